What follows belongs to an exercise in optimizing a design on an open flow for small area and a short achievable clock period; a production flow would make more cautious choices. In this exercise RTL edits were held to simulation tests only and were not proved equivalent to the original. Runs are listed by start time; runs that overlapped did not see each other's results, and the first one shown may already differ from the original design. Some runs may be left out. An edit can pass the tests and still lose a function that they never use. Power is estimated from default activity; no workload was simulated.

## flow/config.mk

```make
export PLATFORM = sky130hd
export DESIGN_NAME = alu_top
export DESIGN_NICKNAME = alu_top
export VERILOG_FILES = /design/flow/design.v
export SDC_FILE = /design/flow/constraint.sdc
export NUM_CORES = 4
export LEC_CHECK = 0
export CAP_MARGIN = 20
export CORE_MARGIN = 2
export CORE_UTILIZATION = 40
export SLEW_MARGIN = 20
```

## flow/constraint.sdc

```tcl
create_clock -name core_clock -period 8.0 [get_ports {clk}]
set_input_delay 1.6000 -clock core_clock [delete_from_list [all_inputs] [get_ports {clk}]]
set_output_delay 1.6000 -clock core_clock [all_outputs]
set_load 0.01 [all_outputs]
```

## flow/design.v

```verilog
module alu(output reg [31:0] Y, output reg vout, zout, nout, cout, input [31:0] a, b, input [3:0] opcode, input vin, zin, nin, cin);
	always @(*)
		case(opcode)
			4'b0000:  
				begin
					Y = a & b;
					nout = Y[31];
					cout = cin;
					vout = vin;
					if (Y == 32'b0) zout = 1;
					else zout = 0;
				end
			4'b0001:  
				begin
					Y = a ^ b;
					nout = Y[31];
					cout = cin;
					vout = vin;
					if (Y == 32'b0) zout =1;
					else zout = 0;
				end
			4'b0010:  
				begin
					{cout, Y} = {1'b0, a} + {1'b0, ~b} + 33'd1;
					nout = Y[31];
					vout = (a[31] != b[31]) && (Y[31] != a[31]);
					if (Y==32'b0) zout = 1;
					else zout = 0;
				end
			4'b0011:  
				begin
					{cout, Y} = {1'b0, b} + {1'b0, ~a} + 33'd1;
					nout = Y[31];
					vout = (a[31] != b[31]) && (Y[31] != b[31]);
					if (Y ==32'b0) zout = 1;
					else zout = 0;
				end
			4'b0100:  
				begin
					{cout, Y} = {1'b0, a} + {1'b0, b};
					nout = Y[31];
					vout = (a[31] == b[31]) && (Y[31] != a[31]);
					if (Y==32'b0) zout = 1;
					else zout = 0;
				end
			4'b0101:  
				begin
					{cout, Y} = {1'b0, a} + {1'b0, b} + {32'b0, cin};
					nout = Y[31];
					vout = (a[31] == b[31]) && (Y[31] != a[31]);
					if (Y==32'b0) zout = 1;
					else zout = 0;
				end
			4'b0110:  
				begin
					{cout, Y} = {1'b0, a} + {1'b0, ~b} + {32'b0, cin};
					nout = Y[31];
					vout = (a[31] != b[31]) && (Y[31] != a[31]);
					if (Y==32'b0) zout = 1;
					else zout = 0;
				end
			4'b0111:  
				begin
					{cout, Y} = {1'b0, b} + {1'b0, ~a} + {32'b0, cin};
					nout = Y[31];
					vout = (a[31] != b[31]) && (Y[31] != b[31]);
					if (Y==32'b0) zout = 1;
					else zout = 0;
				end
			4'b1000:  
				begin
					Y = a & b;
					nout = Y[31];
					vout = vin;
					if (Y==32'b0) zout = 1;
					else zout = 0;
					cout = cin;
				end
			4'b1001:  
				begin
					Y = a ^ b;
					nout = Y[31];
					cout = cin;
					vout = vin;
					if (Y == 32'b0) zout =1;
					else zout = 0;
				end
			4'b1010:  
				begin
					{cout, Y} = {1'b0, a} + {1'b0, ~b} + 33'd1;
					nout = Y[31];
					vout = (a[31] != b[31]) && (Y[31] != a[31]);
					if (Y==32'b0) zout = 1;
					else zout = 0;
				end
			4'b1011:  
				begin
					{cout, Y} = {1'b0, a} + {1'b0, b};
					nout = Y[31];
					vout = (a[31] == b[31]) && (Y[31] != a[31]);
					if (Y==32'b0) zout = 1;
					else zout = 0;
				end
			4'b1100:  
				begin
					Y = a | b;
					nout = Y[31];
					cout = cin;
					vout = vin;
					if (Y == 32'b0) zout = 1;
					else zout = 0;
				end
			4'b1101:  
				begin
					Y = b;
					nout = Y[31];
					cout = cin;
					vout = vin;
					if (Y == 32'b0) zout = 1;
					else zout = 0;
				end
			4'b1110:  
				begin
					Y = a & ~b;
					nout = Y[31];
					cout = cin;
					vout = vin;
					if (Y == 32'b0) zout = 1;
					else zout = 0;
				end
			4'b1111:  
				begin
					Y = ~b;
					nout = Y[31];
					cout = cin;
					vout = vin;
					if (Y == 32'b0) zout = 1;
					else zout = 0;
				end
		endcase
endmodule
module alu_top(
	input             clk,
	input      [31:0] a,
	input      [31:0] b,
	input      [3:0]  opcode,
	input             vin,
	input             zin,
	input             nin,
	input             cin,
	output reg [31:0] Y,
	output reg        vout,
	output reg        zout,
	output reg        nout,
	output reg        cout
);
	wire [31:0] y_c;
	wire v_c, z_c, n_c, c_c;
	alu alu1(y_c, v_c, z_c, n_c, c_c, a, b, opcode, vin, zin, nin, cin);
	always @(posedge clk) begin
		Y    <= y_c;
		vout <= v_c;
		zout <= z_c;
		nout <= n_c;
		cout <= c_c;
	end
endmodule
```

## flow/run.sh

```bash
#!/bin/bash
# synth_recipe.tcl (not shown) runs the flow's synth.tcl, then flattens the netlist and writes it again
# the make line also repeats each setting of config.mk as NAME=value (left out here)
make -C /OpenROAD-flow-scripts/flow DESIGN_CONFIG=/design/flow/config.mk WORK_HOME=/design/flow/orfs CLKGATE_MAP_FILE= SYNTH_SCRIPT=/design/flow/synth_recipe.tcl finish
```

==> flow_metrics.tcl, run 1 <==
set metrics [dict create \
    run_status "complete, no violations" \
    track_usage 0.430 \
    fin_crit_sh 0.901 \
    drc 0 \
    power_density_nw_per_um2 128 \
    vias_per_cell 6.97 \
    yosysUniqueCellTypes 115 \
    period_needed_ns 7.21 \
    start_util 0.405 \
    cts.clk_slew.worst_paths_ns 0.06 \
    vias 21400 \
    cts_num_sinks 35 \
    core_um2 39800 \
    ys_seq_area_frac 0.0434 \
    cts_hold_buf 0 \
    wirelength_mm 93.3 \
    synth_common_cells "215 x nor2_1, 193 x nand2_1, 170 x a21oi_1, 163 x xnor2_1, 136 x ha_1" \
    clock_path_buffers 2 \
    peakVddDrop_mv 0.0850 \
    grt_pass1_wl_mm 133 \
    nNetsFinal 2755 \
    drive_gt1_frac 0.107 \
    slew_violations 0 \
    cts_buffers 5 \
    hp-class "input port to flip-flop" \
    postCtsSetupBuffers 0 \
    setup_viol 0 \
    die_h_um 205 \
    fmax_mhz 139 \
    path_max_fanout 13 \
    io_pins 109 \
    port_buffers 106 \
    rsz0062_at_grt "false" \
    htreeDepth 2 \
    max_slew.worst_pin.slew_ns 1.19 \
    synth_top_cell_by_area "ha_1" \
    setup.worst_path.start "b[14]" \
    die_x_um 205 \
    dr.pass1.iters 8 \
    synth_area_leaders "ha_1 11%, xnor2_1 8.8%, a21oi_1 5.3%, nor2_1 5.0%, nand2_1 4.5%" \
    synthCells 2399 \
    place_area_um2 18500 \
    yosys_warnings 2 \
    synth_top_area_frac 0.105 \
    area_growth_pct 15.6 \
    place_congestion 1.10 \
    crit_path_start_kind "input port" \
    overflow 0 \
    antenna_found_initial 1 \
    antenna_left 0 \
    synth_edf_count 0 \
    syn-num-nets 2611 \
    end_kind "flip-flop" \
    crit_arrival_ns 7.44 \
    cts-root-buf "clkbuf_16" \
    grt_pass1_vias 19400 \
    rows 73 \
    cts_tree "yes" \
    crit_type "input port to flip-flop" \
    syn-cell-area_um2 16100 \
    ctsResizeCount 0 \
    grt_max_degree 49 \
    synth_top_flop_cell "dfxtp_1" \
    final_cell_area_um2 18700 \
    dpl.hpwl_mm 77.4 \
    final_util 0.468 \
    timing.slew.headroom 0.202 \
    final.setup.tns_ns 0 \
    drt_iter0_drc 3847 \
    cap_viol_max_count 0 \
    hold_viol_final 0 \
    synth_seq_cells 35 \
    synthArstFlopShare 0 \
    die_area_um2 42000 \
    crit_required_ns 8.23 \
    wl_per_cell_um 30.4 \
    avgSynthCellArea_um2 6.73 \
    hp-start "opcode[0]" \
    leakagePower_uw 0.00689 \
    yosysMostFrequentCell "nor2_1" \
]
==> cell type report <==
| class | count | area, um2 |
|---|---|---|
| fillers | 4188 | 21200 |
| multi-input cells | 2127 | 14500 |
| repair buffers | 261 | 2210 |
| flip-flops and latches | 35 | 701 |
| well taps | 525 | 657 |
| inverters | 113 | 427 |
| clock buffers | 7 | 133 |
| clock inverters | 1 | 5.00 |
| diodes | 1 | 2.50 |
==> worst max-delay path, cell delays in order <==
cell             delay, ns
clkdlybuf4s50_1       0.72
inv_1                 0.13
ha_1                  0.51
buf_4                 0.30
nor4_2                0.54
nand2_1               0.16
nor2_1                0.39
nand3_1               0.24
a31oi_1               0.65
o211ai_1              0.25
or4_1                 0.52
nor4b_1               0.40
buf_4                 0.19
xor2_1                0.18
nand2_1               0.07
nor4_1                0.30
a211oi_1              0.13
nand3_1               0.13
==> placed cells by master (no fill, tap or decap), drive strengths merged, types with 33 or more instances in the layout <==
cell type / count
a31oi: 43
nand3: 101
xnor2: 164
or3: 35
a21oi: 174
nand2: 194
dfxtp: 35
a22oi: 33
nand4: 78
nor3: 93
clkdlybuf4s50: 104
ha: 136
o21ai: 135
buf: 157
o211ai: 37
inv: 108
nor2: 216
nor2b: 37
xor2: 47
nor4: 91
a221oi: 42
==> layer usage <==
layer | part of all wire | vias up | GRT usage
li1 | - | 9419 | -
met1 | 0.40 | 10200 | 0.580
met2 | 0.42 | 1504 | 0.653
met3 | 0.13 | 263 | 0.0869
met4 | 0.057 | 0 | 0.204
met5 | 0 | - | 0
==> power by group <==
| group | total (uW) | internal (uW) | switching (uW) |
|---|---|---|---|
| logic | 1980 | 678 | 1300 |
| registers | 219 | 210 | 8.71 |
| clock network | 197 | 115 | 81.8 |
| total | 2390 | 1000 | 1390 |
==> logic make-up after synthesis <==
family	count (synthesis)	synth area share
buffers and inverters	237	0.0593
xor gates and xnor gates	211	0.115
adders and majority gates	139	0.109
DFF	35	0.0434
muxes	17	0.0107
and+or+nand+nor	1004	0.334
AOI/OAI and AO/OA	756	0.329
==> flip-flops by register name, indices dropped and copies added (netlist names) <==
| signal | count |
|---|---|
| Y | 32 |
| cout | 1 |
| vout | 1 |
| zout | 1 |
==> stage by stage <==
stage / total power, uW / std cells / hold slack (ns) / setup WS, ns
2_1_floorplan: 1360 / 2399 / 1.80 / 2.53
3_3_place_gp: 2090 / 3061 / 2.10 / 0.775
3_5_place_dp: 2100 / 3061 / 2.09 / 0.754
4_1_cts: 2300 / 3069 / 1.79 / 1.04
5_1_grt: 2480 / 3069 / 1.84 / 0.630
6_report: 2390 / 3070 / 1.84 / 0.789
==> final timing paths <==
check | slack [ns] | cells after the start | end
worst max-delay path | 0.79 | 18 | zout$_DFF_P_
worst min-delay path | 1.84 | 3 | Y[0]$_DFF_P_
==> run 2, diff against run 1 <==
==> flow/design.v (replaced) <==
module alu(output [31:0] Y, output vout, zout, nout, cout, input [31:0] a, b, input [3:0] opcode, input vin, zin, nin, cin);
	wire op_and = (opcode[2:0] == 3'b000);                                 
	wire op_eor = (opcode[2:0] == 3'b001);                                 
	wire op_sub = (opcode == 4'b0010) | (opcode == 4'b0110) | (opcode == 4'b1010);  
	wire op_rsb = (opcode == 4'b0011) | (opcode == 4'b0111);               
	wire op_add = (opcode == 4'b0100) | (opcode == 4'b0101) | (opcode == 4'b1011);  
	wire op_orr = (opcode == 4'b1100);
	wire op_mov = (opcode == 4'b1101);
	wire op_bic = (opcode == 4'b1110);
	wire op_mvn = (opcode == 4'b1111);
	wire arith  = op_sub | op_rsb | op_add;
	wire invb   = op_sub | op_rsb | op_bic | op_mvn;
	wire ma     = ~(op_mov | op_mvn);
	wire kp     = op_eor | op_sub | op_add | op_orr | op_mov | op_mvn;
	wire kg     = op_and | op_orr | op_bic | op_rsb;
	wire kn     = op_rsb;
	wire c0     = (opcode == 4'b0010) | (opcode == 4'b1010) | (cin & ((opcode == 4'b0101) | (opcode == 4'b0110))) |
	              (~cin & (opcode == 4'b0111));
	wire c0n    = ~c0;
	wire [31:0] y, g, qn, p, tn;
	wire gn0_0;
	wire gn0_1;
	wire gn0_2;
	wire gn0_3;
	wire gn0_4;
	wire gn0_5;
	wire gn0_6;
	wire gn0_7;
	wire gn0_8;
	wire gn0_9;
	wire gn0_10;
	wire gn0_11;
	wire gn0_12;
	wire gn0_13;
	wire gn0_14;
	wire gn0_15;
	wire gn0_16;
	wire gn0_17;
	wire gn0_18;
	wire gn0_19;
	wire gn0_20;
	wire gn0_21;
	wire gn0_22;
	wire gn0_23;
	wire gn0_24;
	wire gn0_25;
	wire gn0_26;
	wire gn0_27;
	wire gn0_28;
	wire gn0_29;
	wire gn0_30;
	wire gn0_31;
	wire G1_1;
	wire G1_3;
	wire P1_3;
	wire G1_5;
	wire P1_5;
	wire G1_7;
	wire P1_7;
	wire G1_9;
	wire P1_9;
	wire G1_11;
	wire P1_11;
	wire G1_13;
	wire P1_13;
	wire G1_15;
	wire P1_15;
	wire G1_17;
	wire P1_17;
	wire G1_19;
	wire P1_19;
	wire G1_21;
	wire P1_21;
	wire G1_23;
	wire P1_23;
	wire G1_25;
	wire P1_25;
	wire G1_27;
	wire P1_27;
	wire G1_29;
	wire P1_29;
	wire G1_31;
	wire P1_31;
	wire G2_3n;
	wire G2_7n;
	wire P2_7n;
	wire G2_11n;
	wire P2_11n;
	wire G2_15n;
	wire P2_15n;
	wire G2_19n;
	wire P2_19n;
	wire G2_23n;
	wire P2_23n;
	wire G2_27n;
	wire P2_27n;
	wire G2_31n;
	wire P2_31n;
	wire G3_7;
	wire G3_15;
	wire P3_15;
	wire G3_23;
	wire P3_23;
	wire G3_31;
	wire P3_31;
	wire G4_15n;
	wire G4_31n;
	wire P4_31n;
	wire G5_31;
	wire G4_15n_i;
	wire G6_23n;
	wire G3_7_i;
	wire G7_11;
	wire G7_19;
	wire G7_27;
	wire G2_3n_i;
	wire G8_5n;
	wire G8_9n;
	wire G8_13n;
	wire G8_17n;
	wire G8_21n;
	wire G6_23n_i;
	wire G8_25n;
	wire G8_29n;
	wire G1_1_i;
	wire G9_2;
	wire G9_4;
	wire G9_6;
	wire G9_8;
	wire G9_10;
	wire G7_11_i;
	wire G9_12;
	wire G9_14;
	wire G9_16;
	wire G9_18;
	wire G7_19_i;
	wire G9_20;
	wire G9_22;
	wire G9_24;
	wire G9_26;
	wire G7_27_i;
	wire G9_28;
	wire G9_30;
	genvar i;
	generate for (i = 0; i < 32; i = i + 1) begin : sl
		alu_xor2   ux (.y(y[i]),  .a(b[i]), .b(invb));
		alu_and3   ug (.y(g[i]),  .a(a[i]), .b(ma), .c(y[i]));
		alu_a21oi  uq (.y(qn[i]), .a1(a[i]), .a2(ma), .b(y[i]));
		alu_nor2   up (.y(p[i]),  .a(qn[i]), .b(g[i]));
		alu_a222oi ut (.y(tn[i]), .a1(p[i]), .a2(kp), .b1(g[i]), .b2(kg), .c1(qn[i]), .c2(kn));
	end endgenerate
	alu_a2bb2oi u1 (.y(gn0_0), .a1n(qn[0]), .a2n(c0n), .b1(g[0]), .b2(arith));
	alu_nand2 u2 (.y(gn0_1), .a(g[1]), .b(arith));
	alu_nand2 u3 (.y(gn0_2), .a(g[2]), .b(arith));
	alu_nand2 u4 (.y(gn0_3), .a(g[3]), .b(arith));
	alu_nand2 u5 (.y(gn0_4), .a(g[4]), .b(arith));
	alu_nand2 u6 (.y(gn0_5), .a(g[5]), .b(arith));
	alu_nand2 u7 (.y(gn0_6), .a(g[6]), .b(arith));
	alu_nand2 u8 (.y(gn0_7), .a(g[7]), .b(arith));
	alu_nand2 u9 (.y(gn0_8), .a(g[8]), .b(arith));
	alu_nand2 u10 (.y(gn0_9), .a(g[9]), .b(arith));
	alu_nand2 u11 (.y(gn0_10), .a(g[10]), .b(arith));
	alu_nand2 u12 (.y(gn0_11), .a(g[11]), .b(arith));
	alu_nand2 u13 (.y(gn0_12), .a(g[12]), .b(arith));
	alu_nand2 u14 (.y(gn0_13), .a(g[13]), .b(arith));
	alu_nand2 u15 (.y(gn0_14), .a(g[14]), .b(arith));
	alu_nand2 u16 (.y(gn0_15), .a(g[15]), .b(arith));
	alu_nand2 u17 (.y(gn0_16), .a(g[16]), .b(arith));
	alu_nand2 u18 (.y(gn0_17), .a(g[17]), .b(arith));
	alu_nand2 u19 (.y(gn0_18), .a(g[18]), .b(arith));
	alu_nand2 u20 (.y(gn0_19), .a(g[19]), .b(arith));
	alu_nand2 u21 (.y(gn0_20), .a(g[20]), .b(arith));
	alu_nand2 u22 (.y(gn0_21), .a(g[21]), .b(arith));
	alu_nand2 u23 (.y(gn0_22), .a(g[22]), .b(arith));
	alu_nand2 u24 (.y(gn0_23), .a(g[23]), .b(arith));
	alu_nand2 u25 (.y(gn0_24), .a(g[24]), .b(arith));
	alu_nand2 u26 (.y(gn0_25), .a(g[25]), .b(arith));
	alu_nand2 u27 (.y(gn0_26), .a(g[26]), .b(arith));
	alu_nand2 u28 (.y(gn0_27), .a(g[27]), .b(arith));
	alu_nand2 u29 (.y(gn0_28), .a(g[28]), .b(arith));
	alu_nand2 u30 (.y(gn0_29), .a(g[29]), .b(arith));
	alu_nand2 u31 (.y(gn0_30), .a(g[30]), .b(arith));
	alu_nand2 u32 (.y(gn0_31), .a(g[31]), .b(arith));
	alu_o21ai u33 (.y(G1_1), .a1(qn[1]), .a2(gn0_0), .b(gn0_1));
	alu_o21ai u34 (.y(G1_3), .a1(qn[3]), .a2(gn0_2), .b(gn0_3));
	alu_nor2 u35 (.y(P1_3), .a(qn[3]), .b(qn[2]));
	alu_o21ai u36 (.y(G1_5), .a1(qn[5]), .a2(gn0_4), .b(gn0_5));
	alu_nor2 u37 (.y(P1_5), .a(qn[5]), .b(qn[4]));
	alu_o21ai u38 (.y(G1_7), .a1(qn[7]), .a2(gn0_6), .b(gn0_7));
	alu_nor2 u39 (.y(P1_7), .a(qn[7]), .b(qn[6]));
	alu_o21ai u40 (.y(G1_9), .a1(qn[9]), .a2(gn0_8), .b(gn0_9));
	alu_nor2 u41 (.y(P1_9), .a(qn[9]), .b(qn[8]));
	alu_o21ai u42 (.y(G1_11), .a1(qn[11]), .a2(gn0_10), .b(gn0_11));
	alu_nor2 u43 (.y(P1_11), .a(qn[11]), .b(qn[10]));
	alu_o21ai u44 (.y(G1_13), .a1(qn[13]), .a2(gn0_12), .b(gn0_13));
	alu_nor2 u45 (.y(P1_13), .a(qn[13]), .b(qn[12]));
	alu_o21ai u46 (.y(G1_15), .a1(qn[15]), .a2(gn0_14), .b(gn0_15));
	alu_nor2 u47 (.y(P1_15), .a(qn[15]), .b(qn[14]));
	alu_o21ai u48 (.y(G1_17), .a1(qn[17]), .a2(gn0_16), .b(gn0_17));
	alu_nor2 u49 (.y(P1_17), .a(qn[17]), .b(qn[16]));
	alu_o21ai u50 (.y(G1_19), .a1(qn[19]), .a2(gn0_18), .b(gn0_19));
	alu_nor2 u51 (.y(P1_19), .a(qn[19]), .b(qn[18]));
	alu_o21ai u52 (.y(G1_21), .a1(qn[21]), .a2(gn0_20), .b(gn0_21));
	alu_nor2 u53 (.y(P1_21), .a(qn[21]), .b(qn[20]));
	alu_o21ai u54 (.y(G1_23), .a1(qn[23]), .a2(gn0_22), .b(gn0_23));
	alu_nor2 u55 (.y(P1_23), .a(qn[23]), .b(qn[22]));
	alu_o21ai u56 (.y(G1_25), .a1(qn[25]), .a2(gn0_24), .b(gn0_25));
	alu_nor2 u57 (.y(P1_25), .a(qn[25]), .b(qn[24]));
	alu_o21ai u58 (.y(G1_27), .a1(qn[27]), .a2(gn0_26), .b(gn0_27));
	alu_nor2 u59 (.y(P1_27), .a(qn[27]), .b(qn[26]));
	alu_o21ai u60 (.y(G1_29), .a1(qn[29]), .a2(gn0_28), .b(gn0_29));
	alu_nor2 u61 (.y(P1_29), .a(qn[29]), .b(qn[28]));
	alu_o21ai u62 (.y(G1_31), .a1(qn[31]), .a2(gn0_30), .b(gn0_31));
	alu_nor2 u63 (.y(P1_31), .a(qn[31]), .b(qn[30]));
	alu_a21oi u64 (.y(G2_3n), .a1(P1_3), .a2(G1_1), .b(G1_3));
	alu_a21oi u65 (.y(G2_7n), .a1(P1_7), .a2(G1_5), .b(G1_7));
	alu_nand2 u66 (.y(P2_7n), .a(P1_7), .b(P1_5));
	alu_a21oi u67 (.y(G2_11n), .a1(P1_11), .a2(G1_9), .b(G1_11));
	alu_nand2 u68 (.y(P2_11n), .a(P1_11), .b(P1_9));
	alu_a21oi u69 (.y(G2_15n), .a1(P1_15), .a2(G1_13), .b(G1_15));
	alu_nand2 u70 (.y(P2_15n), .a(P1_15), .b(P1_13));
	alu_a21oi u71 (.y(G2_19n), .a1(P1_19), .a2(G1_17), .b(G1_19));
	alu_nand2 u72 (.y(P2_19n), .a(P1_19), .b(P1_17));
	alu_a21oi u73 (.y(G2_23n), .a1(P1_23), .a2(G1_21), .b(G1_23));
	alu_nand2 u74 (.y(P2_23n), .a(P1_23), .b(P1_21));
	alu_a21oi u75 (.y(G2_27n), .a1(P1_27), .a2(G1_25), .b(G1_27));
	alu_nand2 u76 (.y(P2_27n), .a(P1_27), .b(P1_25));
	alu_a21oi u77 (.y(G2_31n), .a1(P1_31), .a2(G1_29), .b(G1_31));
	alu_nand2 u78 (.y(P2_31n), .a(P1_31), .b(P1_29));
	alu_o21ai u79 (.y(G3_7), .a1(P2_7n), .a2(G2_3n), .b(G2_7n));
	alu_o21ai u80 (.y(G3_15), .a1(P2_15n), .a2(G2_11n), .b(G2_15n));
	alu_nor2 u81 (.y(P3_15), .a(P2_15n), .b(P2_11n));
	alu_o21ai u82 (.y(G3_23), .a1(P2_23n), .a2(G2_19n), .b(G2_23n));
	alu_nor2 u83 (.y(P3_23), .a(P2_23n), .b(P2_19n));
	alu_o21ai u84 (.y(G3_31), .a1(P2_31n), .a2(G2_27n), .b(G2_31n));
	alu_nor2 u85 (.y(P3_31), .a(P2_31n), .b(P2_27n));
	alu_a21oi u86 (.y(G4_15n), .a1(P3_15), .a2(G3_7), .b(G3_15));
	alu_a21oi u87 (.y(G4_31n), .a1(P3_31), .a2(G3_23), .b(G3_31));
	alu_nand2 u88 (.y(P4_31n), .a(P3_31), .b(P3_23));
	alu_o21ai u89 (.y(G5_31), .a1(P4_31n), .a2(G4_15n), .b(G4_31n));
	alu_inv u90 (.y(G4_15n_i), .a(G4_15n));
	alu_a21oi u91 (.y(G6_23n), .a1(P3_23), .a2(G4_15n_i), .b(G3_23));
	alu_inv u92 (.y(G3_7_i), .a(G3_7));
	alu_o21ai u93 (.y(G7_11), .a1(P2_11n), .a2(G3_7_i), .b(G2_11n));
	alu_o21ai u94 (.y(G7_19), .a1(P2_19n), .a2(G4_15n), .b(G2_19n));
	alu_o21ai u95 (.y(G7_27), .a1(P2_27n), .a2(G6_23n), .b(G2_27n));
	alu_inv u96 (.y(G2_3n_i), .a(G2_3n));
	alu_a21oi u97 (.y(G8_5n), .a1(P1_5), .a2(G2_3n_i), .b(G1_5));
	alu_a21oi u98 (.y(G8_9n), .a1(P1_9), .a2(G3_7), .b(G1_9));
	alu_a21oi u99 (.y(G8_13n), .a1(P1_13), .a2(G7_11), .b(G1_13));
	alu_a21oi u100 (.y(G8_17n), .a1(P1_17), .a2(G4_15n_i), .b(G1_17));
	alu_a21oi u101 (.y(G8_21n), .a1(P1_21), .a2(G7_19), .b(G1_21));
	alu_inv u102 (.y(G6_23n_i), .a(G6_23n));
	alu_a21oi u103 (.y(G8_25n), .a1(P1_25), .a2(G6_23n_i), .b(G1_25));
	alu_a21oi u104 (.y(G8_29n), .a1(P1_29), .a2(G7_27), .b(G1_29));
	alu_inv u105 (.y(G1_1_i), .a(G1_1));
	alu_o21ai u106 (.y(G9_2), .a1(qn[2]), .a2(G1_1_i), .b(gn0_2));
	alu_o21ai u107 (.y(G9_4), .a1(qn[4]), .a2(G2_3n), .b(gn0_4));
	alu_o21ai u108 (.y(G9_6), .a1(qn[6]), .a2(G8_5n), .b(gn0_6));
	alu_o21ai u109 (.y(G9_8), .a1(qn[8]), .a2(G3_7_i), .b(gn0_8));
	alu_o21ai u110 (.y(G9_10), .a1(qn[10]), .a2(G8_9n), .b(gn0_10));
	alu_inv u111 (.y(G7_11_i), .a(G7_11));
	alu_o21ai u112 (.y(G9_12), .a1(qn[12]), .a2(G7_11_i), .b(gn0_12));
	alu_o21ai u113 (.y(G9_14), .a1(qn[14]), .a2(G8_13n), .b(gn0_14));
	alu_o21ai u114 (.y(G9_16), .a1(qn[16]), .a2(G4_15n), .b(gn0_16));
	alu_o21ai u115 (.y(G9_18), .a1(qn[18]), .a2(G8_17n), .b(gn0_18));
	alu_inv u116 (.y(G7_19_i), .a(G7_19));
	alu_o21ai u117 (.y(G9_20), .a1(qn[20]), .a2(G7_19_i), .b(gn0_20));
	alu_o21ai u118 (.y(G9_22), .a1(qn[22]), .a2(G8_21n), .b(gn0_22));
	alu_o21ai u119 (.y(G9_24), .a1(qn[24]), .a2(G6_23n), .b(gn0_24));
	alu_o21ai u120 (.y(G9_26), .a1(qn[26]), .a2(G8_25n), .b(gn0_26));
	alu_inv u121 (.y(G7_27_i), .a(G7_27));
	alu_o21ai u122 (.y(G9_28), .a1(qn[28]), .a2(G7_27_i), .b(gn0_28));
	alu_o21ai u123 (.y(G9_30), .a1(qn[30]), .a2(G8_29n), .b(gn0_30));
	assign Y[0] = ~(tn[0] ^ c0);
	alu_xor2 u124 (.y(Y[1]), .a(tn[1]), .b(gn0_0));
	alu_xnor2 u125 (.y(Y[2]), .a(tn[2]), .b(G1_1));
	alu_xnor2 u126 (.y(Y[3]), .a(tn[3]), .b(G9_2));
	alu_xor2 u127 (.y(Y[4]), .a(tn[4]), .b(G2_3n));
	alu_xnor2 u128 (.y(Y[5]), .a(tn[5]), .b(G9_4));
	alu_xor2 u129 (.y(Y[6]), .a(tn[6]), .b(G8_5n));
	alu_xnor2 u130 (.y(Y[7]), .a(tn[7]), .b(G9_6));
	alu_xnor2 u131 (.y(Y[8]), .a(tn[8]), .b(G3_7));
	alu_xnor2 u132 (.y(Y[9]), .a(tn[9]), .b(G9_8));
	alu_xor2 u133 (.y(Y[10]), .a(tn[10]), .b(G8_9n));
	alu_xnor2 u134 (.y(Y[11]), .a(tn[11]), .b(G9_10));
	alu_xnor2 u135 (.y(Y[12]), .a(tn[12]), .b(G7_11));
	alu_xnor2 u136 (.y(Y[13]), .a(tn[13]), .b(G9_12));
	alu_xor2 u137 (.y(Y[14]), .a(tn[14]), .b(G8_13n));
	alu_xnor2 u138 (.y(Y[15]), .a(tn[15]), .b(G9_14));
	alu_xor2 u139 (.y(Y[16]), .a(tn[16]), .b(G4_15n));
	alu_xnor2 u140 (.y(Y[17]), .a(tn[17]), .b(G9_16));
	alu_xor2 u141 (.y(Y[18]), .a(tn[18]), .b(G8_17n));
	alu_xnor2 u142 (.y(Y[19]), .a(tn[19]), .b(G9_18));
	alu_xnor2 u143 (.y(Y[20]), .a(tn[20]), .b(G7_19));
	alu_xnor2 u144 (.y(Y[21]), .a(tn[21]), .b(G9_20));
	alu_xor2 u145 (.y(Y[22]), .a(tn[22]), .b(G8_21n));
	alu_xnor2 u146 (.y(Y[23]), .a(tn[23]), .b(G9_22));
	alu_xor2 u147 (.y(Y[24]), .a(tn[24]), .b(G6_23n));
	alu_xnor2 u148 (.y(Y[25]), .a(tn[25]), .b(G9_24));
	alu_xor2 u149 (.y(Y[26]), .a(tn[26]), .b(G8_25n));
	alu_xnor2 u150 (.y(Y[27]), .a(tn[27]), .b(G9_26));
	alu_xnor2 u151 (.y(Y[28]), .a(tn[28]), .b(G7_27));
	alu_xnor2 u152 (.y(Y[29]), .a(tn[29]), .b(G9_28));
	alu_xor2 u153 (.y(Y[30]), .a(tn[30]), .b(G8_29n));
	alu_xnor2 u154 (.y(Y[31]), .a(tn[31]), .b(G9_30));
	wire c32 = G5_31;
	wire c31 = G9_30;
	assign nout = Y[31];
	assign cout = arith ? (c32 ^ kn) : cin;
	assign vout = arith ? (c32 ^ c31) : vin;
	assign zout = ~|Y;
endmodule
module alu_a21oi(output y, input a1, a2, b);
	assign y = ~((a1 & a2) | b);
endmodule
module alu_a222oi(output y, input a1, a2, b1, b2, c1, c2);
	assign y = ~((a1 & a2) | (b1 & b2) | (c1 & c2));
endmodule
module alu_a2bb2oi(output y, input a1n, a2n, b1, b2);
	assign y = ~((~a1n & ~a2n) | (b1 & b2));
endmodule
module alu_and3(output y, input a, b, c);
	assign y = a & b & c;
endmodule
module alu_inv(output y, input a);
	assign y = ~a;
endmodule
module alu_nand2(output y, input a, b);
	assign y = ~(a & b);
endmodule
module alu_nor2(output y, input a, b);
	assign y = ~(a | b);
endmodule
module alu_o21ai(output y, input a1, a2, b);
	assign y = ~((a1 | a2) & b);
endmodule
module alu_xnor2(output y, input a, b);
	assign y = ~(a ^ b);
endmodule
module alu_xor2(output y, input a, b);
	assign y = a ^ b;
endmodule
module alu_top(
	input             clk,
	input      [31:0] a,
	input      [31:0] b,
	input      [3:0]  opcode,
	input             vin,
	input             zin,
	input             nin,
	input             cin,
	output reg [31:0] Y,
	output reg        vout,
	output reg        zout,
	output reg        nout,
	output reg        cout
);
	wire [31:0] y_c;
	wire v_c, z_c, n_c, c_c;
	alu alu1(y_c, v_c, z_c, n_c, c_c, a, b, opcode, vin, zin, nin, cin);
	always @(posedge clk) begin
		Y    <= y_c;
		vout <= v_c;
		zout <= z_c;
		nout <= n_c;
		cout <= c_c;
	end
endmodule
==> flow/flow/run.sh (new file) <==
#!/bin/bash
# The standard layout, except that the port buffers are sky130_fd_sc_hd__buf_2 cells
# (buffer_ports otherwise picks a delay cell, clkdlybuf4s50_1, for every port).
set -euo pipefail
bash standard.sh synth > synth.log 2>&1
bash standard.sh "BUFFER_PORTS_ARGS=-buffer_cell sky130_fd_sc_hd__buf_2" finish > layout.log 2>&1
==> flow/standard.sh (new file) <==
#!/bin/bash
# synth_recipe.tcl (not shown) runs the flow's synth.tcl, then flattens the netlist and writes it again
# the make line also repeats each setting of config.mk as NAME=value (left out here)
make -C /OpenROAD-flow-scripts/flow DESIGN_CONFIG=/design/flow/config.mk WORK_HOME=/design/flow/orfs CLKGATE_MAP_FILE= SYNTH_SCRIPT=/design/flow/synth_recipe.tcl "${@:-finish}"
--- a/flow/config.mk
+++ b/flow/config.mk
@@ -9,3 +9,4 @@
 export CORE_MARGIN = 2
 export CORE_UTILIZATION = 40
 export SLEW_MARGIN = 20
+export SYNTH_HIERARCHICAL = 1
removed: flow/run.sh
==> flow_metrics.tcl, run 2 <==
set metrics [dict create \
    synth_top_cell_by_area "dfxtp_1" \
    cp_slowest_stage_delay_ns 0.43 \
    synthCells 395 \
    p_switching_uw 333 \
    worstPathCellList "buf_2 -> nand2_1 -> o21a_2 -> xor2_1 -> and3_1 -> a2bb2oi_2 -> o21ai_1 -> a21oi_2 -> o21ai_1 -> a21oi_2 -> inv_1 -> a21oi_2 -> o21ai_1 -> a21oi_2 -> o21ai_1 -> xnor2_1 -> nor4_1 -> nand4_1 -> nor3_2" \
    die_area_um2 8490 \
    htreeDepth 2 \
    syn-num-nets 468 \
    yosysUniqueCellTypes 29 \
    syn-cell-area_um2 3110 \
    largest_reg_flops 32 \
    cts-root-buf "clkbuf_8" \
    grt_pass1_vias 3092 \
    synth_common_cells "53 x nor2_1, 51 x a21oi_2, 44 x xor2_1, 41 x nand2_1, 39 x o21ai_1" \
    ys_seq_area_frac 0.232 \
    drive_gt1_frac 0.353 \
    critical-path-slowest-cell "o21a_2" \
    slew_violations 0 \
    clock_path_buffers 2 \
    setup.worst_path.start "opcode[3]" \
    rsz0062_at_grt "false" \
    port_buffers 106 \
    core_um2 7610 \
    synth_area_leaders "dfxtp_1 23%, a21oi_2 14%, xor2_1 12%, a222oi_1 10%, and3_1 6.4%" \
    crit_arrival_ns 5.54 \
    fill_cells 786 \
    yosys_warnings 7 \
    synth_edf_count 0 \
    final.setup.tns_ns 0 \
    vias 3447 \
    largest_register "Y" \
    run_status "complete, no violations" \
    vias_per_cell 5.63 \
    area_growth_pct 25.0 \
    grt_pass1_wl_mm 14.0 \
    end_kind "flip-flop" \
    peakVddDrop_mv 0.105 \
    fmax_mhz 188 \
    crit_type "input port to flip-flop" \
    place_ws_ns 2.37 \
    power_density_nw_per_um2 209 \
    drc 0 \
    yosysMostFrequentCell "nor2_1" \
    wirelength_mm 8.73 \
    cts_num_sinks 36 \
    place_congestion 0.820 \
    crit_path_start_kind "input port" \
    period_needed_ns 5.32 \
    dpl.hpwl_mm 6.34 \
    nNetsFinal 582 \
    synth_top_flop_cell "dfxtp_1" \
    die_x_um 92.1 \
    cts_hold_buf 0 \
    overflow 0 \
    seqPwrFrac 0.323 \
    final_common_cell "buf_2" \
    fin_crit_sh 0.665 \
    antenna_found_initial 0 \
    die_h_um 92.1 \
    grt_max_degree 39 \
    switching_share 0.410 \
    io_pins 109 \
    synth_top_area_frac 0.232 \
    final_cell_area_um2 3880 \
    leakagePower_uw 0.00167 \
    hp-class "input port to flip-flop" \
    setup_ws_ns 2.68 \
    antenna_left 0 \
    drt_iter0_drc 237 \
    cts.clk_slew.worst_paths_ns 0.07 \
    rows 32 \
    crit_required_ns 8.22 \
    ctsResizeCount 0 \
    n_antenna_cell 0 \
    avgSynthCellArea_um2 7.87 \
    max_slew.worst_pin.slew_ns 0.723 \
    setup_viol 0 \
    hold_viol_final 0 \
    timing.slew.headroom 0.518 \
    dr.pass1.iters 8 \
    power_frac_clock 0.161 \
    p_int_uw 480 \
    layout_common_cells "106 x buf_2, 53 x nor2_1, 52 x a21oi_2" \
    synthArstFlopShare 0 \
    start_util 0.408 \
    crit_end "zout$_DFF_P_" \
    path_max_fanout 16 \
    synth_seq_cells 36 \
    cts_tree "yes" \
    combPwrFrac 0.516 \
    track_usage 0.196 \
    postCtsSetupBuffers 0 \
    cts_buffers 5 \
    cap_viol_max_count 0 \
    wl_per_cell_um 14.3 \
    place_area_um2 3780 \
]
-- run 2: power groups by stage --
stage / Clock, uW / Sequential, uW / Combinational (uW)
6_report: 131 / 263 / 419
3_5_place_dp: 0 / 266 / 419
4_1_cts: 134 / 263 / 421
2_1_floorplan: 0 / 303 / 246
3_3_place_gp: 0 / 265 / 414
5_1_grt: 141 / 268 / 461
-- run 2: per-stage QoR --
stage	cells	hold WS (ns)	total power, uW	utilization
2_1_floorplan	395	1.75	548	-
3_3_place_gp	603	1.85	680	0.497
3_5_place_dp	603	1.85	685	0.497
4_1_cts	611	1.56	817	0.509
5_1_grt	612	1.59	871	0.511
6_report	612	1.56	813	0.511
-- run 2: how the worst min path moves through the flow --
| stage | from | to | slack [ns] | cells after the start |
|---|---|---|---|---|
| global route | vin | vout$_DFF_P_ | 1.59 | 3 |
| floorplan | cin | cout$_DFF_P_ | 1.75 | 2 |
| detailed placement | vin | vout$_DFF_P_ | 1.85 | 3 |
| CTS | vin | vout$_DFF_P_ | 1.56 | 3 |
| finish | vin | vout$_DFF_P_ | 1.56 | 3 |
| global placement | vin | vout$_DFF_P_ | 1.85 | 3 |
-- run 2: critical path: cells and delay by family --
kind	cells	cell delay, ns
AOI/OAI and AO/OA	10	2.32
xor gates and xnor gates	2	0.41
and+or+nand+nor	5	0.89
buffers and inverters	2	0.30
-- run 2: Yosys stat by module (local to each module, per instance), excerpt --
module	cells inside	copies in the design	flops+latches	area, um2
alu_a21oi	1	50	0	8.76
alu_a222oi	1	32	0	10.0
alu_and3	1	32	0	6.26
alu_nand2	1	39	0	3.75
alu_nor2	1	50	0	3.75
alu_o21ai	1	39	0	5.00
alu_top	36	1	36	721
alu_xnor2	1	20	0	8.76
-- run 2: routing by layer --
layer  GRT usage  share of wire  routed length [um]  vias up
li1            -              -                   -     1713
met5           0              0                   0        -
met4      0.0435         0.0048                  42        0
met3      0.0353          0.073                 635        4
met2       0.342           0.47                4120      143
met1       0.253           0.45                3930     1587
-- run 2: layout make-up --
type / count / area (um2) / share of cell area
clock buffers: 5 / 68.8 / 0.0177
clock inverters: 3 / 18.8 / 0.00483
repair buffers: 112 / 583 / 0.150
flip-flops and latches: 36 / 721 / 0.186
multi-input cells: 344 / 2330 / 0.599
inverters: 10 / 37.5 / 0.00966
well taps: 102 / 128 / 0.0329
-- run 2: cells by family after synthesis --
logic type,count (synthesis),share of synthesized area
AND/OR/NAND/NOR,145,0.220
AO/OA/AOI/OAI,133,0.338
XOR/XNOR,65,0.183
flip-flops,36,0.232
buffers and inverters,15,0.0234
multiplexers,1,0.00322
==> run 3, diff against run 2 <==
==> flow/design.v (replaced) <==
module alu(output [31:0] Y, output vout, zout, nout, cout, input [31:0] a, b, input [3:0] opcode, input vin, zin, nin, cin);
	wire [3:0] invb, ma, arith, kp, kg, kn;
	genvar k;
	generate for (k = 0; k < 4; k = k + 1) begin : dec
		alu_dec ud (.opcode(opcode), .invb(invb[k]), .ma(ma[k]), .arith(arith[k]), .kp(kp[k]), .kg(kg[k]), .kn(kn[k]));
	end endgenerate
	wire c0  = (opcode == 4'b0010) | (opcode == 4'b1010) | (cin & ((opcode == 4'b0101) | (opcode == 4'b0110))) |
	           (~cin & (opcode == 4'b0111));
	wire c0n = ~c0;
	wire ar  = (opcode[3:2] == 2'b01) | (opcode[3:1] == 3'b001) | (opcode[3:1] == 3'b101);
	wire rs  = (opcode == 4'b0011) | (opcode == 4'b0111);
	wire [31:0] y, g, qn, p, tn, gn;
	wire gn0_0;
	wire G1_1;
	wire G1_3;
	wire P1_3;
	wire G1_5;
	wire P1_5;
	wire G1_7;
	wire P1_7;
	wire G1_9;
	wire P1_9;
	wire G1_11;
	wire P1_11;
	wire G1_13;
	wire P1_13;
	wire G1_15;
	wire P1_15;
	wire G1_17;
	wire P1_17;
	wire G1_19;
	wire P1_19;
	wire G1_21;
	wire P1_21;
	wire G1_23;
	wire P1_23;
	wire G1_25;
	wire P1_25;
	wire G1_27;
	wire P1_27;
	wire G1_29;
	wire P1_29;
	wire G1_31;
	wire P1_31;
	wire G2_3n;
	wire G2_5n;
	wire P2_5n;
	wire G2_7n;
	wire P2_7n;
	wire G2_9n;
	wire P2_9n;
	wire G2_11n;
	wire P2_11n;
	wire G2_13n;
	wire P2_13n;
	wire G2_15n;
	wire P2_15n;
	wire G2_17n;
	wire P2_17n;
	wire G2_19n;
	wire P2_19n;
	wire G2_21n;
	wire P2_21n;
	wire G2_23n;
	wire P2_23n;
	wire G2_25n;
	wire P2_25n;
	wire G2_27n;
	wire P2_27n;
	wire G2_29n;
	wire P2_29n;
	wire G2_31n;
	wire P2_31n;
	wire G1_1_i;
	wire G3_5;
	wire G3_7;
	wire G3_9;
	wire P3_9;
	wire G3_11;
	wire P3_11;
	wire G3_13;
	wire P3_13;
	wire G3_15;
	wire P3_15;
	wire G3_17;
	wire P3_17;
	wire G3_19;
	wire P3_19;
	wire G3_21;
	wire P3_21;
	wire G3_23;
	wire P3_23;
	wire G3_25;
	wire P3_25;
	wire G3_27;
	wire P3_27;
	wire G3_29;
	wire P3_29;
	wire G3_31;
	wire P3_31;
	wire G4_9n;
	wire G2_3n_i;
	wire G4_11n;
	wire G4_13n;
	wire G4_15n;
	wire G4_17n;
	wire P4_17n;
	wire G4_19n;
	wire P4_19n;
	wire G4_21n;
	wire P4_21n;
	wire G4_23n;
	wire P4_23n;
	wire G4_25n;
	wire P4_25n;
	wire G4_27n;
	wire P4_27n;
	wire G4_29n;
	wire P4_29n;
	wire G4_31n;
	wire P4_31n;
	wire G5_17;
	wire G5_19;
	wire G3_5_i;
	wire G5_21;
	wire G3_7_i;
	wire G5_23;
	wire G5_25;
	wire G5_27;
	wire G5_29;
	wire G5_31;
	wire gn_2_i;
	wire qn_2_i;
	wire G6_2n;
	wire G6_4;
	wire gn_6_i;
	wire qn_6_i;
	wire G6_6n;
	wire gn_8_i;
	wire qn_8_i;
	wire G6_8n;
	wire G6_10;
	wire G6_12;
	wire G6_14;
	wire G6_16;
	wire gn_18_i;
	wire qn_18_i;
	wire G6_18n;
	wire gn_20_i;
	wire qn_20_i;
	wire G6_20n;
	wire gn_22_i;
	wire qn_22_i;
	wire G6_22n;
	wire gn_24_i;
	wire qn_24_i;
	wire G6_24n;
	wire gn_26_i;
	wire qn_26_i;
	wire G6_26n;
	wire gn_28_i;
	wire qn_28_i;
	wire G6_28n;
	wire gn_30_i;
	wire qn_30_i;
	wire G6_30n;
	genvar i;
	generate for (i = 0; i < 32; i = i + 1) begin : sl
		localparam integer K = i / 8;
		alu_xor2   ux (.y(y[i]),  .a(b[i]), .b(invb[K]));
		alu_and3   ug (.y(g[i]),  .a(a[i]), .b(ma[K]), .c(y[i]));
		alu_a21oi  uq (.y(qn[i]), .a1(a[i]), .a2(ma[K]), .b(y[i]));
		alu_nor2   up (.y(p[i]),  .a(qn[i]), .b(g[i]));
		alu_a222oi ut (.y(tn[i]), .a1(p[i]), .a2(kp[K]), .b1(g[i]), .b2(kg[K]), .c1(qn[i]), .c2(kn[K]));
		alu_nand3  un (.y(gn[i]), .a(a[i]), .b(y[i]), .c(arith[K]));
	end endgenerate
	alu_a2bb2oi u1 (.y(gn0_0), .a1n(qn[0]), .a2n(c0n), .b1(g[0]), .b2(arith[0]));
	alu_o21ai u2 (.y(G1_1), .a1(qn[1]), .a2(gn0_0), .b(gn[1]));
	alu_o21ai u3 (.y(G1_3), .a1(qn[3]), .a2(gn[2]), .b(gn[3]));
	alu_nor2 u4 (.y(P1_3), .a(qn[3]), .b(qn[2]));
	alu_o21ai u5 (.y(G1_5), .a1(qn[5]), .a2(gn[4]), .b(gn[5]));
	alu_nor2 u6 (.y(P1_5), .a(qn[5]), .b(qn[4]));
	alu_o21ai u7 (.y(G1_7), .a1(qn[7]), .a2(gn[6]), .b(gn[7]));
	alu_nor2 u8 (.y(P1_7), .a(qn[7]), .b(qn[6]));
	alu_o21ai u9 (.y(G1_9), .a1(qn[9]), .a2(gn[8]), .b(gn[9]));
	alu_nor2 u10 (.y(P1_9), .a(qn[9]), .b(qn[8]));
	alu_o21ai u11 (.y(G1_11), .a1(qn[11]), .a2(gn[10]), .b(gn[11]));
	alu_nor2 u12 (.y(P1_11), .a(qn[11]), .b(qn[10]));
	alu_o21ai u13 (.y(G1_13), .a1(qn[13]), .a2(gn[12]), .b(gn[13]));
	alu_nor2 u14 (.y(P1_13), .a(qn[13]), .b(qn[12]));
	alu_o21ai u15 (.y(G1_15), .a1(qn[15]), .a2(gn[14]), .b(gn[15]));
	alu_nor2 u16 (.y(P1_15), .a(qn[15]), .b(qn[14]));
	alu_o21ai u17 (.y(G1_17), .a1(qn[17]), .a2(gn[16]), .b(gn[17]));
	alu_nor2 u18 (.y(P1_17), .a(qn[17]), .b(qn[16]));
	alu_o21ai u19 (.y(G1_19), .a1(qn[19]), .a2(gn[18]), .b(gn[19]));
	alu_nor2 u20 (.y(P1_19), .a(qn[19]), .b(qn[18]));
	alu_o21ai u21 (.y(G1_21), .a1(qn[21]), .a2(gn[20]), .b(gn[21]));
	alu_nor2 u22 (.y(P1_21), .a(qn[21]), .b(qn[20]));
	alu_o21ai u23 (.y(G1_23), .a1(qn[23]), .a2(gn[22]), .b(gn[23]));
	alu_nor2 u24 (.y(P1_23), .a(qn[23]), .b(qn[22]));
	alu_o21ai u25 (.y(G1_25), .a1(qn[25]), .a2(gn[24]), .b(gn[25]));
	alu_nor2 u26 (.y(P1_25), .a(qn[25]), .b(qn[24]));
	alu_o21ai u27 (.y(G1_27), .a1(qn[27]), .a2(gn[26]), .b(gn[27]));
	alu_nor2 u28 (.y(P1_27), .a(qn[27]), .b(qn[26]));
	alu_o21ai u29 (.y(G1_29), .a1(qn[29]), .a2(gn[28]), .b(gn[29]));
	alu_nor2 u30 (.y(P1_29), .a(qn[29]), .b(qn[28]));
	alu_o21ai u31 (.y(G1_31), .a1(qn[31]), .a2(gn[30]), .b(gn[31]));
	alu_nor2 u32 (.y(P1_31), .a(qn[31]), .b(qn[30]));
	alu_a21oi u33 (.y(G2_3n), .a1(P1_3), .a2(G1_1), .b(G1_3));
	alu_a21oi u34 (.y(G2_5n), .a1(P1_5), .a2(G1_3), .b(G1_5));
	alu_nand2 u35 (.y(P2_5n), .a(P1_5), .b(P1_3));
	alu_a21oi u36 (.y(G2_7n), .a1(P1_7), .a2(G1_5), .b(G1_7));
	alu_nand2 u37 (.y(P2_7n), .a(P1_7), .b(P1_5));
	alu_a21oi u38 (.y(G2_9n), .a1(P1_9), .a2(G1_7), .b(G1_9));
	alu_nand2 u39 (.y(P2_9n), .a(P1_9), .b(P1_7));
	alu_a21oi u40 (.y(G2_11n), .a1(P1_11), .a2(G1_9), .b(G1_11));
	alu_nand2 u41 (.y(P2_11n), .a(P1_11), .b(P1_9));
	alu_a21oi u42 (.y(G2_13n), .a1(P1_13), .a2(G1_11), .b(G1_13));
	alu_nand2 u43 (.y(P2_13n), .a(P1_13), .b(P1_11));
	alu_a21oi u44 (.y(G2_15n), .a1(P1_15), .a2(G1_13), .b(G1_15));
	alu_nand2 u45 (.y(P2_15n), .a(P1_15), .b(P1_13));
	alu_a21oi u46 (.y(G2_17n), .a1(P1_17), .a2(G1_15), .b(G1_17));
	alu_nand2 u47 (.y(P2_17n), .a(P1_17), .b(P1_15));
	alu_a21oi u48 (.y(G2_19n), .a1(P1_19), .a2(G1_17), .b(G1_19));
	alu_nand2 u49 (.y(P2_19n), .a(P1_19), .b(P1_17));
	alu_a21oi u50 (.y(G2_21n), .a1(P1_21), .a2(G1_19), .b(G1_21));
	alu_nand2 u51 (.y(P2_21n), .a(P1_21), .b(P1_19));
	alu_a21oi u52 (.y(G2_23n), .a1(P1_23), .a2(G1_21), .b(G1_23));
	alu_nand2 u53 (.y(P2_23n), .a(P1_23), .b(P1_21));
	alu_a21oi u54 (.y(G2_25n), .a1(P1_25), .a2(G1_23), .b(G1_25));
	alu_nand2 u55 (.y(P2_25n), .a(P1_25), .b(P1_23));
	alu_a21oi u56 (.y(G2_27n), .a1(P1_27), .a2(G1_25), .b(G1_27));
	alu_nand2 u57 (.y(P2_27n), .a(P1_27), .b(P1_25));
	alu_a21oi u58 (.y(G2_29n), .a1(P1_29), .a2(G1_27), .b(G1_29));
	alu_nand2 u59 (.y(P2_29n), .a(P1_29), .b(P1_27));
	alu_a21oi u60 (.y(G2_31n), .a1(P1_31), .a2(G1_29), .b(G1_31));
	alu_nand2 u61 (.y(P2_31n), .a(P1_31), .b(P1_29));
	alu_inv u62 (.y(G1_1_i), .a(G1_1));
	alu_o21ai u63 (.y(G3_5), .a1(P2_5n), .a2(G1_1_i), .b(G2_5n));
	alu_o21ai u64 (.y(G3_7), .a1(P2_7n), .a2(G2_3n), .b(G2_7n));
	alu_o21ai u65 (.y(G3_9), .a1(P2_9n), .a2(G2_5n), .b(G2_9n));
	alu_nor2 u66 (.y(P3_9), .a(P2_9n), .b(P2_5n));
	alu_o21ai u67 (.y(G3_11), .a1(P2_11n), .a2(G2_7n), .b(G2_11n));
	alu_nor2 u68 (.y(P3_11), .a(P2_11n), .b(P2_7n));
	alu_o21ai u69 (.y(G3_13), .a1(P2_13n), .a2(G2_9n), .b(G2_13n));
	alu_nor2 u70 (.y(P3_13), .a(P2_13n), .b(P2_9n));
	alu_o21ai u71 (.y(G3_15), .a1(P2_15n), .a2(G2_11n), .b(G2_15n));
	alu_nor2 u72 (.y(P3_15), .a(P2_15n), .b(P2_11n));
	alu_o21ai u73 (.y(G3_17), .a1(P2_17n), .a2(G2_13n), .b(G2_17n));
	alu_nor2 u74 (.y(P3_17), .a(P2_17n), .b(P2_13n));
	alu_o21ai u75 (.y(G3_19), .a1(P2_19n), .a2(G2_15n), .b(G2_19n));
	alu_nor2 u76 (.y(P3_19), .a(P2_19n), .b(P2_15n));
	alu_o21ai u77 (.y(G3_21), .a1(P2_21n), .a2(G2_17n), .b(G2_21n));
	alu_nor2 u78 (.y(P3_21), .a(P2_21n), .b(P2_17n));
	alu_o21ai u79 (.y(G3_23), .a1(P2_23n), .a2(G2_19n), .b(G2_23n));
	alu_nor2 u80 (.y(P3_23), .a(P2_23n), .b(P2_19n));
	alu_o21ai u81 (.y(G3_25), .a1(P2_25n), .a2(G2_21n), .b(G2_25n));
	alu_nor2 u82 (.y(P3_25), .a(P2_25n), .b(P2_21n));
	alu_o21ai u83 (.y(G3_27), .a1(P2_27n), .a2(G2_23n), .b(G2_27n));
	alu_nor2 u84 (.y(P3_27), .a(P2_27n), .b(P2_23n));
	alu_o21ai u85 (.y(G3_29), .a1(P2_29n), .a2(G2_25n), .b(G2_29n));
	alu_nor2 u86 (.y(P3_29), .a(P2_29n), .b(P2_25n));
	alu_o21ai u87 (.y(G3_31), .a1(P2_31n), .a2(G2_27n), .b(G2_31n));
	alu_nor2 u88 (.y(P3_31), .a(P2_31n), .b(P2_27n));
	alu_a21oi u89 (.y(G4_9n), .a1(P3_9), .a2(G1_1), .b(G3_9));
	alu_inv u90 (.y(G2_3n_i), .a(G2_3n));
	alu_a21oi u91 (.y(G4_11n), .a1(P3_11), .a2(G2_3n_i), .b(G3_11));
	alu_a21oi u92 (.y(G4_13n), .a1(P3_13), .a2(G3_5), .b(G3_13));
	alu_a21oi u93 (.y(G4_15n), .a1(P3_15), .a2(G3_7), .b(G3_15));
	alu_a21oi u94 (.y(G4_17n), .a1(P3_17), .a2(G3_9), .b(G3_17));
	alu_nand2 u95 (.y(P4_17n), .a(P3_17), .b(P3_9));
	alu_a21oi u96 (.y(G4_19n), .a1(P3_19), .a2(G3_11), .b(G3_19));
	alu_nand2 u97 (.y(P4_19n), .a(P3_19), .b(P3_11));
	alu_a21oi u98 (.y(G4_21n), .a1(P3_21), .a2(G3_13), .b(G3_21));
	alu_nand2 u99 (.y(P4_21n), .a(P3_21), .b(P3_13));
	alu_a21oi u100 (.y(G4_23n), .a1(P3_23), .a2(G3_15), .b(G3_23));
	alu_nand2 u101 (.y(P4_23n), .a(P3_23), .b(P3_15));
	alu_a21oi u102 (.y(G4_25n), .a1(P3_25), .a2(G3_17), .b(G3_25));
	alu_nand2 u103 (.y(P4_25n), .a(P3_25), .b(P3_17));
	alu_a21oi u104 (.y(G4_27n), .a1(P3_27), .a2(G3_19), .b(G3_27));
	alu_nand2 u105 (.y(P4_27n), .a(P3_27), .b(P3_19));
	alu_a21oi u106 (.y(G4_29n), .a1(P3_29), .a2(G3_21), .b(G3_29));
	alu_nand2 u107 (.y(P4_29n), .a(P3_29), .b(P3_21));
	alu_a21oi u108 (.y(G4_31n), .a1(P3_31), .a2(G3_23), .b(G3_31));
	alu_nand2 u109 (.y(P4_31n), .a(P3_31), .b(P3_23));
	alu_o21ai u110 (.y(G5_17), .a1(P4_17n), .a2(G1_1_i), .b(G4_17n));
	alu_o21ai u111 (.y(G5_19), .a1(P4_19n), .a2(G2_3n), .b(G4_19n));
	alu_inv u112 (.y(G3_5_i), .a(G3_5));
	alu_o21ai u113 (.y(G5_21), .a1(P4_21n), .a2(G3_5_i), .b(G4_21n));
	alu_inv u114 (.y(G3_7_i), .a(G3_7));
	alu_o21ai u115 (.y(G5_23), .a1(P4_23n), .a2(G3_7_i), .b(G4_23n));
	alu_o21ai u116 (.y(G5_25), .a1(P4_25n), .a2(G4_9n), .b(G4_25n));
	alu_o21ai u117 (.y(G5_27), .a1(P4_27n), .a2(G4_11n), .b(G4_27n));
	alu_o21ai u118 (.y(G5_29), .a1(P4_29n), .a2(G4_13n), .b(G4_29n));
	alu_o21ai u119 (.y(G5_31), .a1(P4_31n), .a2(G4_15n), .b(G4_31n));
	alu_inv u120 (.y(gn_2_i), .a(gn[2]));
	alu_inv u121 (.y(qn_2_i), .a(qn[2]));
	alu_a21oi u122 (.y(G6_2n), .a1(qn_2_i), .a2(G1_1), .b(gn_2_i));
	alu_o21ai u123 (.y(G6_4), .a1(qn[4]), .a2(G2_3n), .b(gn[4]));
	alu_inv u124 (.y(gn_6_i), .a(gn[6]));
	alu_inv u125 (.y(qn_6_i), .a(qn[6]));
	alu_a21oi u126 (.y(G6_6n), .a1(qn_6_i), .a2(G3_5), .b(gn_6_i));
	alu_inv u127 (.y(gn_8_i), .a(gn[8]));
	alu_inv u128 (.y(qn_8_i), .a(qn[8]));
	alu_a21oi u129 (.y(G6_8n), .a1(qn_8_i), .a2(G3_7), .b(gn_8_i));
	alu_o21ai u130 (.y(G6_10), .a1(qn[10]), .a2(G4_9n), .b(gn[10]));
	alu_o21ai u131 (.y(G6_12), .a1(qn[12]), .a2(G4_11n), .b(gn[12]));
	alu_o21ai u132 (.y(G6_14), .a1(qn[14]), .a2(G4_13n), .b(gn[14]));
	alu_o21ai u133 (.y(G6_16), .a1(qn[16]), .a2(G4_15n), .b(gn[16]));
	alu_inv u134 (.y(gn_18_i), .a(gn[18]));
	alu_inv u135 (.y(qn_18_i), .a(qn[18]));
	alu_a21oi u136 (.y(G6_18n), .a1(qn_18_i), .a2(G5_17), .b(gn_18_i));
	alu_inv u137 (.y(gn_20_i), .a(gn[20]));
	alu_inv u138 (.y(qn_20_i), .a(qn[20]));
	alu_a21oi u139 (.y(G6_20n), .a1(qn_20_i), .a2(G5_19), .b(gn_20_i));
	alu_inv u140 (.y(gn_22_i), .a(gn[22]));
	alu_inv u141 (.y(qn_22_i), .a(qn[22]));
	alu_a21oi u142 (.y(G6_22n), .a1(qn_22_i), .a2(G5_21), .b(gn_22_i));
	alu_inv u143 (.y(gn_24_i), .a(gn[24]));
	alu_inv u144 (.y(qn_24_i), .a(qn[24]));
	alu_a21oi u145 (.y(G6_24n), .a1(qn_24_i), .a2(G5_23), .b(gn_24_i));
	alu_inv u146 (.y(gn_26_i), .a(gn[26]));
	alu_inv u147 (.y(qn_26_i), .a(qn[26]));
	alu_a21oi u148 (.y(G6_26n), .a1(qn_26_i), .a2(G5_25), .b(gn_26_i));
	alu_inv u149 (.y(gn_28_i), .a(gn[28]));
	alu_inv u150 (.y(qn_28_i), .a(qn[28]));
	alu_a21oi u151 (.y(G6_28n), .a1(qn_28_i), .a2(G5_27), .b(gn_28_i));
	alu_inv u152 (.y(gn_30_i), .a(gn[30]));
	alu_inv u153 (.y(qn_30_i), .a(qn[30]));
	alu_a21oi u154 (.y(G6_30n), .a1(qn_30_i), .a2(G5_29), .b(gn_30_i));
	assign Y[0] = ~(tn[0] ^ c0);
	alu_xor2 u155 (.y(Y[1]), .a(tn[1]), .b(gn0_0));
	alu_xnor2 u156 (.y(Y[2]), .a(tn[2]), .b(G1_1));
	alu_xor2 u157 (.y(Y[3]), .a(tn[3]), .b(G6_2n));
	alu_xor2 u158 (.y(Y[4]), .a(tn[4]), .b(G2_3n));
	alu_xnor2 u159 (.y(Y[5]), .a(tn[5]), .b(G6_4));
	alu_xnor2 u160 (.y(Y[6]), .a(tn[6]), .b(G3_5));
	alu_xor2 u161 (.y(Y[7]), .a(tn[7]), .b(G6_6n));
	alu_xnor2 u162 (.y(Y[8]), .a(tn[8]), .b(G3_7));
	alu_xor2 u163 (.y(Y[9]), .a(tn[9]), .b(G6_8n));
	alu_xor2 u164 (.y(Y[10]), .a(tn[10]), .b(G4_9n));
	alu_xnor2 u165 (.y(Y[11]), .a(tn[11]), .b(G6_10));
	alu_xor2 u166 (.y(Y[12]), .a(tn[12]), .b(G4_11n));
	alu_xnor2 u167 (.y(Y[13]), .a(tn[13]), .b(G6_12));
	alu_xor2 u168 (.y(Y[14]), .a(tn[14]), .b(G4_13n));
	alu_xnor2 u169 (.y(Y[15]), .a(tn[15]), .b(G6_14));
	alu_xor2 u170 (.y(Y[16]), .a(tn[16]), .b(G4_15n));
	alu_xnor2 u171 (.y(Y[17]), .a(tn[17]), .b(G6_16));
	alu_xnor2 u172 (.y(Y[18]), .a(tn[18]), .b(G5_17));
	alu_xor2 u173 (.y(Y[19]), .a(tn[19]), .b(G6_18n));
	alu_xnor2 u174 (.y(Y[20]), .a(tn[20]), .b(G5_19));
	alu_xor2 u175 (.y(Y[21]), .a(tn[21]), .b(G6_20n));
	alu_xnor2 u176 (.y(Y[22]), .a(tn[22]), .b(G5_21));
	alu_xor2 u177 (.y(Y[23]), .a(tn[23]), .b(G6_22n));
	alu_xnor2 u178 (.y(Y[24]), .a(tn[24]), .b(G5_23));
	alu_xor2 u179 (.y(Y[25]), .a(tn[25]), .b(G6_24n));
	alu_xnor2 u180 (.y(Y[26]), .a(tn[26]), .b(G5_25));
	alu_xor2 u181 (.y(Y[27]), .a(tn[27]), .b(G6_26n));
	alu_xnor2 u182 (.y(Y[28]), .a(tn[28]), .b(G5_27));
	alu_xor2 u183 (.y(Y[29]), .a(tn[29]), .b(G6_28n));
	alu_xnor2 u184 (.y(Y[30]), .a(tn[30]), .b(G5_29));
	alu_xor2 u185 (.y(Y[31]), .a(tn[31]), .b(G6_30n));
	wire c32 = G5_31;
	wire c31 = ~G6_30n;
	assign nout = Y[31];
	assign cout = ar ? (c32 ^ rs) : cin;
	assign vout = ar ? (c32 ^ c31) : vin;
	assign zout = ~|Y;
endmodule
module alu_dec(input [3:0] opcode, output invb, ma, arith, kp, kg, kn);
	wire op_and = (opcode[2:0] == 3'b000);                                 
	wire op_eor = (opcode[2:0] == 3'b001);                                 
	wire op_sub = (opcode == 4'b0010) | (opcode == 4'b0110) | (opcode == 4'b1010);  
	wire op_rsb = (opcode == 4'b0011) | (opcode == 4'b0111);               
	wire op_add = (opcode == 4'b0100) | (opcode == 4'b0101) | (opcode == 4'b1011);  
	wire op_orr = (opcode == 4'b1100);
	wire op_mov = (opcode == 4'b1101);
	wire op_bic = (opcode == 4'b1110);
	wire op_mvn = (opcode == 4'b1111);
	assign arith = op_sub | op_rsb | op_add;
	assign invb  = op_sub | op_rsb | op_bic | op_mvn;
	assign ma    = ~(op_mov | op_mvn);
	assign kp    = op_eor | op_sub | op_add | op_orr | op_mov | op_mvn;
	assign kg    = op_and | op_orr | op_bic | op_rsb;
	assign kn    = op_rsb;
endmodule
module alu_a21oi(output y, input a1, a2, b);
	assign y = ~((a1 & a2) | b);
endmodule
module alu_a222oi(output y, input a1, a2, b1, b2, c1, c2);
	assign y = ~((a1 & a2) | (b1 & b2) | (c1 & c2));
endmodule
module alu_a2bb2oi(output y, input a1n, a2n, b1, b2);
	assign y = ~((~a1n & ~a2n) | (b1 & b2));
endmodule
module alu_and3(output y, input a, b, c);
	assign y = a & b & c;
endmodule
module alu_inv(output y, input a);
	assign y = ~a;
endmodule
module alu_nand2(output y, input a, b);
	assign y = ~(a & b);
endmodule
module alu_nand3(output y, input a, b, c);
	assign y = ~(a & b & c);
endmodule
module alu_nor2(output y, input a, b);
	assign y = ~(a | b);
endmodule
module alu_o21ai(output y, input a1, a2, b);
	assign y = ~((a1 | a2) & b);
endmodule
module alu_xnor2(output y, input a, b);
	assign y = ~(a ^ b);
endmodule
module alu_xor2(output y, input a, b);
	assign y = a ^ b;
endmodule
module alu_top(
	input             clk,
	input      [31:0] a,
	input      [31:0] b,
	input      [3:0]  opcode,
	input             vin,
	input             zin,
	input             nin,
	input             cin,
	output reg [31:0] Y,
	output reg        vout,
	output reg        zout,
	output reg        nout,
	output reg        cout
);
	wire [31:0] y_c;
	wire v_c, z_c, n_c, c_c;
	alu alu1(y_c, v_c, z_c, n_c, c_c, a, b, opcode, vin, zin, nin, cin);
	always @(posedge clk) begin
		Y    <= y_c;
		vout <= v_c;
		zout <= z_c;
		nout <= y_c[31];
		cout <= c_c;
	end
endmodule
==> flow/flow/run.sh (replaced) <==
#!/bin/bash
# The standard layout, except that the port buffers are sky130_fd_sc_hd__buf_1 cells
# (buffer_ports otherwise picks a delay cell, clkdlybuf4s50_1, for every port).
set -euo pipefail
bash standard.sh synth > synth.log 2>&1
bash standard.sh "BUFFER_PORTS_ARGS=-buffer_cell sky130_fd_sc_hd__buf_1" finish > layout.log 2>&1
--- a/flow/config.mk
+++ b/flow/config.mk
@@ -8,5 +8,6 @@
 export CAP_MARGIN = 20
 export CORE_MARGIN = 2
 export CORE_UTILIZATION = 40
+export SETUP_SLACK_MARGIN = 3.6
 export SLEW_MARGIN = 20
 export SYNTH_HIERARCHICAL = 1
==> flow_metrics.tcl, run 3 <==
set metrics [dict create \
    run_status "complete, no violations" \
    final_util 0.512 \
    core_um2 9110 \
    max_slew.worst_pin.slew_ns 0.748 \
    cap_viol_max_count 0 \
    vias 4213 \
    start_util 0.406 \
    n_antenna_cell 0 \
    antenna_found_initial 0 \
    cts-root-buf "clkbuf_8" \
    cts_num_sinks 35 \
    synth_seq_cells 35 \
    drive_gt1_frac 0.243 \
    dr.pass1.iters 9 \
    synthArstFlopShare 0 \
    grt_pass1_vias 3759 \
    setup_ws_ns 3.72 \
    die_h_um 100 \
    clock_path_buffers 2 \
    largest_reg_flops 32 \
    place_ws_ns 2.01 \
    drt_iter0_drc 359 \
    wirelength_mm 11.3 \
    period_needed_ns 4.28 \
    synthCells 488 \
    power_density_nw_per_um2 194 \
    htreeDepth 2 \
    fmax_mhz 234 \
    dpl.hpwl_mm 8.46 \
    yosysUniqueCellTypes 32 \
    io_pins 109 \
    port_buffers 106 \
    end_kind "flip-flop" \
    synth_top_cell_by_area "dfxtp_1" \
    ys_seq_area_frac 0.189 \
    synth_top_area_frac 0.189 \
    layout_common_cells "102 x buf_1, 68 x a21oi_2, 58 x nor2_1" \
    peakVddDrop_mv 0.0988 \
    fill_cells 929 \
    vias_per_cell 5.88 \
    path_max_fanout 28 \
    slew_violations 0 \
    synth_area_leaders "dfxtp_1 19%, a21oi_2 17%, xor2_1 12%, a222oi_1 8.7%, nor2_1 6.7%" \
    setup.worst_path.start "opcode[3]" \
    final_common_cell "buf_1" \
    largest_register "Y" \
    crit_path_start_kind "input port" \
    setup_viol 0 \
    yosys_warnings 7 \
    timing.slew.headroom 0.501 \
    crit_required_ns 8.23 \
    fin_crit_sh 0.534 \
    grt_max_degree 30 \
    nNetsFinal 678 \
    leakagePower_uw 0.00170 \
    hold_viol_final 0 \
    cts_buffers 5 \
    avgSynthCellArea_um2 7.59 \
    syn-cell-area_um2 3700 \
    rsz0062_at_grt "false" \
    cts_tree "yes" \
    cts_hold_buf 0 \
    synth_top_flop_cell "dfxtp_1" \
    antenna_left 0 \
    drc 0 \
    hp-class "input port to flip-flop" \
    yosysMostFrequentCell "a21oi_2" \
    crit_arrival_ns 4.51 \
    die_x_um 100 \
    crit_type "input port to flip-flop" \
    die_area_um2 10000 \
    crit_end "zout$_DFF_P_" \
    rows 35 \
    area_growth_pct 26.0 \
    final.setup.tns_ns 0 \
    wl_per_cell_um 15.7 \
    grt_pass1_wl_mm 17.8 \
    synth_common_cells "70 x a21oi_2, 66 x nor2_1, 49 x xor2_1, 43 x o21ai_1" \
    synth_edf_count 0 \
    syn-num-nets 561 \
    overflow 0 \
    cts.clk_slew.worst_paths_ns 0.08 \
    track_usage 0.215 \
    place_congestion 0.845 \
    power.total_uw 904 \
]
## run 3: cell types whose count changed in the layout (fill, tap and decap cells not counted), moves of 7 or more
cell,delta
buf_2,-106
buf_1,+102
nand3_1,+32
a21oi_2,+16
inv_1,+16
nand2_1,-14
o21ai_1,-10
o21ai_2,+10
nor2_2,+8
xor2_2,+7
## run 3: modules after synthesis (local to each module, per instance)
| module | cells inside | cell area [um2] | flip-flops and latches | times used |
|---|---|---|---|---|
| alu | 36 | 253 | 0 | 1 |
| alu_a21oi | 1 | 8.76 | 0 | 69 |
| alu_a222oi | 1 | 10.0 | 0 | 32 |
| alu_a2bb2oi | 1 | 15.0 | 0 | 1 |
| alu_and3 | 1 | 6.26 | 0 | 32 |
| alu_dec | 10 | 71.3 | 0 | 4 |
| alu_inv | 1 | 3.75 | 0 | 24 |
| alu_nand2 | 1 | 3.75 | 0 | 22 |
| alu_nand3 | 1 | 5.00 | 0 | 31 |
| alu_nor2 | 1 | 3.75 | 0 | 59 |
| alu_o21ai | 1 | 5.00 | 0 | 43 |
| alu_top | 36 | 708 | 35 | 1 |
| alu_xnor2 | 1 | 8.76 | 0 | 15 |
| alu_xor2 | 1 | 8.76 | 0 | 48 |
## run 3: cell type report
| class | count | area [um2] | area share |
|---|---|---|---|
| multi-input combinational | 425 | 3160 | 0.677 |
| clock inverter | 1 | 5.00 | 0.00107 |
| tap | 111 | 139 | 0.0298 |
| clock buffer | 6 | 82.6 | 0.0177 |
| inverter | 26 | 97.6 | 0.0209 |
| timing repair buffer | 112 | 480 | 0.103 |
| sequential | 35 | 701 | 0.150 |
## run 3: kinds of logic after synthesis
logic type / Yosys count / share of synthesized area
AOI/OAI and AO/OA: 166 / 0.353
xor gates and xnor gates: 65 / 0.154
buffers and inverters: 28 / 0.0304
DFF: 35 / 0.189
muxes: 1 / 0.00304
and+or+nand+nor: 193 / 0.270
## run 3: power breakdown
part | total [uW] | internal, uW | switching [uW]
clock network | 135 | 67.6 | 67.5
registers | 256 | 241 | 15.2
logic | 513 | 190 | 323
## run 3: metrics by stage
step                      area, um2  instances  hold WS [ns]
after floorplan                3710        488          1.70
after global placement         4230        703          1.83
after detailed placement       4230        703          1.84
after CTS                      4420        712          1.54
after global routing           4670        716          1.53
final                          4670        716          1.53
## run 3: layer usage
layer | track usage | routed length [um] | share of wire
met5 | 0 | 0 | 0
met4 | 0.0537 | 196 | 0.017
met3 | 0.0348 | 776 | 0.069
met2 | 0.363 | 5350 | 0.48
met1 | 0.287 | 4930 | 0.44
## run 3: critical path: stages
cell and delay, ns:
buf_8 0.18, nand2_1 0.10, o21a_4 0.28, xor2_2 0.20, and3_1 0.27, a2bb2oi_4 0.10
o21ai_4 0.23, inv_1 0.13, o21ai_4 0.20, a21oi_4 0.10, o21ai_2 0.20, buf_4 0.14
xnor2_1 0.10, nor4_2 0.29, nand4_1 0.22, nor3_2 0.14
## run 3: how the worst min path moves through the flow
stage / from / cells past startpoint / slack (ns) / to
floorplan: opcode[3] / 1 / 1.70 / cout$_DFF_P_
global placement: vin / 2 / 1.83 / vout$_DFF_P_
detailed placement: vin / 2 / 1.84 / vout$_DFF_P_
CTS: vin / 2 / 1.54 / vout$_DFF_P_
global route: vin / 2 / 1.53 / vout$_DFF_P_
finish: vin / 2 / 1.53 / vout$_DFF_P_
## run 3: timing repair
action,CTS,global route
setup buffers,2,4
pin swaps,2,8
endpoints found under the setup margin,28,1
gates resized for setup,37,43

afterwards: timing with drivers on the ports:
No port has a modelled driver above. Below, the same layouts with a new extraction and two added sets of constraints. Step 1 assumes that a clkbuf_16 drives the clock port and a buf_2 every other input. Step 2 times the ports against the registers' clock, not the clock port: input delays grow and output delays shrink by t, the midpoint of the rising clock arrivals with the driver on. a / b / c = ideal ports / drivers / drivers and shift; a / b = the first two.
run	t (ns)	setup slack, ns	slew at the worst register clock pin (ns)	worst data-port slew with drivers (ns)	cell pins on the clock port's net
run 1	0.334	0.789 / 0.807 / 0.474	0.06 / 0.06	0.04	1
run 2	0.314	2.680 / 2.684 / 2.370	0.08 / 0.08	0.04	1
run 3	0.326	3.725 / 3.709 / 3.383	0.08 / 0.08	0.05	1
After both steps every run listed still meets setup and hold. For run 3, which loses most, drivers alone change the setup slack by -0.016 ns; drivers and shift together by -0.342 ns.
